From an optimization exercise on the open Yosys and OpenROAD flow, aimed at small area and a short achievable clock period; shortcuts taken in it are not production practice. Only simulation tests tie the RTL to the original design; equivalence was not proved. Runs are listed by start time; runs that overlapped did not see each other's results, and the first one shown may already differ from the original design. Not every run is shown, and edits may drop behaviour that the tests do not exercise. Power figures rest on the tool's default switching activity, not on a simulated workload.

[flow/design.v]
module ALU(
    input [3:0] Op,
    input [17:0] SData,
    input [17:0] DData,
    output ZOut,
    output FOut,
    output [17:0] Result
    );
    function [17:0] trunc18(input [31:0] val32);
        trunc18 = val32[17:0];
    endfunction
    assign ZOut = !(|Result);
    wire [4:0] NData = SData[4:0];
    assign {FOut, Result} =
        (Op == 4'O00)? {Result[17], trunc18(DData - SData)} :
        (Op == 4'O02)? {Result[17], trunc18(18'd0 - SData)} :
        (Op == 4'O03)? {Result[17], ~SData} :
        (Op == 4'O04)? {DData[0],  trunc18(DData >> NData)} :
        (Op == 4'O05)? {DData[17], trunc18(DData << NData)} :
        (Op == 4'O11)? {Result[17], trunc18(DData + SData)} :
        (Op == 4'O12)? {Result[17], trunc18(DData - SData)} :
        (Op == 4'O13)? {Result[17], trunc18(DData * SData)} :
        (Op == 4'O14)? {Result[17], DData & SData} :
        (Op == 4'O15)? {Result[17], DData | SData} :
        (Op == 4'O16)? {Result[17], DData ^ SData} :
                       {Result[17], SData};
endmodule
module AdrsMux(
    input [2:0]  SEL,
    input [17:0] SREG,
    input [17:0] DREG,
    input [11:0] NDATA,
    input [17:0] SP,
    output [17:0] Z
    );
    assign Z = (SEL == 3'd1) ? SP :             
               (SEL == 3'd2) ? DREG :           
               (SEL == 3'd3) ? {6'd0, NDATA} :  
                               SREG;            
endmodule
module AluSMux(
    input [1:0]  S,
    input [17:0] SREG,
    input [17:0] DATA,
    input [17:0] INST,
    input [5:0] NDATA,
    output [17:0] Z
    );
    assign Z = (S == 0) ? SREG :
               (S == 1) ? DATA :
               (S == 2) ? INST :
                          {12'd0, NDATA} ;
endmodule
module BitMem(
    input CLK,
    input RESET,
    input [1:0] LOAD,
    input [2:0] OP,
    input [5:0] SADRS,
    input [5:0] DADRS,
    input BRANCH,
    input [63:0] BITS_IN,
    output BIT,
    output [63:0] BITS_OUT
    );
    reg [63:0] bit_mem;
    assign BIT = (OP == 0) ?  BITS_IN[DADRS] ^ BITS_IN[SADRS] :
                 (OP == 1) ?  BITS_IN[SADRS] :
                 (OP == 2) ? !BITS_IN[SADRS] :
                 (OP == 3) ?  1'd0 :
                 (OP == 4) ?  1'd1 :
                 (OP == 5) ?  BITS_IN[DADRS] & BITS_IN[SADRS] :
                 (OP == 6) ?  BITS_IN[DADRS] | BITS_IN[SADRS] :
                  BITS_IN[DADRS] ^ BITS_IN[SADRS];
    assign BITS_OUT = bit_mem;
    always @ (posedge CLK) begin
        casex ( {RESET, LOAD} )
        3'b1XX: bit_mem <= 0;
        3'b001: bit_mem[DADRS] <= BIT;
        3'b010: bit_mem[DADRS] <= BRANCH;
        endcase
    end
endmodule
module DataMux(
    input SEL,
    input [11:0] PCO,
    input [1:0] STAT,
    input [3:0] LEVEL,
    input [17:0] SREG,
    output [17:0] Z
    );
    assign Z = (SEL) ? {STAT, LEVEL, PCO} : SREG;
endmodule
module InstDecode(
    CLK, RUN, VECTOR, INST,
    DATAIN, TIMER_ZERO, BRANCH,
    CONST_RD, PORT_WR, PORT_RD, RAM_WR,
    RESET, RUNS, PC, SP, PCO,
    DATA_SL, TIMER_LD, NDATA, BRANCH_OP,
    BIT_LD, STAT_LD, ALU_OP, ALUS_SL,
    ADRS_SL, REG_WE, DADRS, SADRS
    );
    input CLK;
    input RUN;
    input [3:0] VECTOR;
    input [17:0] INST;
    input [17:0] DATAIN;
    input TIMER_ZERO;
    input BRANCH;
    output reg CONST_RD;
    output reg PORT_WR;
    output reg PORT_RD;
    output reg RAM_WR;
    output reg RESET;
    output reg RUNS;
    output reg [11:0] PC;
    output reg [11:0] PCO;
    output reg [17:0] SP;
    output reg DATA_SL;
    output reg [2:0] ADRS_SL;
    output     TIMER_LD;
    output reg [1:0] BIT_LD;
    output reg [1:0] STAT_LD;
    output reg [3:0] ALU_OP;
    output reg [1:0] ALUS_SL;
    output reg REG_WE;
    output reg [5:0] DADRS;
    output reg [5:0] SADRS;
    output reg [11:0] NDATA;
    output reg [2:0] BRANCH_OP;
    localparam STATE_0 = 10'b0000000001,  
               STATE_1 = 10'b0000000010,  
               STATE_2 = 10'b0000000100,  
               STATE_3 = 10'b0000001000,  
               STATE_4 = 10'b0000010000,  
               STATE_5 = 10'b0000100000,  
               STATE_6 = 10'b0001000000,  
               STATE_7 = 10'b0010000000,  
               STATE_8 = 10'b0100000000,  
               STATE_9 = 10'b1000000000;  
    localparam ZERO = 1'b0, ONE = 1'b1;
    reg [9:0] state;
    reg [5:0] dadrs_temp;
    reg [3:0] level;
    reg stat_flag;
    wire [11:0] pc_plus_one = PC + 12'd1;
    wire interrupt = (VECTOR > level) & (state[0] | state[4]);
    wire op_halt  = state[0] & (INST[17:6] == 12'o0001);
    wire op_pause = state[0] & (INST[17:6] == 12'o0002);
    wire op_rts   = state[0] & (INST[17:6] == 12'o0003);
    wire op_rti   = state[0] & (INST[17:6] == 12'o0004);
    wire op_level = state[0] & (INST[17:6] == 12'o0005);
    wire op_reset = state[0] & (INST[17:6] == 12'o0006);
    wire op_ldi   = state[0] & (INST[17:6] == 12'o0007);
    wire op_call  = state[0] & (INST[17:12] == 6'o01);
    wire op_ldr   = state[0] & (INST[17:12] == 6'o02);
    wire op_str   = state[0] & (INST[17:12] == 6'o03);
    wire op_ldc   = state[0] & (INST[17:12] == 6'o04);
    wire op_timer = state[0] & (INST[17:12] == 6'o05);
    wire op_in    = state[0] & (INST[17:12] == 6'o06);
    wire op_out   = state[0] & (INST[17:12] == 6'o07);
    wire op_sxx   = state[0] & (INST[17:15] == 3'o1);
    wire op_jxx   = state[0] & (INST[17:15] == 3'o2);
    wire op_alub  = state[0] & (INST[17:15] == 3'o3);
    wire op_alu   = state[0] & (INST[17] && INST[15:12] != 0);
    wire op_cmp   = state[0] & (INST[17] && INST[15:12] == 0);
    wire op_alui  = state[0] & (INST[17:16] == 2'o3);
    assign TIMER_LD = !interrupt & state[0] & op_timer;    
    always @ (posedge CLK) begin
        RUNS <= RUN;
        RESET <= !RUNS | (!interrupt & state[0] & op_reset);
        PC <= (!RUNS)                          ? 18'd0 :            
              (interrupt)                      ? {14'd0, VECTOR} :  
              (state[9])                       ? PC :               
              (state[7] & BRANCH)              ? INST[11:0] :       
              (op_jxx)                         ? PC :               
              (state[2] | state[3] | state[4]) ? PC :               
              (op_call)                        ? INST[11:0] :       
              (op_pause & !TIMER_ZERO)         ? PC :               
              (state[6])                       ? DATAIN :           
                                                 pc_plus_one;       
        PCO <= (interrupt)  ? PC :           
               (op_call)    ? pc_plus_one :  
                              PCO;           
        SP <= (!RUNS)                  ? 18'd0      :  
              (interrupt)              ? SP         :  
              (state[9])               ? SP - 18'd1 :  
              (op_call)                ? SP - 18'd1 :  
              (state[6])               ? SP + 18'd1 :  
              (state[0] & PC == 12'd0) ? 18'd0      :  
                                         SP;           
        state <= (!RUNS)     ? STATE_0 :  
                 (interrupt) ? STATE_9 :  
                 (op_ldi)    ? STATE_1 :  
                 (op_ldr)    ? STATE_2 :  
                 (op_ldc)    ? STATE_3 :  
                 (op_halt)   ? STATE_4 :  
                 (state[4])  ? STATE_4 :  
                 (op_rts)    ? STATE_5 :  
                 (op_rti)    ? STATE_5 :  
                 (state[5])  ? STATE_6 :  
                 (op_jxx)    ? STATE_7 :  
                               STATE_0;   
        DATA_SL  <= state[9] |    
                    (op_call);    
        RAM_WR <= (!RUNS)     ? ZERO :  
                  (interrupt) ? ZERO :  
                  (state[9])  ? ONE  :  
                  (op_call)   ? ONE  :  
                  (op_str)    ? ONE  :  
                                ZERO;   
        CONST_RD <= state[3];  
        PORT_RD  <= RUNS & !interrupt & op_in;    
        PORT_WR  <= RUNS & !interrupt & op_out;   
        ADRS_SL <= (op_str)   ? 3'd2 :  
                   (op_in)    ? 3'd3 :  
                   (op_out)   ? 3'd3 :  
                   (op_ldc)   ? 3'd0 :  
                   (op_ldr)   ? 3'd0 :  
                   (state[3]) ? 3'd0 :  
                   (state[2]) ? 3'd0 :  
                                3'd1;   
        BIT_LD <= (!RUNS | interrupt)          ? 2'd0 :  
                  (op_alub & INST[14:12] != 0) ? 2'd1 :  
                  (op_sxx)                     ? 2'd2 :  
                                                 2'd0 ;  
        dadrs_temp <= INST[5:0];
        DADRS <= (state[1] | state[2] | state[3]) ? dadrs_temp :  
                                                    INST[5:0];    
        SADRS <= INST[11:6];
        REG_WE <= (!RUNS)     ? ZERO :  
                  (interrupt) ? ZERO :  
                  (op_ldi)    ? ONE  :  
                  (state[2])  ? ONE  :  
                  (state[3])  ? ONE  :  
                  (op_in)     ? ONE  :  
                  (op_alu)    ? ONE  :  
                                ZERO;
        ALUS_SL <= (op_ldi)   ? 2'd2 :  
                   (state[2]) ? 2'd1 :  
                   (state[3]) ? 2'd1 :  
                   (op_in)    ? 2'd1 :  
                   (op_alui)  ? 2'd3 :  
                                2'd0;   
        ALU_OP <= (state[2]) ? 4'd1 :        
                  (state[3]) ? 4'd1 :        
                  (op_ldi)   ? 4'd1 :        
                  (op_in)    ? 4'd1 :        
                               INST[15:12];  
        if (state[0]) stat_flag <= op_rti;
        level <= (!RUNS)                  ? 4'd15 :          
                 (interrupt)              ? VECTOR :         
                 (op_level)               ? INST[3:0] :      
                 (state[6] & stat_flag)   ? DATAIN[15:12] :  
                 (state[0] & PC == 12'd0) ? 4'd15 :          
                                            level;           
        STAT_LD <= (!RUNS | interrupt)    ? 2'd0 :  
                   (state[5] & stat_flag) ? 2'd3 :  
                   (op_cmp | op_in)       ? 2'd1 :  
                   (op_alu | op_alui)     ? 2'd1 :  
                   (op_ldr | op_ldc)      ? 2'd1 :  
                   (op_alub)              ? 2'd2 :  
                                            2'd0;   
        NDATA <= (interrupt) ? {8'd0, level} :       
                 (op_alui)   ? {6'd0, INST[11:6]} :  
                 (op_in)     ? {6'd0, INST[11:6]} :  
                 (op_out)    ? {6'd0, INST[5:0]} :   
                               NDATA;                
        BRANCH_OP <= INST[14:12];
    end
endmodule
module RegBank(
    input CLK,
    input WE,
    input [17:0] WD,
    input [5:0] SA,
    input [5:0] DA,
    output [17:0] SD,
    output [17:0] DD
    );
    reg [17:0] reg_array [63:0];
    assign SD = reg_array[SA];
    assign DD = reg_array[DA];
    always @ (posedge CLK) begin
        if (WE) begin
            reg_array[DA] <= WD;
        end
    end
endmodule
module Status(
    input CLK,
    input [2:0] BRANCH_OP,
    input [1:0] LOAD,
    input BIT,
    input ZIn,
	input FIn,
    input [1:0] STATIN,
    output [1:0] STAT,
    output BRANCH
    );
    reg Z;
    reg F;
    assign STAT = {F, Z};
    assign BRANCH = (BRANCH_OP == 2) ?  Z      :  
                    (BRANCH_OP == 3) ? !Z      :  
                    (BRANCH_OP == 4) ? !Z &  F :  
                    (BRANCH_OP == 5) ? !Z & !F :  
                    (BRANCH_OP == 6) ?  Z |  F :  
                    (BRANCH_OP == 7) ?  Z | !F :  
                                       1'd1;
    always @ (posedge CLK) begin
        casex (LOAD)
        2'b01: begin
            Z <= ZIn;
            F <= FIn;
            end
        2'b10: begin
            Z <= !BIT;
            F <= 0;
            end
        2'b11: begin
            Z <= STATIN[0];
            F <= STATIN[1];
            end
        endcase
    end
endmodule
module Timer(
    input CLK,
    input RESET,
    input LOAD,
    input [11:0] DATA,
    output ZERO
    );
    localparam ONE = 12'd1;
    reg [11:0] counter;
    assign ZERO = counter == 0;
    always @ (posedge CLK) begin
        casex ({RESET, LOAD})
            2'b1X : counter <= 0;
            2'b01 : counter <= DATA;
            2'b00 : if (counter != 0) counter <= counter - ONE;
        endcase
    end
endmodule
module Core18(CLK, RUN, VECTOR, BITSIN, INST, DATAIN, 
              PORT_RD, PORT_WR, CONST_RD, RAM_WR, RESET, 
              BITSOUT, PC, DATAOUT, ADRS); 
    input CLK;
    input RUN;
    input [17:0] INST;
    input [3:0] VECTOR;
    input [17:0] DATAIN;
    input [63:0] BITSIN;
    output [63:0] BITSOUT;
    output CONST_RD;
    output PORT_RD;
    output PORT_WR;
    output RAM_WR;
    output RESET;
    output [17:0] DATAOUT;
    output [17:0] ADRS;
    output [11:0] PC;
    wire TIMER_LD;
    wire TIMER_ZERO;
    wire BRANCH;
    wire DATA_SL;
    wire [3:0] ALU_OP;
    wire [1:0] ALUS_SL;
    wire [2:0] ADRS_SL;
    wire [1:0] BIT_LD;
    wire REG_WE;
    wire [5:0] SADRS;
    wire [5:0] DADRS;
    wire [11:0] NDATA;
    wire [2:0] BRANCH_OP;
    wire [17:0] SP;
    wire [11:0] PCO;
    wire [1:0] STAT;
    wire [1:0] STAT_LD;
    wire BIT;
    wire RUNS;
    wire [17:0] DREG;
    wire [17:0] SREG;
    wire [17:0] SDATA;
    wire [17:0] RESULT;
    wire ZFLAG;
    wire FFLAG;
    AluSMux  AluSMux_ (
        .SREG(SREG), 
        .DATA(DATAIN), 
        .INST(INST), 
        .NDATA(NDATA[5:0]), 
        .S(ALUS_SL), 
        .Z(SDATA));
    ALU  ALU_ (
        .Op(ALU_OP), 
        .DData(DREG), 
        .SData(SDATA), 
        .Result(RESULT), 
        .FOut(FFLAG), 
        .ZOut(ZFLAG));
    BitMem  BitMem_ (
        .CLK(CLK), 
        .RESET(!RUNS), 
        .LOAD(BIT_LD), 
        .OP(ALU_OP[2:0]),
        .SADRS(SADRS), 
        .DADRS(DADRS), 
        .BRANCH(BRANCH),
        .BITS_IN(BITSIN), 
        .BITS_OUT(BITSOUT), 
        .BIT(BIT));
    AdrsMux  AdrsMux_ (
        .SEL(ADRS_SL), 
        .SREG(SREG), 
        .DREG(DREG), 
        .NDATA(NDATA), 
        .SP(SP), 
        .Z(ADRS));
    DataMux  DataMux_ (
        .SEL(DATA_SL), 
        .PCO(PCO), 
        .STAT(STAT), 
        .LEVEL(NDATA[3:0]), 
        .SREG(SREG), 
        .Z(DATAOUT));
    InstDecode  InstDecode_ (
        .CLK(CLK), 
        .RUN(RUN), 
        .RUNS(RUNS), 
        .VECTOR(VECTOR), 
        .INST(INST), 
        .DATAIN(DATAIN), 
        .TIMER_ZERO(TIMER_ZERO), 
        .BRANCH(BRANCH), 
        .CONST_RD(CONST_RD), 
        .PORT_WR(PORT_WR), 
        .PORT_RD(PORT_RD), 
        .RAM_WR(RAM_WR), 
        .RESET(RESET), 
        .DATA_SL(DATA_SL), 
        .TIMER_LD(TIMER_LD),
        .BIT_LD(BIT_LD), 
        .STAT_LD(STAT_LD), 
        .ALU_OP(ALU_OP), 
        .ALUS_SL(ALUS_SL), 
        .ADRS_SL(ADRS_SL), 
        .REG_WE(REG_WE), 
        .DADRS(DADRS), 
        .SADRS(SADRS), 
        .NDATA(NDATA),
        .BRANCH_OP(BRANCH_OP),
        .PC(PC), 
        .PCO(PCO), 
        .SP(SP));
    RegBank  RegBank_ (
        .CLK(CLK), 
        .WE(REG_WE), 
        .DA(DADRS), 
        .SA(SADRS), 
        .WD(RESULT), 
        .DD(DREG), 
        .SD(SREG));
    Status  Status_ (
        .CLK(CLK), 
        .BRANCH_OP(BRANCH_OP), 
        .LOAD(STAT_LD), 
        .STATIN(DATAIN[17:16]), 
        .BIT(BIT), 
        .ZIn(ZFLAG), 
        .FIn(FFLAG), 
        .BRANCH(BRANCH), 
        .STAT(STAT));
    Timer  Timer_ (
        .CLK(CLK), 
        .RESET(!RUNS), 
        .LOAD(TIMER_LD), 
        .DATA(INST[11:0]), 
        .ZERO(TIMER_ZERO));
endmodule
[flow/run.sh]
#!/bin/bash
# synth_recipe.tcl (not shown) runs the flow's synth.tcl, then flattens the netlist and writes it again
# the make line also repeats each setting of config.mk as NAME=value (left out here)
make -C /OpenROAD-flow-scripts/flow DESIGN_CONFIG=/design/flow/config.mk WORK_HOME=/design/flow/orfs CLKGATE_MAP_FILE= SYNTH_SCRIPT=/design/flow/synth_recipe.tcl finish
[flow/config.mk]
export PLATFORM = sky130hd
export DESIGN_NAME = Core18
export DESIGN_NICKNAME = Core18
export VERILOG_FILES = /design/flow/design.v
export SDC_FILE = /design/flow/constraint.sdc
export NUM_CORES = 4
export LEC_CHECK = 0
export CAP_MARGIN = 20
export CORE_MARGIN = 2
export CORE_UTILIZATION = 35
export PLACE_DENSITY = 0.5
export SLEW_MARGIN = 20
[flow/constraint.sdc]
create_clock -name core_clock -period 12.0 [get_ports {CLK}]
set_input_delay 2.4000 -clock core_clock [delete_from_list [all_inputs] [get_ports {CLK}]]
set_output_delay 2.4000 -clock core_clock [all_outputs]
set_load 0.01 [all_outputs]
==> results of run 1 <==
## worst paths after layout
path                                      startpoint                        end  slack, ns
worst max-delay path            InstDecode_.DADRS[0]  RegBank_.reg_array[6][17]       0.80
worst min-delay path            InstDecode_.state[5]       InstDecode_.state[6]       0.45
worst max register to register  InstDecode_.DADRS[0]  RegBank_.reg_array[6][17]       0.80
worst min register to register  InstDecode_.state[5]       InstDecode_.state[6]       0.45
## synthesized netlist by cell type, types with 48 or more instances
library cell	count	area share, %
mux4_2	402	12
edfxtp_1	1247	49
dfxtp_1	86	2.3
nand2_1	524	2.6
nor3_1	67	0.44
mux2i_1	273	3.6
xnor2_1	83	0.96
nor2_1	461	2.3
a21oi_1	242	1.6
buf_2	102	0.67
fa_1	111	2.9
o22ai_1	105	0.87
o21ai_0	178	1.2
ha_1	124	2.1
inv_1	188	0.93
nand3_1	97	0.64
mux2_2	112	1.7
buf_4	62	0.62
clkbuf_1	216	1.1
a22o_1	48	0.56
a221oi_1	115	1.3
a22oi_1	194	1.9
## per-stage QoR
stage	power, mW	util, %	setup slack, ns	hold WS (ns)	instances
finish	17.31	40.76	0.8000	0.4539	9089
global route	17.99	40.75	0.6608	0.4999	9080
CTS	17.21	40.73	1.073	0.4556	9073
detailed placement	12.41	38.37	1.153	0.4436	8797
global placement	12.41	38.37	1.109	0.4413	8797
floorplan	9.997	-	0.1409	0.3763	5846
## cells by family after synthesis
kind of cell	after synthesis
multiplexers	789
AND/OR/NAND/NOR	1430
flip-flops	1333
buffers and inverters	652
XOR/XNOR	114
AO/OA/AOI/OAI	1293
adder cells (fa/ha/maj)	235
## worst register-to-register path: cells and delay by family (launching register included)
family	cells	cell delay [ns]
xor gates and xnor gates	1	0.42
adders and majority gates	8	2.90
buffers and inverters	8	1.46
and+or+nand+nor	5	1.85
AOI/OAI and AO/OA	12	3.18
DFF	1	0.91
## layout make-up
type,count,area (um2)
Clock buffer,180,4025
Tap cell,2838,3551
Fill cell,20060,127300
Multi-Input combinational cell,3861,33930
Timing Repair Buffer,565,5034
Sequential cell,1333,39200
Antenna cell,12,30.03
Clock inverter,96,1041
Inverter,204,770.7
## routing by layer
layer,vias up,global-route usage (%),share of wire (%)
met1,30760,40.50,37
met2,4408,48.99,44
met5,-,0,0.016
met3,1022,8.911,11
met4,10,20.29,7.6
li1,23460,-,-
## registers in the layout, indices dropped and copies added, names as in the netlist, 2 cells and up
name	count
InstDecode_.ALUS_SL	2
InstDecode_.BRANCH_OP	3
InstDecode_.ALU_OP	4
InstDecode_.PC	12
InstDecode_.SADRS	6
Timer_.counter	12
InstDecode_.dadrs_temp	6
BitMem_.bit_mem	64
InstDecode_.NDATA	6
RegBank_.reg_array	1152
InstDecode_.level	4
InstDecode_.STAT_LD	2
InstDecode_.state	9
InstDecode_.ADRS_SL	2
InstDecode_.BIT_LD	2
InstDecode_.SP	18
InstDecode_.PCO	12
InstDecode_.DADRS	6
## power by group
part,internal [mW],leakage [nW],switching (mW)
logic,2.38,15.1,4.22
registers,5.78,12.1,0.115
clock network,2.78,2.47,2.04
==> flow_metrics.tcl, run 1 <==
set metrics [dict create \
    syn-instance-count 5846 \
    vias_per_cell 6.564 \
    grt_pass1_wl_um 488200 \
    path_depth 34 \
    synth_edf_count 1247 \
    num_vias 59660 \
    clock_sinks 1333 \
    syn_area_per_cell_um2 12.94 \
    end_kind "flip-flop" \
    p_leak_nw 29.63 \
    nNetsFinal 6460 \
    final_common_cell "edfxtp_1" \
    dpl.hpwl_um 251200 \
    clkTransAtPathRegs_ns 0.06 \
    setup-violations-final 0 \
    yosysUniqueCellTypes 106 \
    grt_setup_unrepaired "no" \
    max_cap_viol_count 0 \
    cpMaxStageDelayCell "dfxtp_4" \
    chipWidth_um 468.9 \
    globalRouteOverflowTotal 0 \
    hold_viol 0 \
    arrival_ns 11.66 \
    crit_path_max_incr_delay_ns 0.91 \
    hp-class "flip-flop to flip-flop" \
    drtIter0Drc 9251 \
    antenna_left 0 \
    min_period_ns 11.20 \
    holdBufCountCts 0 \
    cp_max_fo 65 \
    irDropWorstVdd_uv 374.7 \
    hold_depth 2 \
    period_share_pct 93.33 \
    synth.area.mux_share_pct 17.28 \
    ys_ff_latch 1333 \
    synthesis.area_um2 75660 \
    drc_errors 0 \
    p_per_area_nw_per_um2 197.7 \
    clock_latency_ns 0.83 \
    io_buffers 222 \
    final_cell_mix "1247 x edfxtp_1, 519 x nand2_1, 402 x mux4_2, 395 x nor2_1, 321 x buf_4" \
    ctsResizeCount 0 \
    synthXorXnorAreaFrac_pct 1.431 \
    start_util_pct 35.22 \
    cts_buffers 154 \
    start_kind "flip-flop" \
    ys_warn_count 6 \
    async_flop_share_pct 0 \
    area_delta_synth_final_pct 15.75 \
    wirelength_um 361800 \
    rr_worst_depth 34 \
    fin_tns_setup_ns 0 \
    io_pins 223 \
    crit_required_ns 12.46 \
    crit_top_cell "inv_1" \
    first_pass_iters 6 \
    status "complete, no violations" \
    wire_per_inst_um 39.80 \
    drive_above_1_share_pct 20.18 \
    slew_violations 0 \
    worst_path_dominant_cell_family "compound AO/OA/AOI/OAI gates" \
    synth-main-ff-cell "edfxtp_1" \
    ys_seq_area_share_pct 51.77 \
    cts_buffer_depth 3 \
    die_area_um2 219900 \
    slew_headroom_pct 11.81 \
    root_buffer "clkbuf_16" \
    synth-simple-area-share_pct 8.578 \
    syn_nets 6187 \
    post_dp_cell_area_um2 82430 \
    grtUsageTotal_pct 32.20 \
    synth_top_family_by_area "multiplexers" \
    cts_tree "built" \
    cts_setup_buffers 0 \
    htree_levels 4 \
    core-area_um2 214800 \
    die_h_um 468.9 \
    grt_pass1_vias 57150 \
    skew_ns 0.06388 \
    synthAdderAreaFrac_pct 4.988 \
    synth_compound_area_share_pct 12.02 \
    antenna_found_initial 22 \
    fmax_mhz 89.29 \
    criticalPathCategory "flip-flop to flip-flop" \
    place_congestion 1.025 \
    fin_area_um2 87580 \
    rows 170 \
    grt_max_degree 68 \
    path_buf_inv 8 \
    worst_slew_pin_slew_ns 1.320 \
]
==> inputs of run 2 (changes only) <==
==> flow/design.v (replaced) <==
module Mul18(input [17:0] A, input [17:0] B, output [17:0] P);
    wire [18:0] Bx = {B, 1'b0};
    wire b0_0 = Bx[0], b0_1 = Bx[1], b0_2 = Bx[2];
    wire one0 = b0_0 ^ b0_1;
    wire two0 = (b0_2 & ~b0_1 & ~b0_0) | (~b0_2 & b0_1 & b0_0);
    wire neg0 = b0_2;
    wire p0_0 = ((one0 & A[0]) | (two0 & 1'b0)) ^ neg0;
    wire p0_1 = ((one0 & A[1]) | (two0 & A[0])) ^ neg0;
    wire p0_2 = ((one0 & A[2]) | (two0 & A[1])) ^ neg0;
    wire p0_3 = ((one0 & A[3]) | (two0 & A[2])) ^ neg0;
    wire p0_4 = ((one0 & A[4]) | (two0 & A[3])) ^ neg0;
    wire p0_5 = ((one0 & A[5]) | (two0 & A[4])) ^ neg0;
    wire p0_6 = ((one0 & A[6]) | (two0 & A[5])) ^ neg0;
    wire p0_7 = ((one0 & A[7]) | (two0 & A[6])) ^ neg0;
    wire p0_8 = ((one0 & A[8]) | (two0 & A[7])) ^ neg0;
    wire p0_9 = ((one0 & A[9]) | (two0 & A[8])) ^ neg0;
    wire p0_10 = ((one0 & A[10]) | (two0 & A[9])) ^ neg0;
    wire p0_11 = ((one0 & A[11]) | (two0 & A[10])) ^ neg0;
    wire p0_12 = ((one0 & A[12]) | (two0 & A[11])) ^ neg0;
    wire p0_13 = ((one0 & A[13]) | (two0 & A[12])) ^ neg0;
    wire p0_14 = ((one0 & A[14]) | (two0 & A[13])) ^ neg0;
    wire p0_15 = ((one0 & A[15]) | (two0 & A[14])) ^ neg0;
    wire p0_16 = ((one0 & A[16]) | (two0 & A[15])) ^ neg0;
    wire p0_17 = ((one0 & A[17]) | (two0 & A[16])) ^ neg0;
    wire b1_0 = Bx[2], b1_1 = Bx[3], b1_2 = Bx[4];
    wire one1 = b1_0 ^ b1_1;
    wire two1 = (b1_2 & ~b1_1 & ~b1_0) | (~b1_2 & b1_1 & b1_0);
    wire neg1 = b1_2;
    wire p1_0 = ((one1 & A[0]) | (two1 & 1'b0)) ^ neg1;
    wire p1_1 = ((one1 & A[1]) | (two1 & A[0])) ^ neg1;
    wire p1_2 = ((one1 & A[2]) | (two1 & A[1])) ^ neg1;
    wire p1_3 = ((one1 & A[3]) | (two1 & A[2])) ^ neg1;
    wire p1_4 = ((one1 & A[4]) | (two1 & A[3])) ^ neg1;
    wire p1_5 = ((one1 & A[5]) | (two1 & A[4])) ^ neg1;
    wire p1_6 = ((one1 & A[6]) | (two1 & A[5])) ^ neg1;
    wire p1_7 = ((one1 & A[7]) | (two1 & A[6])) ^ neg1;
    wire p1_8 = ((one1 & A[8]) | (two1 & A[7])) ^ neg1;
    wire p1_9 = ((one1 & A[9]) | (two1 & A[8])) ^ neg1;
    wire p1_10 = ((one1 & A[10]) | (two1 & A[9])) ^ neg1;
    wire p1_11 = ((one1 & A[11]) | (two1 & A[10])) ^ neg1;
    wire p1_12 = ((one1 & A[12]) | (two1 & A[11])) ^ neg1;
    wire p1_13 = ((one1 & A[13]) | (two1 & A[12])) ^ neg1;
    wire p1_14 = ((one1 & A[14]) | (two1 & A[13])) ^ neg1;
    wire p1_15 = ((one1 & A[15]) | (two1 & A[14])) ^ neg1;
    wire b2_0 = Bx[4], b2_1 = Bx[5], b2_2 = Bx[6];
    wire one2 = b2_0 ^ b2_1;
    wire two2 = (b2_2 & ~b2_1 & ~b2_0) | (~b2_2 & b2_1 & b2_0);
    wire neg2 = b2_2;
    wire p2_0 = ((one2 & A[0]) | (two2 & 1'b0)) ^ neg2;
    wire p2_1 = ((one2 & A[1]) | (two2 & A[0])) ^ neg2;
    wire p2_2 = ((one2 & A[2]) | (two2 & A[1])) ^ neg2;
    wire p2_3 = ((one2 & A[3]) | (two2 & A[2])) ^ neg2;
    wire p2_4 = ((one2 & A[4]) | (two2 & A[3])) ^ neg2;
    wire p2_5 = ((one2 & A[5]) | (two2 & A[4])) ^ neg2;
    wire p2_6 = ((one2 & A[6]) | (two2 & A[5])) ^ neg2;
    wire p2_7 = ((one2 & A[7]) | (two2 & A[6])) ^ neg2;
    wire p2_8 = ((one2 & A[8]) | (two2 & A[7])) ^ neg2;
    wire p2_9 = ((one2 & A[9]) | (two2 & A[8])) ^ neg2;
    wire p2_10 = ((one2 & A[10]) | (two2 & A[9])) ^ neg2;
    wire p2_11 = ((one2 & A[11]) | (two2 & A[10])) ^ neg2;
    wire p2_12 = ((one2 & A[12]) | (two2 & A[11])) ^ neg2;
    wire p2_13 = ((one2 & A[13]) | (two2 & A[12])) ^ neg2;
    wire b3_0 = Bx[6], b3_1 = Bx[7], b3_2 = Bx[8];
    wire one3 = b3_0 ^ b3_1;
    wire two3 = (b3_2 & ~b3_1 & ~b3_0) | (~b3_2 & b3_1 & b3_0);
    wire neg3 = b3_2;
    wire p3_0 = ((one3 & A[0]) | (two3 & 1'b0)) ^ neg3;
    wire p3_1 = ((one3 & A[1]) | (two3 & A[0])) ^ neg3;
    wire p3_2 = ((one3 & A[2]) | (two3 & A[1])) ^ neg3;
    wire p3_3 = ((one3 & A[3]) | (two3 & A[2])) ^ neg3;
    wire p3_4 = ((one3 & A[4]) | (two3 & A[3])) ^ neg3;
    wire p3_5 = ((one3 & A[5]) | (two3 & A[4])) ^ neg3;
    wire p3_6 = ((one3 & A[6]) | (two3 & A[5])) ^ neg3;
    wire p3_7 = ((one3 & A[7]) | (two3 & A[6])) ^ neg3;
    wire p3_8 = ((one3 & A[8]) | (two3 & A[7])) ^ neg3;
    wire p3_9 = ((one3 & A[9]) | (two3 & A[8])) ^ neg3;
    wire p3_10 = ((one3 & A[10]) | (two3 & A[9])) ^ neg3;
    wire p3_11 = ((one3 & A[11]) | (two3 & A[10])) ^ neg3;
    wire b4_0 = Bx[8], b4_1 = Bx[9], b4_2 = Bx[10];
    wire one4 = b4_0 ^ b4_1;
    wire two4 = (b4_2 & ~b4_1 & ~b4_0) | (~b4_2 & b4_1 & b4_0);
    wire neg4 = b4_2;
    wire p4_0 = ((one4 & A[0]) | (two4 & 1'b0)) ^ neg4;
    wire p4_1 = ((one4 & A[1]) | (two4 & A[0])) ^ neg4;
    wire p4_2 = ((one4 & A[2]) | (two4 & A[1])) ^ neg4;
    wire p4_3 = ((one4 & A[3]) | (two4 & A[2])) ^ neg4;
    wire p4_4 = ((one4 & A[4]) | (two4 & A[3])) ^ neg4;
    wire p4_5 = ((one4 & A[5]) | (two4 & A[4])) ^ neg4;
    wire p4_6 = ((one4 & A[6]) | (two4 & A[5])) ^ neg4;
    wire p4_7 = ((one4 & A[7]) | (two4 & A[6])) ^ neg4;
    wire p4_8 = ((one4 & A[8]) | (two4 & A[7])) ^ neg4;
    wire p4_9 = ((one4 & A[9]) | (two4 & A[8])) ^ neg4;
    wire b5_0 = Bx[10], b5_1 = Bx[11], b5_2 = Bx[12];
    wire one5 = b5_0 ^ b5_1;
    wire two5 = (b5_2 & ~b5_1 & ~b5_0) | (~b5_2 & b5_1 & b5_0);
    wire neg5 = b5_2;
    wire p5_0 = ((one5 & A[0]) | (two5 & 1'b0)) ^ neg5;
    wire p5_1 = ((one5 & A[1]) | (two5 & A[0])) ^ neg5;
    wire p5_2 = ((one5 & A[2]) | (two5 & A[1])) ^ neg5;
    wire p5_3 = ((one5 & A[3]) | (two5 & A[2])) ^ neg5;
    wire p5_4 = ((one5 & A[4]) | (two5 & A[3])) ^ neg5;
    wire p5_5 = ((one5 & A[5]) | (two5 & A[4])) ^ neg5;
    wire p5_6 = ((one5 & A[6]) | (two5 & A[5])) ^ neg5;
    wire p5_7 = ((one5 & A[7]) | (two5 & A[6])) ^ neg5;
    wire b6_0 = Bx[12], b6_1 = Bx[13], b6_2 = Bx[14];
    wire one6 = b6_0 ^ b6_1;
    wire two6 = (b6_2 & ~b6_1 & ~b6_0) | (~b6_2 & b6_1 & b6_0);
    wire neg6 = b6_2;
    wire p6_0 = ((one6 & A[0]) | (two6 & 1'b0)) ^ neg6;
    wire p6_1 = ((one6 & A[1]) | (two6 & A[0])) ^ neg6;
    wire p6_2 = ((one6 & A[2]) | (two6 & A[1])) ^ neg6;
    wire p6_3 = ((one6 & A[3]) | (two6 & A[2])) ^ neg6;
    wire p6_4 = ((one6 & A[4]) | (two6 & A[3])) ^ neg6;
    wire p6_5 = ((one6 & A[5]) | (two6 & A[4])) ^ neg6;
    wire b7_0 = Bx[14], b7_1 = Bx[15], b7_2 = Bx[16];
    wire one7 = b7_0 ^ b7_1;
    wire two7 = (b7_2 & ~b7_1 & ~b7_0) | (~b7_2 & b7_1 & b7_0);
    wire neg7 = b7_2;
    wire p7_0 = ((one7 & A[0]) | (two7 & 1'b0)) ^ neg7;
    wire p7_1 = ((one7 & A[1]) | (two7 & A[0])) ^ neg7;
    wire p7_2 = ((one7 & A[2]) | (two7 & A[1])) ^ neg7;
    wire p7_3 = ((one7 & A[3]) | (two7 & A[2])) ^ neg7;
    wire b8_0 = Bx[16], b8_1 = Bx[17], b8_2 = Bx[18];
    wire one8 = b8_0 ^ b8_1;
    wire two8 = (b8_2 & ~b8_1 & ~b8_0) | (~b8_2 & b8_1 & b8_0);
    wire neg8 = b8_2;
    wire [1:0] mag8 = one8 ? A[1:0] : two8 ? {A[0:0], 1'b0} : 2'd0;
    wire [1:0] r8 = neg8 ? (2'd0 - mag8) : mag8;
    wire t1 = p0_10 ^ p1_8;
    wire t2 = p0_10 & p1_8;
    wire t3 = p0_11 ^ p1_9;
    wire t4 = p0_11 & p1_9;
    wire t5 = p0_12 ^ p1_10 ^ p2_8;
    wire t6 = (p0_12 & p1_10) | (p0_12 & p2_8) | (p1_10 & p2_8);
    wire t7 = p3_6 ^ p4_4;
    wire t8 = p3_6 & p4_4;
    wire t9 = p0_13 ^ p1_11 ^ p2_9;
    wire t10 = (p0_13 & p1_11) | (p0_13 & p2_9) | (p1_11 & p2_9);
    wire t11 = p3_7 ^ p4_5;
    wire t12 = p3_7 & p4_5;
    wire t13 = p0_14 ^ p1_12 ^ p2_10;
    wire t14 = (p0_14 & p1_12) | (p0_14 & p2_10) | (p1_12 & p2_10);
    wire t15 = p3_8 ^ p4_6 ^ p5_4;
    wire t16 = (p3_8 & p4_6) | (p3_8 & p5_4) | (p4_6 & p5_4);
    wire t17 = p6_2 ^ p7_0;
    wire t18 = p6_2 & p7_0;
    wire t19 = p0_15 ^ p1_13 ^ p2_11;
    wire t20 = (p0_15 & p1_13) | (p0_15 & p2_11) | (p1_13 & p2_11);
    wire t21 = p3_9 ^ p4_7 ^ p5_5;
    wire t22 = (p3_9 & p4_7) | (p3_9 & p5_5) | (p4_7 & p5_5);
    wire t23 = p6_3 ^ p7_1;
    wire t24 = p6_3 & p7_1;
    wire t25 = p0_16 ^ p1_14 ^ p2_12;
    wire t26 = (p0_16 & p1_14) | (p0_16 & p2_12) | (p1_14 & p2_12);
    wire t27 = p3_10 ^ p4_8 ^ p5_6;
    wire t28 = (p3_10 & p4_8) | (p3_10 & p5_6) | (p4_8 & p5_6);
    wire t29 = p6_4 ^ p7_2 ^ r8[0];
    wire t30 = (p6_4 & p7_2) | (p6_4 & r8[0]) | (p7_2 & r8[0]);
    wire t31 = p0_17 ^ p1_15 ^ p2_13;
    wire t33 = p3_11 ^ p4_9 ^ p5_7;
    wire t35 = p6_5 ^ p7_3 ^ r8[1];
    wire t37 = p0_6 ^ p1_4;
    wire t38 = p0_6 & p1_4;
    wire t39 = p0_7 ^ p1_5;
    wire t40 = p0_7 & p1_5;
    wire t41 = p0_8 ^ p1_6 ^ p2_4;
    wire t42 = (p0_8 & p1_6) | (p0_8 & p2_4) | (p1_6 & p2_4);
    wire t43 = p3_2 ^ p4_0;
    wire t44 = p3_2 & p4_0;
    wire t45 = p0_9 ^ p1_7 ^ p2_5;
    wire t46 = (p0_9 & p1_7) | (p0_9 & p2_5) | (p1_7 & p2_5);
    wire t47 = p3_3 ^ p4_1;
    wire t48 = p3_3 & p4_1;
    wire t49 = p2_6 ^ p3_4 ^ p4_2;
    wire t50 = (p2_6 & p3_4) | (p2_6 & p4_2) | (p3_4 & p4_2);
    wire t51 = p5_0 ^ neg5 ^ t1;
    wire t52 = (p5_0 & neg5) | (p5_0 & t1) | (neg5 & t1);
    wire t53 = p2_7 ^ p3_5 ^ p4_3;
    wire t54 = (p2_7 & p3_5) | (p2_7 & p4_3) | (p3_5 & p4_3);
    wire t55 = p5_1 ^ t3 ^ t2;
    wire t56 = (p5_1 & t3) | (p5_1 & t2) | (t3 & t2);
    wire t57 = p5_2 ^ p6_0 ^ neg6;
    wire t58 = (p5_2 & p6_0) | (p5_2 & neg6) | (p6_0 & neg6);
    wire t59 = t5 ^ t7 ^ t4;
    wire t60 = (t5 & t7) | (t5 & t4) | (t7 & t4);
    wire t61 = p5_3 ^ p6_1 ^ t9;
    wire t62 = (p5_3 & p6_1) | (p5_3 & t9) | (p6_1 & t9);
    wire t63 = t11 ^ t6 ^ t8;
    wire t64 = (t11 & t6) | (t11 & t8) | (t6 & t8);
    wire t65 = neg7 ^ t13 ^ t15;
    wire t66 = (neg7 & t13) | (neg7 & t15) | (t13 & t15);
    wire t67 = t17 ^ t10 ^ t12;
    wire t68 = (t17 & t10) | (t17 & t12) | (t10 & t12);
    wire t69 = t19 ^ t21 ^ t23;
    wire t70 = (t19 & t21) | (t19 & t23) | (t21 & t23);
    wire t71 = t14 ^ t16 ^ t18;
    wire t72 = (t14 & t16) | (t14 & t18) | (t16 & t18);
    wire t73 = t25 ^ t27 ^ t29;
    wire t74 = (t25 & t27) | (t25 & t29) | (t27 & t29);
    wire t75 = t20 ^ t22 ^ t24;
    wire t76 = (t20 & t22) | (t20 & t24) | (t22 & t24);
    wire t77 = t31 ^ t33 ^ t35;
    wire t79 = t26 ^ t28 ^ t30;
    wire t81 = p0_4 ^ p1_2;
    wire t82 = p0_4 & p1_2;
    wire t83 = p0_5 ^ p1_3;
    wire t84 = p0_5 & p1_3;
    wire t85 = p2_2 ^ p3_0 ^ neg3;
    wire t86 = (p2_2 & p3_0) | (p2_2 & neg3) | (p3_0 & neg3);
    wire t87 = p2_3 ^ p3_1 ^ t39;
    wire t88 = (p2_3 & p3_1) | (p2_3 & t39) | (p3_1 & t39);
    wire t89 = neg4 ^ t41 ^ t43;
    wire t90 = (neg4 & t41) | (neg4 & t43) | (t41 & t43);
    wire t91 = t45 ^ t47 ^ t42;
    wire t92 = (t45 & t47) | (t45 & t42) | (t47 & t42);
    wire t93 = t49 ^ t51 ^ t46;
    wire t94 = (t49 & t51) | (t49 & t46) | (t51 & t46);
    wire t95 = t53 ^ t55 ^ t50;
    wire t96 = (t53 & t55) | (t53 & t50) | (t55 & t50);
    wire t97 = t57 ^ t59 ^ t54;
    wire t98 = (t57 & t59) | (t57 & t54) | (t59 & t54);
    wire t99 = t61 ^ t63 ^ t58;
    wire t100 = (t61 & t63) | (t61 & t58) | (t63 & t58);
    wire t101 = t65 ^ t67 ^ t62;
    wire t102 = (t65 & t67) | (t65 & t62) | (t67 & t62);
    wire t103 = t69 ^ t71 ^ t66;
    wire t104 = (t69 & t71) | (t69 & t66) | (t71 & t66);
    wire t105 = t73 ^ t75 ^ t70;
    wire t106 = (t73 & t75) | (t73 & t70) | (t75 & t70);
    wire t107 = t77 ^ t79 ^ t74;
    wire t109 = p0_2 ^ p1_0;
    wire t110 = p0_2 & p1_0;
    wire t111 = p0_3 ^ p1_1;
    wire t112 = p0_3 & p1_1;
    wire t113 = p2_0 ^ neg2 ^ t81;
    wire t114 = (p2_0 & neg2) | (p2_0 & t81) | (neg2 & t81);
    wire t115 = p2_1 ^ t83 ^ t82;
    wire t116 = (p2_1 & t83) | (p2_1 & t82) | (t83 & t82);
    wire t117 = t37 ^ t85 ^ t84;
    wire t118 = (t37 & t85) | (t37 & t84) | (t85 & t84);
    wire t119 = t38 ^ t87 ^ t86;
    wire t120 = (t38 & t87) | (t38 & t86) | (t87 & t86);
    wire t121 = t40 ^ t89 ^ t88;
    wire t122 = (t40 & t89) | (t40 & t88) | (t89 & t88);
    wire t123 = t44 ^ t91 ^ t90;
    wire t124 = (t44 & t91) | (t44 & t90) | (t91 & t90);
    wire t125 = t48 ^ t93 ^ t92;
    wire t126 = (t48 & t93) | (t48 & t92) | (t93 & t92);
    wire t127 = t52 ^ t95 ^ t94;
    wire t128 = (t52 & t95) | (t52 & t94) | (t95 & t94);
    wire t129 = t56 ^ t97 ^ t96;
    wire t130 = (t56 & t97) | (t56 & t96) | (t97 & t96);
    wire t131 = t60 ^ t99 ^ t98;
    wire t132 = (t60 & t99) | (t60 & t98) | (t99 & t98);
    wire t133 = t64 ^ t101 ^ t100;
    wire t134 = (t64 & t101) | (t64 & t100) | (t101 & t100);
    wire t135 = t68 ^ t103 ^ t102;
    wire t136 = (t68 & t103) | (t68 & t102) | (t103 & t102);
    wire t137 = t72 ^ t105 ^ t104;
    wire t138 = (t72 & t105) | (t72 & t104) | (t105 & t104);
    wire t139 = t76 ^ t107 ^ t106;
    wire [17:0] R0 = {t139, t137, t135, t133, t131, t129, t127, t125, t123, t121, t119, t117, t115, t113, t111, neg1, p0_1, p0_0};
    wire [17:0] R1 = {t138, t136, t134, t132, t130, t128, t126, t124, t122, t120, t118, t116, t114, t112, t110, t109, 1'b0, neg0};
    assign P = R0 + R1;
endmodule
module ALU(
    input [3:0] Op,
    input [17:0] SData,
    input [17:0] DData,
    output FOut,
    output [17:0] Result
    );
    wire sub = (Op == 4'o00) | (Op == 4'o12);
    wire neg = (Op == 4'o02);
    wire [17:0] add_a = neg ? 18'd0 : DData;
    wire [17:0] add_b = (sub | neg) ? ~SData : SData;
    wire [17:0] sum = add_a + add_b + {17'd0, sub | neg};
    wire [17:0] prod;
    Mul18 mul_ (.A(DData), .B(SData), .P(prod));
    wire [4:0] NData = SData[4:0];
    wire [17:0] shr = DData >> NData;
    wire [17:0] shl = DData << NData;
    reg [17:0] r;
    always @* begin
        case (Op)
        4'o00, 4'o12, 4'o02, 4'o11: r = sum;
        4'o03: r = ~SData;
        4'o04: r = shr;
        4'o05: r = shl;
        4'o13: r = prod;
        4'o14: r = DData & SData;
        4'o15: r = DData | SData;
        4'o16: r = DData ^ SData;
        default: r = SData;
        endcase
    end
    assign Result = r;
    assign FOut = (Op == 4'o04) ? DData[0] :
                  (Op == 4'o05) ? DData[17] : r[17];
endmodule
module AdrsMux(
    input [2:0]  SEL,
    input [17:0] SREG,
    input [17:0] DREG,
    input [11:0] NDATA,
    input [17:0] SP,
    output [17:0] Z
    );
    assign Z = (SEL == 3'd1) ? SP :             
               (SEL == 3'd2) ? DREG :           
               (SEL == 3'd3) ? {6'd0, NDATA} :  
                               SREG;            
endmodule
module AluSMux(
    input [1:0]  S,
    input [17:0] DATA,
    input [17:0] INST,
    output [17:0] Z
    );
    assign Z = S[1] ? INST : DATA;
endmodule
module BitMem(
    input CLK,
    input RESET,
    input [1:0] LOAD,
    input [2:0] OP,
    input [5:0] SADRS,
    input [5:0] DADRS,
    input BRANCH,
    input [63:0] BITS_IN,
    output BIT,
    output [63:0] BITS_OUT
    );
    reg [63:0] bit_mem;
    assign BIT = (OP == 0) ?  BITS_IN[DADRS] ^ BITS_IN[SADRS] :
                 (OP == 1) ?  BITS_IN[SADRS] :
                 (OP == 2) ? !BITS_IN[SADRS] :
                 (OP == 3) ?  1'd0 :
                 (OP == 4) ?  1'd1 :
                 (OP == 5) ?  BITS_IN[DADRS] & BITS_IN[SADRS] :
                 (OP == 6) ?  BITS_IN[DADRS] | BITS_IN[SADRS] :
                  BITS_IN[DADRS] ^ BITS_IN[SADRS];
    assign BITS_OUT = bit_mem;
    always @ (posedge CLK) begin
        casex ( {RESET, LOAD} )
        3'b1XX: bit_mem <= 0;
        3'b001: bit_mem[DADRS] <= BIT;
        3'b010: bit_mem[DADRS] <= BRANCH;
        endcase
    end
endmodule
module DataMux(
    input SEL,
    input [11:0] PCO,
    input [1:0] STAT,
    input [3:0] LEVEL,
    input [17:0] SREG,
    output [17:0] Z
    );
    assign Z = (SEL) ? {STAT, LEVEL, PCO} : SREG;
endmodule
module InstDecode(
    input CLK,
    input RUN,
    input [3:0] VECTOR,
    input [17:0] INST,
    input [17:0] DATAIN,
    input TIMER_ZERO,
    input BRANCH,
    output reg CONST_RD,
    output reg PORT_WR,
    output reg PORT_RD,
    output reg RAM_WR,
    output reg RESET,
    output reg RUNS,
    output reg [11:0] PC,
    output reg [11:0] PCO,
    output reg [17:0] SP,
    output reg DATA_SL,
    output reg [2:0] ADRS_SL,
    output     TIMER_LD,
    output reg [1:0] BIT_LD,
    output reg [1:0] STAT_LD,
    output reg [3:0] ALU_OP,
    output reg [1:0] ALUS_SL,
    output reg REG_WE,
    output reg [5:0] DADRS,
    output reg [5:0] SADRS,
    output reg [11:0] NDATA,
    output reg [2:0] BRANCH_OP,
    output [5:0] SADRS_N,
    output [5:0] DADRS_N,
    output ALUI_N
    );
    reg [9:0] state;
    reg [5:0] dadrs_temp;
    reg [3:0] level;
    reg stat_flag;
    wire [11:0] pc_plus_one = PC + 12'd1;
    wire interrupt = (VECTOR > level) & (state[0] | state[4]);
    wire op_halt  = state[0] & (INST[17:6] == 12'o0001);
    wire op_pause = state[0] & (INST[17:6] == 12'o0002);
    wire op_rts   = state[0] & (INST[17:6] == 12'o0003);
    wire op_rti   = state[0] & (INST[17:6] == 12'o0004);
    wire op_level = state[0] & (INST[17:6] == 12'o0005);
    wire op_reset = state[0] & (INST[17:6] == 12'o0006);
    wire op_ldi   = state[0] & (INST[17:6] == 12'o0007);
    wire op_call  = state[0] & (INST[17:12] == 6'o01);
    wire op_ldr   = state[0] & (INST[17:12] == 6'o02);
    wire op_str   = state[0] & (INST[17:12] == 6'o03);
    wire op_ldc   = state[0] & (INST[17:12] == 6'o04);
    wire op_timer = state[0] & (INST[17:12] == 6'o05);
    wire op_in    = state[0] & (INST[17:12] == 6'o06);
    wire op_out   = state[0] & (INST[17:12] == 6'o07);
    wire op_sxx   = state[0] & (INST[17:15] == 3'o1);
    wire op_jxx   = state[0] & (INST[17:15] == 3'o2);
    wire op_alub  = state[0] & (INST[17:15] == 3'o3);
    wire op_alu   = state[0] & (INST[17] && INST[15:12] != 0);
    wire op_cmp   = state[0] & (INST[17] && INST[15:12] == 0);
    wire op_alui  = state[0] & (INST[17:16] == 2'o3);
    assign TIMER_LD = !interrupt & state[0] & op_timer;
    assign SADRS_N = INST[11:6];
    assign DADRS_N = (state[1] | state[2] | state[3]) ? dadrs_temp : INST[5:0];
    assign ALUI_N  = op_alui;
    always @ (posedge CLK) begin
        RUNS <= RUN;
        RESET <= !RUNS | (!interrupt & state[0] & op_reset);
        PC <= (!RUNS)                          ? 12'd0 :
              (interrupt)                      ? {8'd0, VECTOR} :
              (state[9])                       ? PC :
              (state[7] & BRANCH)              ? INST[11:0] :
              (op_jxx)                         ? PC :
              (state[2] | state[3] | state[4]) ? PC :
              (op_call)                        ? INST[11:0] :
              (op_pause & !TIMER_ZERO)         ? PC :
              (state[6])                       ? DATAIN[11:0] :
                                                 pc_plus_one;
        PCO <= (interrupt)  ? PC :
               (op_call)    ? pc_plus_one :
                              PCO;
        SP <= (!RUNS)                  ? 18'd0      :
              (interrupt)              ? SP         :
              (state[9])               ? SP - 18'd1 :
              (op_call)                ? SP - 18'd1 :
              (state[6])               ? SP + 18'd1 :
              (state[0] & PC == 12'd0) ? 18'd0      :
                                         SP;
        state <= (!RUNS)     ? 10'b0000000001 :
                 (interrupt) ? 10'b1000000000 :
                 (op_ldi)    ? 10'b0000000010 :
                 (op_ldr)    ? 10'b0000000100 :
                 (op_ldc)    ? 10'b0000001000 :
                 (op_halt)   ? 10'b0000010000 :
                 (state[4])  ? 10'b0000010000 :
                 (op_rts)    ? 10'b0000100000 :
                 (op_rti)    ? 10'b0000100000 :
                 (state[5])  ? 10'b0001000000 :
                 (op_jxx)    ? 10'b0010000000 :
                               10'b0000000001;
        DATA_SL  <= state[9] | op_call;
        RAM_WR <= (!RUNS)     ? 1'b0 :
                  (interrupt) ? 1'b0 :
                  (state[9])  ? 1'b1 :
                  (op_call)   ? 1'b1 :
                  (op_str)    ? 1'b1 :
                                1'b0;
        CONST_RD <= state[3];
        PORT_RD  <= RUNS & !interrupt & op_in;
        PORT_WR  <= RUNS & !interrupt & op_out;
        ADRS_SL <= (op_str)   ? 3'd2 :
                   (op_in)    ? 3'd3 :
                   (op_out)   ? 3'd3 :
                   (op_ldc)   ? 3'd0 :
                   (op_ldr)   ? 3'd0 :
                   (state[3]) ? 3'd0 :
                   (state[2]) ? 3'd0 :
                                3'd1;
        BIT_LD <= (!RUNS | interrupt)          ? 2'd0 :
                  (op_alub & INST[14:12] != 0) ? 2'd1 :
                  (op_sxx)                     ? 2'd2 :
                                                 2'd0 ;
        dadrs_temp <= INST[5:0];
        DADRS <= DADRS_N;
        SADRS <= INST[11:6];
        REG_WE <= (!RUNS)     ? 1'b0 :
                  (interrupt) ? 1'b0 :
                  (op_ldi)    ? 1'b1 :
                  (state[2])  ? 1'b1 :
                  (state[3])  ? 1'b1 :
                  (op_in)     ? 1'b1 :
                  (op_alu)    ? 1'b1 :
                                1'b0;
        ALUS_SL <= (op_ldi)   ? 2'd2 :
                   (state[2]) ? 2'd1 :
                   (state[3]) ? 2'd1 :
                   (op_in)    ? 2'd1 :
                   (op_alui)  ? 2'd3 :
                                2'd0;
        ALU_OP <= (state[2]) ? 4'd1 :
                  (state[3]) ? 4'd1 :
                  (op_ldi)   ? 4'd1 :
                  (op_in)    ? 4'd1 :
                               INST[15:12];
        if (state[0]) stat_flag <= op_rti;
        level <= (!RUNS)                  ? 4'd15 :
                 (interrupt)              ? VECTOR :
                 (op_level)               ? INST[3:0] :
                 (state[6] & stat_flag)   ? DATAIN[15:12] :
                 (state[0] & PC == 12'd0) ? 4'd15 :
                                            level;
        STAT_LD <= (!RUNS | interrupt)    ? 2'd0 :
                   (state[5] & stat_flag) ? 2'd3 :
                   (op_cmp | op_in)       ? 2'd1 :
                   (op_alu | op_alui)     ? 2'd1 :
                   (op_ldr | op_ldc)      ? 2'd1 :
                   (op_alub)              ? 2'd2 :
                                            2'd0;
        NDATA <= (interrupt) ? {8'd0, level} :
                 (op_alui)   ? {6'd0, INST[11:6]} :
                 (op_in)     ? {6'd0, INST[11:6]} :
                 (op_out)    ? {6'd0, INST[5:0]} :
                               NDATA;
        BRANCH_OP <= INST[14:12];
    end
endmodule
module RegBank(
    input CLK,
    input WE,
    input [17:0] WD,
    input [5:0] WA,
    input [5:0] SA,
    input [5:0] DA,
    output [17:0] SD,
    output [17:0] DD
    );
    reg [17:0] reg_array [63:0];
    assign SD = reg_array[SA];
    assign DD = reg_array[DA];
    always @ (posedge CLK) begin
        if (WE) begin
            reg_array[WA] <= WD;
        end
    end
endmodule
module Status(
    input CLK,
    input [2:0] BRANCH_OP,
    input [1:0] LOAD,
    input BIT,
    input ZIn,
	input FIn,
    input [1:0] STATIN,
    output [1:0] STAT,
    output BRANCH
    );
    reg Z;
    reg F;
    assign STAT = {F, Z};
    assign BRANCH = (BRANCH_OP == 2) ?  Z      :  
                    (BRANCH_OP == 3) ? !Z      :  
                    (BRANCH_OP == 4) ? !Z &  F :  
                    (BRANCH_OP == 5) ? !Z & !F :  
                    (BRANCH_OP == 6) ?  Z |  F :  
                    (BRANCH_OP == 7) ?  Z | !F :  
                                       1'd1;
    always @ (posedge CLK) begin
        casex (LOAD)
        2'b01: begin
            Z <= ZIn;
            F <= FIn;
            end
        2'b10: begin
            Z <= !BIT;
            F <= 0;
            end
        2'b11: begin
            Z <= STATIN[0];
            F <= STATIN[1];
            end
        endcase
    end
endmodule
module Timer(
    input CLK,
    input RESET,
    input LOAD,
    input [11:0] DATA,
    output ZERO
    );
    localparam ONE = 12'd1;
    reg [11:0] counter;
    assign ZERO = counter == 0;
    always @ (posedge CLK) begin
        casex ({RESET, LOAD})
            2'b1X : counter <= 0;
            2'b01 : counter <= DATA;
            2'b00 : if (counter != 0) counter <= counter - ONE;
        endcase
    end
endmodule
module Core18(CLK, RUN, VECTOR, BITSIN, INST, DATAIN,
              PORT_RD, PORT_WR, CONST_RD, RAM_WR, RESET,
              BITSOUT, PC, DATAOUT, ADRS);
    input CLK;
    input RUN;
    input [17:0] INST;
    input [3:0] VECTOR;
    input [17:0] DATAIN;
    input [63:0] BITSIN;
    output [63:0] BITSOUT;
    output CONST_RD;
    output PORT_RD;
    output PORT_WR;
    output RAM_WR;
    output RESET;
    output [17:0] DATAOUT;
    output [17:0] ADRS;
    output [11:0] PC;
    wire TIMER_LD;
    wire TIMER_ZERO;
    wire BRANCH;
    wire DATA_SL;
    wire [3:0] ALU_OP;
    wire [1:0] ALUS_SL;
    wire [2:0] ADRS_SL;
    wire [1:0] BIT_LD;
    wire REG_WE;
    wire [5:0] SADRS;
    wire [5:0] DADRS;
    wire [5:0] SADRS_N;
    wire [5:0] DADRS_N;
    wire ALUI_N;
    wire [11:0] NDATA;
    wire [2:0] BRANCH_OP;
    wire [17:0] SP;
    wire [11:0] PCO;
    wire [1:0] STAT;
    wire [1:0] STAT_LD;
    wire BIT;
    wire RUNS;
    reg  [17:0] SREG;
    reg  [17:0] DREG;
    wire [17:0] ALU_RES;
    wire ALU_F;
    wire [17:0] LDATA;
    wire [17:0] RESULT;
    wire ZFLAG;
    wire FFLAG;
    reg [17:0] wr_data;
    reg [5:0]  wr_adrs;
    reg        wr_en;
    wire [17:0] RB_S;
    wire [17:0] RB_D;
    RegBank  RegBank_ (
        .CLK(CLK),
        .WE(wr_en),
        .WA(wr_adrs),
        .WD(wr_data),
        .SA(SADRS_N),
        .DA(DADRS_N),
        .SD(RB_S),
        .DD(RB_D));
    wire [17:0] fwd_s = (REG_WE && DADRS == SADRS_N)  ? RESULT :
                        (wr_en && wr_adrs == SADRS_N) ? wr_data : RB_S;
    wire [17:0] fwd_d = (REG_WE && DADRS == DADRS_N)  ? RESULT :
                        (wr_en && wr_adrs == DADRS_N) ? wr_data : RB_D;
    always @ (posedge CLK) begin
        SREG <= ALUI_N ? {12'd0, SADRS_N} : fwd_s;
        DREG <= fwd_d;
        wr_data <= RESULT;
        wr_adrs <= DADRS;
        wr_en   <= REG_WE;
    end
    AluSMux  AluSMux_ (
        .S(ALUS_SL),
        .DATA(DATAIN),
        .INST(INST),
        .Z(LDATA));
    ALU  ALU_ (
        .Op(ALU_OP),
        .DData(DREG),
        .SData(SREG),
        .Result(ALU_RES),
        .FOut(ALU_F));
    wire load = ALUS_SL[1] ^ ALUS_SL[0];
    assign RESULT = load ? LDATA : ALU_RES;
    assign FFLAG  = load ? LDATA[17] : ALU_F;
    assign ZFLAG  = !(|RESULT);
    BitMem  BitMem_ (
        .CLK(CLK),
        .RESET(!RUNS),
        .LOAD(BIT_LD),
        .OP(ALU_OP[2:0]),
        .SADRS(SADRS),
        .DADRS(DADRS),
        .BRANCH(BRANCH),
        .BITS_IN(BITSIN),
        .BITS_OUT(BITSOUT),
        .BIT(BIT));
    AdrsMux  AdrsMux_ (
        .SEL(ADRS_SL),
        .SREG(SREG),
        .DREG(DREG),
        .NDATA(NDATA),
        .SP(SP),
        .Z(ADRS));
    DataMux  DataMux_ (
        .SEL(DATA_SL),
        .PCO(PCO),
        .STAT(STAT),
        .LEVEL(NDATA[3:0]),
        .SREG(SREG),
        .Z(DATAOUT));
    InstDecode  InstDecode_ (
        .CLK(CLK),
        .RUN(RUN),
        .RUNS(RUNS),
        .VECTOR(VECTOR),
        .INST(INST),
        .DATAIN(DATAIN),
        .TIMER_ZERO(TIMER_ZERO),
        .BRANCH(BRANCH),
        .CONST_RD(CONST_RD),
        .PORT_WR(PORT_WR),
        .PORT_RD(PORT_RD),
        .RAM_WR(RAM_WR),
        .RESET(RESET),
        .DATA_SL(DATA_SL),
        .TIMER_LD(TIMER_LD),
        .BIT_LD(BIT_LD),
        .STAT_LD(STAT_LD),
        .ALU_OP(ALU_OP),
        .ALUS_SL(ALUS_SL),
        .ADRS_SL(ADRS_SL),
        .REG_WE(REG_WE),
        .DADRS(DADRS),
        .SADRS(SADRS),
        .NDATA(NDATA),
        .BRANCH_OP(BRANCH_OP),
        .PC(PC),
        .PCO(PCO),
        .SP(SP),
        .SADRS_N(SADRS_N),
        .DADRS_N(DADRS_N),
        .ALUI_N(ALUI_N));
    Status  Status_ (
        .CLK(CLK),
        .BRANCH_OP(BRANCH_OP),
        .LOAD(STAT_LD),
        .STATIN(DATAIN[17:16]),
        .BIT(BIT),
        .ZIn(ZFLAG),
        .FIn(FFLAG),
        .BRANCH(BRANCH),
        .STAT(STAT));
    Timer  Timer_ (
        .CLK(CLK),
        .RESET(!RUNS),
        .LOAD(TIMER_LD),
        .DATA(INST[11:0]),
        .ZERO(TIMER_ZERO));
endmodule
==> flow_metrics.tcl, run 2 <==
set metrics [dict create \
    holdBufCountCts 0 \
    cts_tree "built" \
    ys_seq_area_share_pct 51.78 \
    ys_warn_count 7 \
    setup-violations-final 0 \
    grt_max_degree 164 \
    clock_sinks 1394 \
    synth-main-ff-cell "edfxtp_1" \
    nFillCells 21000 \
    fmax_mhz 131.7 \
    netlist.area_leader.share_pct 48.00 \
    ctsResizeCount 0 \
    cts_buffers 160 \
    num_vias 61310 \
    yosysUniqueCellTypes 95 \
    synthTopCellsByArea "edfxtp_1 48%, mux4_2 12%, nand2_1 6.9%, nand3_1 4.1%, dfxtp_1 3.8%" \
    wire_per_inst_um 31.26 \
    grt_pass1_wl_um 440800 \
    clock_latency_ns 0.85 \
    htree_levels 4 \
    start_kind "flip-flop" \
    hold_viol 0 \
    final_common_cell "nand2_1" \
    criticalPathCategory "flip-flop to flip-flop" \
    start_util_pct 35.16 \
    synth_most_common_cell "nand2_1" \
    root_buffer "clkbuf_16" \
    dpl.hpwl_um 195200 \
    grt_pass1_vias 58090 \
    core-area_um2 221900 \
    synth_edf_count 1247 \
    cp_max_fo 36 \
    status "complete, no violations" \
    largest-register "RegBank_.reg_array" \
    slew_violations 0 \
    grt_setup_unrepaired "no" \
    end_kind "flip-flop" \
    synthesis.area_um2 78000 \
    io_buffers 222 \
    rows 173 \
    die_h_um 476.1 \
    syn_nets 7216 \
    vias_per_cell 6.086 \
    drive_above_1_share_pct 15.35 \
    arrival_ns 8.26 \
    grtUsageTotal_pct 27.11 \
    drc_errors 0 \
    final_cell_mix "1441 x nand2_1, 1247 x edfxtp_1, 646 x nand3_1, 427 x mux4_2, 273 x nor2_1" \
    io_pins 223 \
    async_flop_share_pct 0 \
    period_share_pct 63.30 \
    fin_tns_setup_ns 0 \
    max_cap_viol_count 0 \
    yosys.area.top_type "edfxtp_1" \
    nNetsFinal 7212 \
    skew_ns 0.05920 \
    first_pass_iters 7 \
    reg.largest.list "RegBank_.reg_array: 1152 flops, BitMem_.bit_mem: 64 flops" \
    slew_headroom_pct 15.34 \
    place_congestion 1.017 \
    p_leak_nw 30.32 \
    wirelength_um 314900 \
    largest_register_ffs 1152 \
    syn-instance-count 6965 \
    min_period_ns 7.596 \
    drtIter0Drc 8445 \
    worst_slew_pin_slew_ns 1.259 \
    antenna_found_initial 19 \
    hp-class "flip-flop to flip-flop" \
    cts_buffer_depth 3 \
    layout_setup_ws_ns 4.404 \
    ys_ff_latch 1394 \
    die_area_um2 226700 \
    antenna_left 0 \
    cts_setup_buffers 0 \
    chipWidth_um 476.1 \
    globalRouteOverflowTotal 0 \
    synthTopCellsByCount "1442 x nand2_1, 1247 x edfxtp_1, 646 x nand3_1, 456 x clkbuf_1, 427 x mux4_2" \
    preCtsSetupSlack_ns 4.072 \
    p_per_area_nw_per_um2 200.6 \
    clkTransAtPathRegs_ns 0.06 \
    crit_required_ns 12.67 \
    irDropWorstVdd_uv 321.8 \
    syn_area_per_cell_um2 11.20 \
    totalPowerFinal_mw 17.88 \
    area_delta_synth_final_pct 14.21 \
]
## run 2: changes by cell type after synthesis, moves of 125 or more
cell	delta
nand2_1	+918
nand3_1	+549
nor2_1	-125
clkbuf_1	+240
a311oi_1	+193
mux2i_1	-162
a22oi_1	-153
## run 2: final timing paths
kind / from / to / slack, ns / cells past startpoint
worst max register to register: SREG[4] / DREG[16] / 4.40 / 25
worst min-delay path: InstDecode_.state[5] / InstDecode_.state[6] / 0.43 / 2
worst min register to register: InstDecode_.state[5] / InstDecode_.state[6] / 0.43 / 2
worst max-delay path: SREG[4] / DREG[16] / 4.40 / 25
## run 2: stage by stage
step	cell area, um2	std cells	hold slack (ns)	util, %
after floorplan	78000	6965	0.3290	-
after global placement	83700	9773	0.4486	37.73
after detailed placement	83700	9773	0.4371	37.73
after CTS	89060	10070	0.4089	40.14
after global routing	89090	10070	0.4568	40.16
final	89090	10070	0.4252	40.16
## run 2: cell type report
| cell class | count | area (um2) | area share (%) |
|---|---|---|---|
| flip-flops and latches | 1394 | 40430 | 45.37 |
| multi-input cells | 4830 | 35010 | 39.29 |
| clock buffers | 205 | 4324 | 4.854 |
| repair buffers | 445 | 4064 | 4.561 |
| well taps | 2975 | 3722 | 4.178 |
| clock inverters | 92 | 1037 | 1.164 |
| inverters | 130 | 505.5 | 0.5674 |
| diodes | 3 | 7.507 | 0.008426 |
## run 2: cell families (layout without fill, tap and decap cells)
| kind of cell | after synthesis | count (layout) | share of synthesized area (%) |
|---|---|---|---|
| other | 0 | 3 | 0 |
| adder cells (fa/ha/maj) | 146 | 146 | 2.781 |
| multiplexers | 568 | 568 | 14.19 |
| XOR/XNOR | 138 | 138 | 1.567 |
| AND/OR/NAND/NOR | 2799 | 2799 | 15.79 |
| flip-flops | 1394 | 1394 | 51.78 |
| buffers and inverters | 741 | 872 | 3.692 |
| AO/OA/AOI/OAI | 1179 | 1179 | 10.20 |
## run 2: report_power, final
part / total [mW] / switching [mW] / leakage, nW / internal, mW
combinational: 6.80 / 4.50 / 15.1 / 2.30
sequential: 6.07 / 0.173 / 12.6 / 5.90
clock: 5.00 / 2.16 / 2.62 / 2.84
## run 2: layer usage
metal / GRT usage (%) / up-vias / routed length, um
li1: - / 26280 / -
met1: 36.82 / 30820 / 127200
met2: 40.93 / 3564 / 138700
met3: 6.918 / 624 / 34250
met4: 11.79 / 14 / 14660
met5: 0 / - / 99
## run 2: worst max-delay path: stages, from the launching register on
cell      delay, ns
dfxtp_1        0.37
buf_4          0.43
clkinv_1       0.12
buf_4          0.30
nor2_1         0.84
a22oi_1        0.15
o22ai_1        0.19
a21oi_1        0.09
fa_1           0.54
fa_1           0.51
inv_1          0.06
fa_1           0.49
fa_1           0.59
inv_1          0.10
ha_1           0.42
and3_1         0.24
nand2_1        0.06
o21ai_0        0.26
a21o_1         0.16
nand2_1        0.06
nand4b_1       0.11
o31ai_1        0.09
o311ai_0       0.87
inv_1          0.13
nand2_1        0.10
o21ai_0        0.08
==> inputs of run 3 (changes only) <==
--- a/flow/design.v
+++ b/flow/design.v
@@ -1,9 +1,6 @@
-module Mul18(input [17:0] A, input [17:0] B, output [17:0] P);
-    wire [18:0] Bx = {B, 1'b0};
-    wire b0_0 = Bx[0], b0_1 = Bx[1], b0_2 = Bx[2];
-    wire one0 = b0_0 ^ b0_1;
-    wire two0 = (b0_2 & ~b0_1 & ~b0_0) | (~b0_2 & b0_1 & b0_0);
-    wire neg0 = b0_2;
+module Mul18(input [17:0] A, input [8:0] ONE, input [8:0] TWO, input [8:0] NNEG,
+             output [17:0] P, output Z);
+    wire one0 = ONE[0], two0 = ~ONE[0] & TWO[0], neg0 = ~NNEG[0];
     wire p0_0 = ((one0 & A[0]) | (two0 & 1'b0)) ^ neg0;
     wire p0_1 = ((one0 & A[1]) | (two0 & A[0])) ^ neg0;
     wire p0_2 = ((one0 & A[2]) | (two0 & A[1])) ^ neg0;
@@ -22,10 +19,7 @@
     wire p0_15 = ((one0 & A[15]) | (two0 & A[14])) ^ neg0;
     wire p0_16 = ((one0 & A[16]) | (two0 & A[15])) ^ neg0;
     wire p0_17 = ((one0 & A[17]) | (two0 & A[16])) ^ neg0;
-    wire b1_0 = Bx[2], b1_1 = Bx[3], b1_2 = Bx[4];
-    wire one1 = b1_0 ^ b1_1;
-    wire two1 = (b1_2 & ~b1_1 & ~b1_0) | (~b1_2 & b1_1 & b1_0);
-    wire neg1 = b1_2;
+    wire one1 = ONE[1], two1 = ~ONE[1] & TWO[1], neg1 = ~NNEG[1];
     wire p1_0 = ((one1 & A[0]) | (two1 & 1'b0)) ^ neg1;
     wire p1_1 = ((one1 & A[1]) | (two1 & A[0])) ^ neg1;
     wire p1_2 = ((one1 & A[2]) | (two1 & A[1])) ^ neg1;
@@ -42,10 +36,7 @@
     wire p1_13 = ((one1 & A[13]) | (two1 & A[12])) ^ neg1;
     wire p1_14 = ((one1 & A[14]) | (two1 & A[13])) ^ neg1;
     wire p1_15 = ((one1 & A[15]) | (two1 & A[14])) ^ neg1;
-    wire b2_0 = Bx[4], b2_1 = Bx[5], b2_2 = Bx[6];
-    wire one2 = b2_0 ^ b2_1;
-    wire two2 = (b2_2 & ~b2_1 & ~b2_0) | (~b2_2 & b2_1 & b2_0);
-    wire neg2 = b2_2;
+    wire one2 = ONE[2], two2 = ~ONE[2] & TWO[2], neg2 = ~NNEG[2];
     wire p2_0 = ((one2 & A[0]) | (two2 & 1'b0)) ^ neg2;
     wire p2_1 = ((one2 & A[1]) | (two2 & A[0])) ^ neg2;
     wire p2_2 = ((one2 & A[2]) | (two2 & A[1])) ^ neg2;
@@ -60,10 +51,7 @@
     wire p2_11 = ((one2 & A[11]) | (two2 & A[10])) ^ neg2;
     wire p2_12 = ((one2 & A[12]) | (two2 & A[11])) ^ neg2;
     wire p2_13 = ((one2 & A[13]) | (two2 & A[12])) ^ neg2;
-    wire b3_0 = Bx[6], b3_1 = Bx[7], b3_2 = Bx[8];
-    wire one3 = b3_0 ^ b3_1;
-    wire two3 = (b3_2 & ~b3_1 & ~b3_0) | (~b3_2 & b3_1 & b3_0);
-    wire neg3 = b3_2;
+    wire one3 = ONE[3], two3 = ~ONE[3] & TWO[3], neg3 = ~NNEG[3];
     wire p3_0 = ((one3 & A[0]) | (two3 & 1'b0)) ^ neg3;
     wire p3_1 = ((one3 & A[1]) | (two3 & A[0])) ^ neg3;
     wire p3_2 = ((one3 & A[2]) | (two3 & A[1])) ^ neg3;
@@ -76,10 +64,7 @@
     wire p3_9 = ((one3 & A[9]) | (two3 & A[8])) ^ neg3;
     wire p3_10 = ((one3 & A[10]) | (two3 & A[9])) ^ neg3;
     wire p3_11 = ((one3 & A[11]) | (two3 & A[10])) ^ neg3;
-    wire b4_0 = Bx[8], b4_1 = Bx[9], b4_2 = Bx[10];
-    wire one4 = b4_0 ^ b4_1;
-    wire two4 = (b4_2 & ~b4_1 & ~b4_0) | (~b4_2 & b4_1 & b4_0);
-    wire neg4 = b4_2;
+    wire one4 = ONE[4], two4 = ~ONE[4] & TWO[4], neg4 = ~NNEG[4];
     wire p4_0 = ((one4 & A[0]) | (two4 & 1'b0)) ^ neg4;
     wire p4_1 = ((one4 & A[1]) | (two4 & A[0])) ^ neg4;
     wire p4_2 = ((one4 & A[2]) | (two4 & A[1])) ^ neg4;
@@ -90,10 +75,7 @@
     wire p4_7 = ((one4 & A[7]) | (two4 & A[6])) ^ neg4;
     wire p4_8 = ((one4 & A[8]) | (two4 & A[7])) ^ neg4;
     wire p4_9 = ((one4 & A[9]) | (two4 & A[8])) ^ neg4;
-    wire b5_0 = Bx[10], b5_1 = Bx[11], b5_2 = Bx[12];
-    wire one5 = b5_0 ^ b5_1;
-    wire two5 = (b5_2 & ~b5_1 & ~b5_0) | (~b5_2 & b5_1 & b5_0);
-    wire neg5 = b5_2;
+    wire one5 = ONE[5], two5 = ~ONE[5] & TWO[5], neg5 = ~NNEG[5];
     wire p5_0 = ((one5 & A[0]) | (two5 & 1'b0)) ^ neg5;
     wire p5_1 = ((one5 & A[1]) | (two5 & A[0])) ^ neg5;
     wire p5_2 = ((one5 & A[2]) | (two5 & A[1])) ^ neg5;
@@ -102,28 +84,19 @@
     wire p5_5 = ((one5 & A[5]) | (two5 & A[4])) ^ neg5;
     wire p5_6 = ((one5 & A[6]) | (two5 & A[5])) ^ neg5;
     wire p5_7 = ((one5 & A[7]) | (two5 & A[6])) ^ neg5;
-    wire b6_0 = Bx[12], b6_1 = Bx[13], b6_2 = Bx[14];
-    wire one6 = b6_0 ^ b6_1;
-    wire two6 = (b6_2 & ~b6_1 & ~b6_0) | (~b6_2 & b6_1 & b6_0);
-    wire neg6 = b6_2;
+    wire one6 = ONE[6], two6 = ~ONE[6] & TWO[6], neg6 = ~NNEG[6];
     wire p6_0 = ((one6 & A[0]) | (two6 & 1'b0)) ^ neg6;
     wire p6_1 = ((one6 & A[1]) | (two6 & A[0])) ^ neg6;
     wire p6_2 = ((one6 & A[2]) | (two6 & A[1])) ^ neg6;
     wire p6_3 = ((one6 & A[3]) | (two6 & A[2])) ^ neg6;
     wire p6_4 = ((one6 & A[4]) | (two6 & A[3])) ^ neg6;
     wire p6_5 = ((one6 & A[5]) | (two6 & A[4])) ^ neg6;
-    wire b7_0 = Bx[14], b7_1 = Bx[15], b7_2 = Bx[16];
-    wire one7 = b7_0 ^ b7_1;
-    wire two7 = (b7_2 & ~b7_1 & ~b7_0) | (~b7_2 & b7_1 & b7_0);
-    wire neg7 = b7_2;
+    wire one7 = ONE[7], two7 = ~ONE[7] & TWO[7], neg7 = ~NNEG[7];
     wire p7_0 = ((one7 & A[0]) | (two7 & 1'b0)) ^ neg7;
     wire p7_1 = ((one7 & A[1]) | (two7 & A[0])) ^ neg7;
     wire p7_2 = ((one7 & A[2]) | (two7 & A[1])) ^ neg7;
     wire p7_3 = ((one7 & A[3]) | (two7 & A[2])) ^ neg7;
-    wire b8_0 = Bx[16], b8_1 = Bx[17], b8_2 = Bx[18];
-    wire one8 = b8_0 ^ b8_1;
-    wire two8 = (b8_2 & ~b8_1 & ~b8_0) | (~b8_2 & b8_1 & b8_0);
-    wire neg8 = b8_2;
+    wire one8 = ONE[8], two8 = ~ONE[8] & TWO[8], neg8 = ~NNEG[8];
     wire [1:0] mag8 = one8 ? A[1:0] : two8 ? {A[0:0], 1'b0} : 2'd0;
     wire [1:0] r8 = neg8 ? (2'd0 - mag8) : mag8;
     wire t1 = p0_10 ^ p1_8;
@@ -262,12 +235,31 @@
     wire [17:0] R0 = {t139, t137, t135, t133, t131, t129, t127, t125, t123, t121, t119, t117, t115, t113, t111, neg1, p0_1, p0_0};
     wire [17:0] R1 = {t138, t136, t134, t132, t130, t128, t126, t124, t122, t120, t118, t116, t114, t112, t110, t109, 1'b0, neg0};
     assign P = R0 + R1;
+    wire [17:0] hx = R0 ^ R1;
+    wire [17:0] cy = {R0[16:0] | R1[16:0], 1'b0};
+    assign Z = &(~(hx ^ cy));
+endmodule
+module BoothEnc(input [17:0] B, output [8:0] ONE, output [8:0] TWO, output [8:0] NNEG);
+    wire [18:0] Bx = {B, 1'b0};
+    genvar i;
+    generate for (i = 0; i < 9; i = i + 1) begin : dig
+        assign ONE[i]  = Bx[2*i] ^ Bx[2*i+1];
+        assign TWO[i]  = Bx[2*i+2] ^ Bx[2*i+1];
+        assign NNEG[i] = ~Bx[2*i+2];
+    end endgenerate
 endmodule
 module ALU(
     input [3:0] Op,
     input [17:0] SData,
     input [17:0] DData,
+    input [17:0] MData,
+    input [8:0] BOne,
+    input [8:0] BTwo,
+    input [8:0] BNNeg,
+    input Load,
+    input [17:0] LData,
     output FOut,
+    output ZOut,
     output [17:0] Result
     );
     wire sub = (Op == 4'o00) | (Op == 4'o12);
@@ -276,40 +268,49 @@
     wire [17:0] add_b = (sub | neg) ? ~SData : SData;
     wire [17:0] sum = add_a + add_b + {17'd0, sub | neg};
     wire [17:0] prod;
-    Mul18 mul_ (.A(DData), .B(SData), .P(prod));
+    wire prod_z;
+    Mul18 mul_ (.A(MData), .ONE(BOne), .TWO(BTwo), .NNEG(BNNeg), .P(prod), .Z(prod_z));
     wire [4:0] NData = SData[4:0];
-    wire [17:0] shr = DData >> NData;
-    wire [17:0] shl = DData << NData;
+    function [17:0] rev18(input [17:0] x);
+        integer k;
+        for (k = 0; k < 18; k = k + 1) rev18[k] = x[17 - k];
+    endfunction
+    wire [17:0] sh_in = (Op == 4'o05) ? rev18(DData) : DData;
+    wire [17:0] shr = sh_in >> NData;
+    wire [17:0] shl = rev18(shr);
     reg [17:0] r;
     always @* begin
-        case (Op)
+        if (Load) r = LData;
+        else case (Op)
         4'o00, 4'o12, 4'o02, 4'o11: r = sum;
         4'o03: r = ~SData;
         4'o04: r = shr;
         4'o05: r = shl;
-        4'o13: r = prod;
         4'o14: r = DData & SData;
         4'o15: r = DData | SData;
         4'o16: r = DData ^ SData;
         default: r = SData;
         endcase
     end
-    assign Result = r;
-    assign FOut = (Op == 4'o04) ? DData[0] :
+    wire is_mul = (Op == 4'o13);
+    assign Result = is_mul ? prod : r;
+    assign ZOut = is_mul ? prod_z : !(|r);
+    assign FOut = is_mul ? prod[17] :
+                  (Op == 4'o04) ? DData[0] :
                   (Op == 4'o05) ? DData[17] : r[17];
 endmodule
 module AdrsMux(
-    input [2:0]  SEL,
+    input [3:0]  SEL,
     input [17:0] SREG,
     input [17:0] DREG,
     input [11:0] NDATA,
     input [17:0] SP,
     output [17:0] Z
     );
-    assign Z = (SEL == 3'd1) ? SP :             
-               (SEL == 3'd2) ? DREG :           
-               (SEL == 3'd3) ? {6'd0, NDATA} :  
-                               SREG;            
+    assign Z = ({18{SEL[0]}} & SP) |
+               ({18{SEL[1]}} & DREG) |
+               ({18{SEL[2]}} & {6'd0, NDATA}) |
+               ({18{SEL[3]}} & SREG);
 endmodule
 module AluSMux(
     input [1:0]  S,
@@ -332,21 +333,24 @@
     output [63:0] BITS_OUT
     );
     reg [63:0] bit_mem;
-    assign BIT = (OP == 0) ?  BITS_IN[DADRS] ^ BITS_IN[SADRS] :
-                 (OP == 1) ?  BITS_IN[SADRS] :
-                 (OP == 2) ? !BITS_IN[SADRS] :
+    wire bs = BITS_IN[SADRS];
+    wire bd = BITS_IN[DADRS];
+    assign BIT = (OP == 0) ?  bd ^ bs :
+                 (OP == 1) ?  bs :
+                 (OP == 2) ? !bs :
                  (OP == 3) ?  1'd0 :
                  (OP == 4) ?  1'd1 :
-                 (OP == 5) ?  BITS_IN[DADRS] & BITS_IN[SADRS] :
-                 (OP == 6) ?  BITS_IN[DADRS] | BITS_IN[SADRS] :
-                  BITS_IN[DADRS] ^ BITS_IN[SADRS];
+                 (OP == 5) ?  bd & bs :
+                 (OP == 6) ?  bd | bs :
+                  bd ^ bs;
     assign BITS_OUT = bit_mem;
+    wire [63:0] dsel = 64'd1 << DADRS;
+    wire we = LOAD[0] ^ LOAD[1];
+    wire wv = !RESET & (LOAD[0] ? BIT : BRANCH);
+    integer i;
     always @ (posedge CLK) begin
-        casex ( {RESET, LOAD} )
-        3'b1XX: bit_mem <= 0;
-        3'b001: bit_mem[DADRS] <= BIT;
-        3'b010: bit_mem[DADRS] <= BRANCH;
-        endcase
+        for (i = 0; i < 64; i = i + 1)
+            if (RESET | (we & dsel[i])) bit_mem[i] <= wv;
     end
 endmodule
 module DataMux(
@@ -377,7 +381,7 @@
     output reg [11:0] PCO,
     output reg [17:0] SP,
     output reg DATA_SL,
-    output reg [2:0] ADRS_SL,
+    output reg [3:0] ADRS_SL,
     output     TIMER_LD,
     output reg [1:0] BIT_LD,
     output reg [1:0] STAT_LD,
@@ -386,7 +390,7 @@
     output reg REG_WE,
     output reg [5:0] DADRS,
     output reg [5:0] SADRS,
-    output reg [11:0] NDATA,
+    output [11:0] NDATA,
     output reg [2:0] BRANCH_OP,
     output [5:0] SADRS_N,
     output [5:0] DADRS_N,
@@ -396,7 +400,10 @@
     reg [5:0] dadrs_temp;
     reg [3:0] level;
     reg stat_flag;
+    reg [5:0] ndata;
+    assign NDATA = {6'd0, ndata};
     wire [11:0] pc_plus_one = PC + 12'd1;
+    wire [17:0] sp_step = SP + {{17{!state[6]}}, 1'b1};
     wire interrupt = (VECTOR > level) & (state[0] | state[4]);
     wire op_halt  = state[0] & (INST[17:6] == 12'o0001);
     wire op_pause = state[0] & (INST[17:6] == 12'o0002);
@@ -440,9 +447,8 @@
                               PCO;
         SP <= (!RUNS)                  ? 18'd0      :
               (interrupt)              ? SP         :
-              (state[9])               ? SP - 18'd1 :
-              (op_call)                ? SP - 18'd1 :
-              (state[6])               ? SP + 18'd1 :
+              (state[9] | op_call)     ? sp_step    :
+              (state[6])               ? sp_step    :
               (state[0] & PC == 12'd0) ? 18'd0      :
                                          SP;
         state <= (!RUNS)     ? 10'b0000000001 :
@@ -467,14 +473,10 @@
         CONST_RD <= state[3];
         PORT_RD  <= RUNS & !interrupt & op_in;
         PORT_WR  <= RUNS & !interrupt & op_out;
-        ADRS_SL <= (op_str)   ? 3'd2 :
-                   (op_in)    ? 3'd3 :
-                   (op_out)   ? 3'd3 :
-                   (op_ldc)   ? 3'd0 :
-                   (op_ldr)   ? 3'd0 :
-                   (state[3]) ? 3'd0 :
-                   (state[2]) ? 3'd0 :
-                                3'd1;
+        ADRS_SL <= (op_str)                                  ? 4'b0010 :
+                   (op_in | op_out)                          ? 4'b0100 :
+                   (op_ldc | op_ldr | state[3] | state[2])   ? 4'b1000 :
+                                                               4'b0001;
         BIT_LD <= (!RUNS | interrupt)          ? 2'd0 :
                   (op_alub & INST[14:12] != 0) ? 2'd1 :
                   (op_sxx)                     ? 2'd2 :
@@ -515,11 +517,11 @@
                    (op_ldr | op_ldc)      ? 2'd1 :
                    (op_alub)              ? 2'd2 :
                                             2'd0;
-        NDATA <= (interrupt) ? {8'd0, level} :
-                 (op_alui)   ? {6'd0, INST[11:6]} :
-                 (op_in)     ? {6'd0, INST[11:6]} :
-                 (op_out)    ? {6'd0, INST[5:0]} :
-                               NDATA;
+        ndata <= (interrupt) ? {2'd0, level} :
+                 (op_alui)   ? INST[11:6] :
+                 (op_in)     ? INST[11:6] :
+                 (op_out)    ? INST[5:0] :
+                               ndata;
         BRANCH_OP <= INST[14:12];
     end
 endmodule
@@ -530,12 +532,21 @@
     input [5:0] WA,
     input [5:0] SA,
     input [5:0] DA,
-    output [17:0] SD,
-    output [17:0] DD
+    output reg [17:0] SD,
+    output reg [17:0] DD
     );
     reg [17:0] reg_array [63:0];
-    assign SD = reg_array[SA];
-    assign DD = reg_array[DA];
+    wire [63:0] s_sel = 64'd1 << SA;
+    wire [63:0] d_sel = 64'd1 << DA;
+    integer i;
+    always @* begin
+        SD = 18'd0;
+        DD = 18'd0;
+        for (i = 0; i < 64; i = i + 1) begin
+            SD = SD | ({18{s_sel[i]}} & reg_array[i]);
+            DD = DD | ({18{d_sel[i]}} & reg_array[i]);
+        end
+    end
     always @ (posedge CLK) begin
         if (WE) begin
             reg_array[WA] <= WD;
@@ -622,7 +633,7 @@
     wire DATA_SL;
     wire [3:0] ALU_OP;
     wire [1:0] ALUS_SL;
-    wire [2:0] ADRS_SL;
+    wire [3:0] ADRS_SL;
     wire [1:0] BIT_LD;
     wire REG_WE;
     wire [5:0] SADRS;
@@ -640,8 +651,6 @@
     wire RUNS;
     reg  [17:0] SREG;
     reg  [17:0] DREG;
-    wire [17:0] ALU_RES;
-    wire ALU_F;
     wire [17:0] LDATA;
     wire [17:0] RESULT;
     wire ZFLAG;
@@ -664,9 +673,18 @@
                         (wr_en && wr_adrs == SADRS_N) ? wr_data : RB_S;
     wire [17:0] fwd_d = (REG_WE && DADRS == DADRS_N)  ? RESULT :
                         (wr_en && wr_adrs == DADRS_N) ? wr_data : RB_D;
+    wire [17:0] sreg_n = ALUI_N ? {12'd0, SADRS_N} : fwd_s;
+    wire [8:0] b_one, b_two, b_nneg;
+    BoothEnc BoothEnc_ (.B(sreg_n), .ONE(b_one), .TWO(b_two), .NNEG(b_nneg));
+    reg [8:0] m_one, m_two, m_nneg;
+    reg [17:0] m_dreg_n;
     always @ (posedge CLK) begin
-        SREG <= ALUI_N ? {12'd0, SADRS_N} : fwd_s;
+        SREG <= sreg_n;
         DREG <= fwd_d;
+        m_one <= b_one;
+        m_two <= b_two;
+        m_nneg <= b_nneg;
+        m_dreg_n <= ~fwd_d;
         wr_data <= RESULT;
         wr_adrs <= DADRS;
         wr_en   <= REG_WE;
@@ -676,16 +694,20 @@
         .DATA(DATAIN),
         .INST(INST),
         .Z(LDATA));
+    wire load = ALUS_SL[1] ^ ALUS_SL[0];
     ALU  ALU_ (
         .Op(ALU_OP),
         .DData(DREG),
         .SData(SREG),
-        .Result(ALU_RES),
-        .FOut(ALU_F));
-    wire load = ALUS_SL[1] ^ ALUS_SL[0];
-    assign RESULT = load ? LDATA : ALU_RES;
-    assign FFLAG  = load ? LDATA[17] : ALU_F;
-    assign ZFLAG  = !(|RESULT);
+        .MData(~m_dreg_n),
+        .BOne(m_one),
+        .BTwo(m_two),
+        .BNNeg(m_nneg),
+        .Load(load),
+        .LData(LDATA),
+        .Result(RESULT),
+        .ZOut(ZFLAG),
+        .FOut(FFLAG));
     BitMem  BitMem_ (
         .CLK(CLK),
         .RESET(!RUNS),
==> flow/flow/run.sh (new file) <==
#!/bin/bash
bash standard.sh SETUP_SLACK_MARGIN=7 \
  "BUFFER_PORTS_ARGS=-buffer_cell sky130_fd_sc_hd__buf_2" \
  "CTS_ARGS=-sink_clustering_enable -repair_clock_nets -dont_use_dummy_load -buf_list sky130_fd_sc_hd__clkbuf_8 -sink_clustering_size 20 -sink_clustering_max_diameter 40" \
  finish > standard.log 2>&1
==> flow/standard.sh (new file) <==
#!/bin/bash
# synth_recipe.tcl (not shown) runs the flow's synth.tcl, then flattens the netlist and writes it again
# the make line also repeats each setting of config.mk as NAME=value (left out here)
make -C /OpenROAD-flow-scripts/flow DESIGN_CONFIG=/design/flow/config.mk WORK_HOME=/design/flow/orfs CLKGATE_MAP_FILE= SYNTH_SCRIPT=/design/flow/synth_recipe.tcl "${@:-finish}"
--- a/flow/config.mk
+++ b/flow/config.mk
@@ -7,6 +7,8 @@
 export LEC_CHECK = 0
 export CAP_MARGIN = 20
 export CORE_MARGIN = 2
-export CORE_UTILIZATION = 35
-export PLACE_DENSITY = 0.5
+export CORE_UTILIZATION = 30
+export CTS_BUF_LIST = sky130_fd_sc_hd__clkbuf_8
+export PLACE_DENSITY = 0.4
+export SETUP_SLACK_MARGIN = 5
 export SLEW_MARGIN = 20
removed: flow/run.sh
==> flow_metrics.tcl, run 3 <==
set metrics [dict create \
    syn_nets 5923 \
    p_sw_mw 9.536 \
    clock_sinks 1440 \
    worst_slew_pin_slew_ns 1.273 \
    synthTopCellsByCount "1247 x edfxtp_1, 453 x nor2_1, 448 x a22oi_1, 391 x a221oi_1, 372 x a22o_1" \
    synthesis.area_um2 70180 \
    cts_buffers 283 \
    switching_share_pct 41.33 \
    core-area_um2 232500 \
    clock_latency_ns 1.08 \
    synthAdderAreaFrac_pct 3.533 \
    synth_top_family_by_area "compound AO/OA/AOI/OAI gates" \
    skew_ns 0.1497 \
    root_buffer "clkbuf_8" \
    setup-violations-final 0 \
    ys_ff_latch 1440 \
    final_cell_mix "1247 x edfxtp_1, 445 x a22oi_1, 379 x a221oi_1, 372 x a22o_1, 330 x buf_4" \
    synth_edf_count 1247 \
    reg.largest.list "RegBank_.reg_array: 1152 flops, BitMem_.bit_mem: 64 flops" \
    yosys.area.top_type "edfxtp_1" \
    layout_setup_ws_ns 6.747 \
    drc_errors 0 \
    chipWidth_um 487.7 \
    globalRouteOverflowTotal 0 \
    die_area_um2 237800 \
    max_cap_viol_count 0 \
    arrival_ns 6.10 \
    wire_per_inst_um 52.30 \
    status "complete, no violations" \
    vias_per_cell 7.261 \
    synthXorXnorAreaFrac_pct 3.107 \
    rows 177 \
    r2r-start "m_one[0]" \
    nFillCells 22610 \
    hp-class "flip-flop to flip-flop" \
    synth_compound_area_share_pct 19.98 \
    fin_tns_setup_ns 0 \
    p_int_mw 13.54 \
    start_kind "primary input" \
    synth-simple-area-share_pct 8.903 \
    cts_tree "built" \
    io_pins 223 \
    area_delta_synth_final_pct 20.22 \
    grt_setup_unrepaired "yes" \
    final_common_cell "edfxtp_1" \
    drive_above_1_share_pct 22.93 \
    cts_buffer_depth 4 \
    largest-register "RegBank_.reg_array" \
    yosysUniqueCellTypes 81 \
    synthTopCellsByArea "edfxtp_1 53%, dfxtp_1 5.5%, a221oi_1 4.9%, a22oi_1 4.8%, a22o_1 4.6%" \
    holdBufCountCts 0 \
    cp_max_fo 19 \
    min_period_ns 5.253 \
    dpl.hpwl_um 280000 \
    die_h_um 487.7 \
    first_pass_iters 14 \
    hold_start "InstDecode_.state[3]" \
    nNetsFinal 6514 \
    end_kind "flip-flop" \
    dp.cells 8863 \
    largest_register_ffs 1152 \
    synth_most_common_cell "edfxtp_1" \
    wirelength_um 489400 \
    syn-instance-count 5647 \
    syn_area_per_cell_um2 12.43 \
    clkPwrFrac_pct 18.0 \
    ys_warn_count 7 \
    clkTransAtPathRegs_ns 0.06 \
    combPwrFrac_pct 53.5 \
    fmax_mhz 190.4 \
    drtIter0Drc 13400 \
    grt_max_degree 76 \
    post_dp_cell_area_um2 77580 \
    power.share.sequential_pct 28.5 \
    netlist.area_leader.share_pct 53.35 \
    p_leak_nw 28.42 \
    stdcell_count 9356 \
    grt_pass1_vias 60640 \
    async_flop_share_pct 0 \
    preCtsSetupSlack_ns 4.743 \
    irDropWorstVdd_uv 940.5 \
    htree_levels 5 \
    p_per_area_nw_per_um2 273.5 \
    synth.area.mux_share_pct 2.756 \
    start_util_pct 30.18 \
    antenna_left 0 \
    synth-main-ff-cell "edfxtp_1" \
    num_vias 67930 \
    grt_pass1_wl_um 621700 \
    slew_headroom_pct 14.91 \
    place_congestion 0.9672 \
    ys_seq_area_share_pct 58.86 \
    hold_viol 0 \
    slew_violations 0 \
    io_buffers 222 \
    period_share_pct 43.78 \
    grtUsageTotal_pct 39.93 \
    cp-startpoint "INST[6]" \
    antenna_found_initial 68 \
    crit_required_ns 12.85 \
    fin_area_um2 84380 \
    totalPowerFinal_mw 23.07 \
    criticalPathCategory "primary input to flip-flop" \
]
==> run 3: power groups by stage <==
stage          registers [mW]  logic (mW)  clock network, mW
2_1_floorplan            6.63        5.99                  0
6_report                 6.58        12.3               4.15
3_5_place_dp             6.65        8.93                  0
4_1_cts                  6.57        11.7               4.16
5_1_grt                  6.60        13.2               4.34
3_3_place_gp             6.65        8.92                  0
==> run 3: cells by family after synthesis <==
logic type | count (synthesis)
buffers and inverters | 525
adder cells (fa/ha/maj) | 170
multiplexers | 120
AO/OA/AOI/OAI | 1858
XOR/XNOR | 249
AND/OR/NAND/NOR | 1285
flip-flops | 1440
==> run 3: path summary, 6_finish.rpt <==
check / endpoint / slack [ns] / cells past startpoint
worst max-delay path: m_two[8] / 6.75 / 16
worst min-delay path: InstDecode_.CONST_RD / 0.39 / 0
worst min register to register: InstDecode_.CONST_RD / 0.39 / 0
worst max register to register: m_two[8] / 6.84 / 22
==> run 3: worst max-delay path, cell delays in order <==
cell,delay (ns)
buf_8,0.20
clkinvlp_4,0.14
nand2_1,0.13
buf_12,0.16
buf_4,0.15
nor2_4,0.03
buf_4,0.38
a22o_1,0.36
a221oi_1,0.32
nand4_1,0.24
nor4_4,0.50
nand2_1,0.34
o211ai_1,0.33
o21ai_2,0.11
xor2_1,0.16
nor2_1,0.05
==> run 3: layer usage <==
layer / up-vias / GRT usage [%] / part of all wire (%)
met5: - / 0.9798 / 0.12
met2: 7393 / 57.25 / 41
li1: 23910 / - / -
met1: 34020 / 48.34 / 36
met3: 2570 / 16.92 / 13
met4: 34 / 27.13 / 9.4
==> run 3: final cells by class <==
cell class | instances | area (um2) | share of cell area (%)
Sequential cell | 1440 | 41380 | 49.05
Multi-Input combinational cell | 3684 | 29550 | 35.02
Timing Repair Buffer | 636 | 4796 | 5.684
Clock buffer | 283 | 3895 | 4.616
Tap cell | 3043 | 3807 | 4.512
Inverter | 193 | 753.2 | 0.8927
Antenna cell | 77 | 192.7 | 0.2284
==> run 3: timing repair <==
action	CTS	global route
buffers inserted	73	55
pin swaps	56	53
cloned	3	2
hold endpoints to repair	0	0
endpoints found under the setup margin	109	133
resized for setup	219	135
==> run 3: per-stage QoR <==
stage	utilization [%]	hold slack (ns)
after floorplan	-	0.3290
after global placement	33.36	0.3813
after detailed placement	33.36	0.3897
after CTS	35.76	0.3902
after global routing	36.21	0.3923
final	36.29	0.3942

[re-timing with driven ports]
Ports are ideal in the flow. The routed layouts listed here were re-timed in OpenROAD.
Step 1 assumes that a clkbuf_16 drives the clock port and a buf_2 every other input.
Step 2 adds t to the input delays and takes it off the output delays; t is the mean of the earliest and latest rising clock arrival at the registers after step 1. Input paths then give back, and output paths get back, about the clock's delay inside the block.
Slacks: no drivers / after step 1 / after step 2; pairs: no drivers / after step 1.
| run | shift t [ns] | setup WS [ns] | hold WS [ns] | worst slew at a driven data input, ns |
|---|---|---|---|---|
| run 1 | 0.881 | 0.800 / 0.800 / 0.800 | 0.454 / 0.454 / 0.454 | 0.25 |
| run 2 | 0.914 | 4.404 / 4.404 / 4.035 | 0.425 / 0.425 / 0.425 | 0.10 |
| run 3 | 1.132 | 6.747 / 6.801 / 5.669 | 0.394 / 0.394 / 0.394 | 0.08 |
After both steps every run listed still meets setup and hold. The setup slack of run 3, which loses most, moves by +0.054 ns with the drivers and by -1.078 ns with both steps.
